Background: an optimization exercise with open tools, aiming at a short achievable clock period and few clock cycles. Do not read the settings as production practice.
Where RTL was checked, it was by simulation tests only, not by an equivalence proof against the original.
Order is by start time. A run may have started before the one above it ended, and the first run may already hold edits.
Some runs may be left out. An edit can pass the tests and still lose a function that they never use.
Function not checked in runs 2 to 6: the RTL went through the layout flow alone.

[config.mk]
export PLATFORM = sky130hd
export DESIGN_NAME = cpu
export DESIGN_NICKNAME = cpu
export VERILOG_FILES = /design/flow/design.v
export SDC_FILE = /design/flow/constraint.sdc
export NUM_CORES = 4
export LEC_CHECK = 0
export CAP_MARGIN = 20
export CORE_MARGIN = 2
export CORE_UTILIZATION = 40
export PLACE_DENSITY = 0.6
export SLEW_MARGIN = 20
[constraint.sdc]
create_clock -name core_clock -period 9.0 [get_ports {clk}]
set_input_delay 1.8000 -clock core_clock [delete_from_list [all_inputs] [get_ports {clk}]]
set_output_delay 1.8000 -clock core_clock [all_outputs]
set_load 0.01 [all_outputs]
[design.v]
typedef logic [1:0] expcmux_sel_t;
localparam expcmux_sel_t expcmux_none = 2'b00;
localparam expcmux_sel_t expcmux_br = 2'b01;
localparam expcmux_sel_t expcmux_alu_out = 2'b10;
localparam expcmux_sel_t expcmux_alu_mod2 = 2'b11;
typedef logic [0:0] cmpmux2_sel_t;
localparam cmpmux2_sel_t cmpmux_rs2_out = 1'b0;
localparam cmpmux2_sel_t cmpmux_i_imm = 1'b1;
typedef logic [0:0] alumux1_sel_t;
localparam alumux1_sel_t alumux_rs1_out = 1'b0;
localparam alumux1_sel_t alumux_pc_out = 1'b1;
typedef logic [2:0] alumux2_sel_t;
localparam alumux2_sel_t alumux_i_imm = 3'b000;
localparam alumux2_sel_t alumux_u_imm = 3'b001;
localparam alumux2_sel_t alumux_b_imm = 3'b010;
localparam alumux2_sel_t alumux_s_imm = 3'b011;
localparam alumux2_sel_t alumux_j_imm = 3'b100;
localparam alumux2_sel_t alumux_rs2_out = 3'b101;
typedef logic [3:0] wbdatamux_sel_t;
localparam wbdatamux_sel_t wbdatamux_alu_out = 4'b0000;
localparam wbdatamux_sel_t wbdatamux_br_en = 4'b0001;
localparam wbdatamux_sel_t wbdatamux_u_imm = 4'b0010;
localparam wbdatamux_sel_t wbdatamux_pc_plus4 = 4'b0011;
localparam wbdatamux_sel_t wbdatamux_lb = 4'b1000;
localparam wbdatamux_sel_t wbdatamux_lh = 4'b1001;
localparam wbdatamux_sel_t wbdatamux_lw = 4'b1010;
localparam wbdatamux_sel_t wbdatamux_lbu = 4'b1100;   
localparam wbdatamux_sel_t wbdatamux_lhu = 4'b1101;   
typedef logic [2:0] rsmux_sel_t;
localparam rsmux_sel_t rsmux_regfile_out = 3'b100;   
localparam rsmux_sel_t rsmux_alu_out = 3'b000;   
localparam rsmux_sel_t rsmux_cmp_out = 3'b001;   
localparam rsmux_sel_t rsmux_u_imm_ex = 3'b010;   
localparam rsmux_sel_t rsmux_pc_ex_plus4 = 3'b011;   
localparam rsmux_sel_t rsmux_wbdatamux_out = 3'b101;   
localparam rsmux_sel_t rsmux_wbdata_out = 3'b110;   
typedef logic [31:0] rv32i_word;
typedef logic [4:0] rv32i_reg;
typedef logic [3:0] rv32i_mem_wmask;
typedef logic [6:0] rv32i_opcode;
localparam rv32i_opcode op_lui = 7'b0110111;   
localparam rv32i_opcode op_auipc = 7'b0010111;   
localparam rv32i_opcode op_jal = 7'b1101111;   
localparam rv32i_opcode op_jalr = 7'b1100111;   
localparam rv32i_opcode op_br = 7'b1100011;   
localparam rv32i_opcode op_load = 7'b0000011;   
localparam rv32i_opcode op_store = 7'b0100011;   
localparam rv32i_opcode op_imm = 7'b0010011;   
localparam rv32i_opcode op_reg = 7'b0110011;   
localparam rv32i_opcode op_csr = 7'b1110011;   
localparam rv32i_opcode op_none = 7'b0000000;
typedef logic [2:0] branch_funct3_t;
localparam branch_funct3_t beq = 3'b000;
localparam branch_funct3_t bne = 3'b001;
localparam branch_funct3_t blt = 3'b100;
localparam branch_funct3_t bge = 3'b101;
localparam branch_funct3_t bltu = 3'b110;
localparam branch_funct3_t bgeu = 3'b111;
typedef logic [2:0] load_funct3_t;
localparam load_funct3_t lb = 3'b000;
localparam load_funct3_t lh = 3'b001;
localparam load_funct3_t lw = 3'b010;
localparam load_funct3_t lbu = 3'b100;
localparam load_funct3_t lhu = 3'b101;
typedef logic [2:0] store_funct3_t;
localparam store_funct3_t sb = 3'b000;
localparam store_funct3_t sh = 3'b001;
localparam store_funct3_t sw = 3'b010;
typedef logic [2:0] arith_funct3_t;
localparam arith_funct3_t add = 3'b000;   
localparam arith_funct3_t sll = 3'b001;
localparam arith_funct3_t slt = 3'b010;
localparam arith_funct3_t sltu = 3'b011;
localparam arith_funct3_t axor = 3'b100;
localparam arith_funct3_t sr = 3'b101;   
localparam arith_funct3_t aor = 3'b110;
localparam arith_funct3_t aand = 3'b111;
typedef logic [2:0] alu_ops;
localparam alu_ops alu_add = 3'b000;
localparam alu_ops alu_sll = 3'b001;
localparam alu_ops alu_sra = 3'b010;
localparam alu_ops alu_sub = 3'b011;
localparam alu_ops alu_xor = 3'b100;
localparam alu_ops alu_srl = 3'b101;
localparam alu_ops alu_or = 3'b110;
localparam alu_ops alu_and = 3'b111;
typedef struct packed {
    rv32i_opcode opcode;
    alumux1_sel_t alumux1_sel;
    alumux2_sel_t alumux2_sel;
    cmpmux2_sel_t cmpmux2_sel;
    rv32i_reg rs1;   
    rv32i_reg rs2;   
    alu_ops aluop;
    branch_funct3_t cmpop;
    expcmux_sel_t expcmux_sel;
    logic d_read;
    logic d_write;
    logic [3:0] d_byte_enable;
    wbdatamux_sel_t wbdatamux_sel;
    rv32i_reg rd;   
} rv32i_control_word;
module alu (
    input alu_ops aluop,
    input [31:0] a, b,
    output logic [31:0] f
);
always_comb begin
    unique case (aluop)
        alu_add:  f = a + b;
        alu_sll:  f = a << b[4:0];
        alu_sra:  f = $signed(a) >>> b[4:0];
        alu_sub:  f = a - b;
        alu_xor:  f = a ^ b;
        alu_srl:  f = a >> b[4:0];
        alu_or:   f = a | b;
        alu_and:  f = a & b;
    endcase
end
endmodule
module cmp (
    input branch_funct3_t cmpop,
    input [31:0] a, b,
    output logic f
);
always_comb begin
    unique case (cmpop)
        beq:   f = (a == b);
        bne:   f = (a != b);
        blt:   f = ($signed(a) < $signed(b));
        bge:   f = ($signed(a) >= $signed(b));
        bltu:  f = (a < b);
        bgeu:  f = (a >= b);
        default: f = 1'b0;
    endcase
end
endmodule
module control_rom (   
    input rv32i_opcode opcode,
    input logic [2:0] funct3,
    input logic [6:0] funct7,
    input rv32i_reg rs1,
    input rv32i_reg rs2,
    input rv32i_reg rd,
    output rv32i_control_word ctrl
);
function void set_defaults();
    ctrl.opcode = opcode;
    ctrl.alumux1_sel = alumux_rs1_out;
    ctrl.alumux2_sel = alumux_i_imm;
    ctrl.cmpmux2_sel = cmpmux_rs2_out;
    ctrl.rs1 = (5'b00000);
    ctrl.rs2 = (5'b00000);
    ctrl.aluop = (funct3);
    ctrl.cmpop = (funct3);
    ctrl.expcmux_sel = expcmux_none;
    ctrl.d_read = 1'b0;
    ctrl.d_write = 1'b0;
    ctrl.d_byte_enable = 4'b0000;
    ctrl.wbdatamux_sel = wbdatamux_alu_out;
    ctrl.rd = (5'b00000);
endfunction
function void set_alu(alumux1_sel_t sel1,
                      alumux2_sel_t sel2,
                      alu_ops op);
    ctrl.alumux1_sel = sel1;
    ctrl.alumux2_sel = sel2;
    ctrl.aluop = op;
endfunction
function automatic void set_cmp(cmpmux2_sel_t sel, branch_funct3_t op);
    ctrl.cmpmux2_sel = sel;
    ctrl.cmpop = op;
endfunction
function void load_pc_at_ex(expcmux_sel_t sel);
    ctrl.expcmux_sel = sel;
endfunction
function void load_regfile(wbdatamux_sel_t sel);
    ctrl.rd = rd;
    ctrl.wbdatamux_sel = sel;
endfunction
always_comb begin
    set_defaults();
    unique case (opcode)
        op_auipc: begin   
            set_alu(alumux_pc_out, alumux_u_imm, alu_add);
            load_regfile(wbdatamux_alu_out);
        end
        op_lui: begin   
            load_regfile(wbdatamux_u_imm);
        end
        op_jal: begin   
            set_alu(alumux_pc_out, alumux_j_imm, alu_add); 
            load_pc_at_ex(expcmux_alu_out);
            load_regfile(wbdatamux_pc_plus4);
        end
        op_jalr: begin   
            set_alu(alumux_rs1_out, alumux_i_imm, alu_add); 
            load_pc_at_ex(expcmux_alu_mod2);
            load_regfile(wbdatamux_pc_plus4);
            ctrl.rs1 = rs1;
        end
        op_br: begin   
            set_alu(alumux_pc_out, alumux_b_imm, alu_add);
            load_pc_at_ex(expcmux_br);
            ctrl.rs1 = rs1;
            ctrl.rs2 = rs2;
        end
        op_load: begin   
            set_alu(alumux_rs1_out, alumux_i_imm, alu_add); 
            ctrl.d_read = 1'b1;
            unique case((funct3))
                lb:  load_regfile(wbdatamux_lb);
                lh:  load_regfile(wbdatamux_lh);
                lw:  load_regfile(wbdatamux_lw);
                lbu: load_regfile(wbdatamux_lbu);
                lhu: load_regfile(wbdatamux_lhu);
                default: ;   
            endcase
            unique case((funct3))
                lb, lbu:  ctrl.d_byte_enable = 4'b0001; 
                lh, lhu:  ctrl.d_byte_enable = 4'b0011;
                lw:       ctrl.d_byte_enable = 4'b1111;
                default:;   
            endcase
            ctrl.rs1 = rs1;
        end
        op_store: begin   
            set_alu(alumux_rs1_out, alumux_s_imm, alu_add);
            ctrl.d_write = 1'b1; 
            unique case((funct3))
                sb : ctrl.d_byte_enable = 4'b0001; 
                sh : ctrl.d_byte_enable = 4'b0011;
                sw : ctrl.d_byte_enable = 4'b1111;
                default:;   
            endcase
            ctrl.rs1 = rs1;
            ctrl.rs2 = rs2;
        end
        op_imm: begin   
            unique case ((funct3))
                slt: begin
                    set_cmp(cmpmux_i_imm, blt);
                    load_regfile(wbdatamux_br_en);
                end
                sltu: begin
                    set_cmp(cmpmux_i_imm, bltu);
                    load_regfile(wbdatamux_br_en);
                end
                sr: begin
                    if (funct7[5] == 1'b1) begin   
                        set_alu(alumux_rs1_out, alumux_i_imm, alu_sra);
                        load_regfile(wbdatamux_alu_out);
                    end else begin
                        set_alu(alumux_rs1_out, alumux_i_imm, alu_srl);
                        load_regfile(wbdatamux_alu_out);
                    end
                end
                default: begin
                    set_alu(alumux_rs1_out, alumux_i_imm, (funct3));
                    load_regfile(wbdatamux_alu_out);
                end
            endcase
            ctrl.rs1 = rs1;
        end
        op_reg: begin   
            unique case ((funct3))
                add: begin
                    if (funct7[5] == 1'b1) begin   
                        set_alu(alumux_rs1_out, alumux_rs2_out, alu_sub);
                        load_regfile(wbdatamux_alu_out);
                    end else begin   
                        set_alu(alumux_rs1_out, alumux_rs2_out, alu_add);
                        load_regfile(wbdatamux_alu_out);
                    end
                end
                sr: begin
                    if (funct7[5] == 1'b1) begin   
                        set_alu(alumux_rs1_out, alumux_rs2_out, alu_sra);
                        load_regfile(wbdatamux_alu_out);
                    end else begin   
                        set_alu(alumux_rs1_out, alumux_rs2_out, alu_srl);
                        load_regfile(wbdatamux_alu_out);
                    end
                end
                slt: begin
                    set_cmp(cmpmux_rs2_out, blt);
                    load_regfile(wbdatamux_br_en);
                end
                sltu: begin
                    set_cmp(cmpmux_rs2_out, bltu);
                    load_regfile(wbdatamux_br_en);
                end
                default: begin
                    set_alu(alumux_rs1_out, alumux_rs2_out, (funct3));
                    load_regfile(wbdatamux_alu_out);
                end
            endcase
            ctrl.rs1 = rs1;
            ctrl.rs2 = rs2;
        end
        default: ;   
    endcase
end
endmodule
module control
(
    input clk,
    input rst,
    input rv32i_word instruction,
    output alumux1_sel_t alumux1_sel,
    output alumux2_sel_t alumux2_sel,
    output cmpmux2_sel_t cmpmux2_sel,
    output rsmux_sel_t rs1mux_sel,
    output rsmux_sel_t rs2mux_sel,
    output rv32i_reg regfile_rs1,
    output rv32i_reg regfile_rs2,
    output alu_ops aluop,
    output branch_funct3_t cmpop,
    output expcmux_sel_t expcmux_sel,
    input  logic ex_load_pc,
    output wbdatamux_sel_t wbdatamux_sel,
    output logic d_read,
    output logic d_write,
    output logic [3:0] d_byte_enable,
    output rv32i_reg regfile_rd,
    output logic bp_update,
    input logic i_resp,
    input logic d_resp,
    output logic stall_id,
    output logic stall_ex,
    output logic stall_mem,
    output logic stall_wb
);
rv32i_control_word if_id, id_ex, ex_mem, mem_wb;   
rv32i_control_word FLUSH;                          
rv32i_control_word new_control_word;               
logic [3:0] flush_list;
logic stall_all, stall_decode;
logic d_ready, d_ready_next;
assign stall_id  = stall_all || stall_decode;
assign stall_ex  = stall_all;
assign stall_mem = stall_all;
assign stall_wb  = stall_all;
assign stall_all = (!i_resp) || (!d_ready_next);
assign bp_update = id_ex.opcode == op_br;
function void set_defaults();
    alumux1_sel = if_id.alumux1_sel;
    alumux2_sel = if_id.alumux2_sel;
    cmpmux2_sel = if_id.cmpmux2_sel;
    rs1mux_sel = rsmux_regfile_out;
    rs2mux_sel = rsmux_regfile_out;
    regfile_rs1 = if_id.rs1;
    regfile_rs2 = if_id.rs2;
    aluop = id_ex.aluop;
    cmpop = id_ex.cmpop;
    expcmux_sel = id_ex.expcmux_sel;
    d_read = ex_mem.d_read;
    d_write = ex_mem.d_write;
    d_byte_enable = ex_mem.d_byte_enable;
    wbdatamux_sel = ex_mem.wbdatamux_sel;
    regfile_rd = mem_wb.rd;
    stall_decode = 1'b0;
    flush_list = 4'b0000;
endfunction
control_rom control_rom(
    .opcode((instruction[6:0])),
    .funct3(instruction[14:12]),
    .funct7(instruction[31:25]),
    .rs1(instruction[19:15]),
    .rs2(instruction[24:20]),
    .rd(instruction[11:7]),
    .ctrl(new_control_word)
);
always_comb begin : FLUSH_ASSIGN
    FLUSH.opcode = op_none;
    FLUSH.alumux1_sel = (1'b0);
    FLUSH.alumux2_sel = (3'b000);
    FLUSH.cmpmux2_sel = (1'b0);
    FLUSH.wbdatamux_sel = (4'b0000);
    FLUSH.aluop = (3'b000);
    FLUSH.cmpop = (3'b000);
    FLUSH.expcmux_sel = expcmux_none;
    FLUSH.d_read = 1'b0;
    FLUSH.d_write = 1'b0;
    FLUSH.d_byte_enable = 4'b0000;
    FLUSH.rs1 = (5'b00000);
    FLUSH.rs2 = (5'b00000);
    FLUSH.rd = (5'b00000);
end
always_comb begin : MAIN_COMB
    set_defaults();
    if (ex_load_pc) begin
        flush_list[1:0] = 2'b11;   
    end
    if (if_id.rs1) begin
        if (id_ex.rd == if_id.rs1) begin
            if (id_ex.wbdatamux_sel[3] == 1'b1) begin
                stall_decode = 1'b1;    
                flush_list[1] = 1'b1;   
            end else begin
                rs1mux_sel = (id_ex.wbdatamux_sel[2:0]);
            end
        end else if (ex_mem.rd == if_id.rs1) begin
            rs1mux_sel = rsmux_wbdatamux_out;   
        end else if (mem_wb.rd == if_id.rs1) begin
            rs1mux_sel = rsmux_wbdata_out;   
        end
    end
    if (if_id.rs2) begin
        if (id_ex.rd == if_id.rs2) begin
            if (id_ex.wbdatamux_sel[3] == 1'b1) begin
                stall_decode = 1'b1;    
                flush_list[1] = 1'b1;   
            end else begin
                rs2mux_sel = (id_ex.wbdatamux_sel[2:0]);
            end
        end else if (ex_mem.rd == if_id.rs2) begin
            rs2mux_sel = rsmux_wbdatamux_out;   
        end else if (mem_wb.rd == if_id.rs2) begin
            rs2mux_sel = rsmux_wbdata_out;   
        end
    end
end
always_comb begin : DATA_READY_CHECK
    d_ready_next = d_ready;
    if (!ex_mem.d_read && !ex_mem.d_write) begin
        d_ready_next = 1'b1;
    end else if (d_resp) begin
        d_ready_next = 1'b1;
    end
end
always_ff @(posedge clk) begin : FF
    if (rst) begin
        if_id <= FLUSH;
        id_ex <= FLUSH;
        ex_mem <= FLUSH;
        mem_wb <= FLUSH;
        d_ready <= 1'b0;
    end else if (stall_all) begin
        if_id <= if_id;
        id_ex <= id_ex;
        ex_mem <= ex_mem;
        mem_wb <= mem_wb;
        d_ready <= d_ready_next;
    end else begin
        if_id <= (stall_decode) ? if_id : ((flush_list[0]) ? FLUSH : new_control_word);
        id_ex <= (flush_list[1]) ? FLUSH : if_id;
        ex_mem <= (flush_list[2]) ? FLUSH : id_ex;
        mem_wb <= (flush_list[3]) ? FLUSH : ex_mem;
        d_ready <= 1'b0;
    end
end
endmodule
module regfile (
    input clk,
    input rst,
    input load,
    input [31:0] in,
    input [4:0] src_a, src_b, dest,
    output logic [31:0] reg_a, reg_b
);
logic [31:0] data [32];
always_ff @(posedge clk) begin
    if (rst) begin
        for (int i=0; i<32; i=i+1) begin
            data[i] <= '0;
        end
    end else if (load && dest) begin
        data[dest] <= in;
    end
end
always_comb begin
    reg_a = src_a ? data[src_a] : 0;
    reg_b = src_b ? data[src_b] : 0;
end
endmodule
module pc_register #(parameter width = 32) (
    input clk,
    input rst,
    input load,
    input [width-1:0] in,
    output logic [width-1:0] out
);
logic [width-1:0] data;
always_ff @(posedge clk) begin
    if (rst) begin
        data <= 32'h00000060;
    end else if (load) begin
        data <= in;
    end else begin
        data <= data;
    end
end
always_comb begin
    out = data;
end
endmodule
module register #(parameter width = 32) (
    input clk,
    input rst,
    input load,
    input [width-1:0] in,
    output logic [width-1:0] out
);
logic [width-1:0] data;
always_ff @(posedge clk) begin
    if (rst) begin
        data <= '0;
    end else if (load) begin
        data <= in;
    end else begin
        data <= data;
    end
end
always_comb begin
    out = data;
end
endmodule
module ir (
    input clk,
    input rst,
    input load,
    input [31:0] in,
    output [2:0] funct3,
    output [6:0] funct7,
    output rv32i_opcode opcode,
    output [31:0] i_imm,
    output [31:0] s_imm,
    output [31:0] b_imm,
    output [31:0] u_imm,
    output [31:0] j_imm,
    output [4:0] rs1,
    output [4:0] rs2,
    output [4:0] rd
);
logic [31:0] data;
assign funct3 = data[14:12];
assign funct7 = data[31:25];
assign opcode = (data[6:0]);
assign i_imm = {{21{data[31]}}, data[30:20]};
assign s_imm = {{21{data[31]}}, data[30:25], data[11:7]};
assign b_imm = {{20{data[31]}}, data[7], data[30:25], data[11:8], 1'b0};
assign u_imm = {data[31:12], 12'h000};
assign j_imm = {{12{data[31]}}, data[19:12], data[20], data[30:21], 1'b0};
assign rs1 = data[19:15];
assign rs2 = data[24:20];
assign rd = data[11:7];
always_ff @(posedge clk) begin
    if (rst) begin
        data <= '0;
    end else if (load == 1) begin
        data <= in;
    end else begin
        data <= data;
    end
end
endmodule
module mem_align (
    input  rv32i_word  raw_addr,
    output rv32i_word  raw_rdata,
    input  rv32i_word  raw_wdata,
    input  logic [3:0] raw_byte_enable,
    output rv32i_word  mem_addr,
    input  rv32i_word  mem_rdata,
    output rv32i_word  mem_wdata,
    output logic [3:0] mem_byte_enable
);
assign mem_addr = {raw_addr[31:2], 2'b00};   
always_comb begin
    unique case (raw_addr[1:0])  
    2'b00: begin
        mem_wdata = raw_wdata;
        mem_byte_enable = raw_byte_enable;
        raw_rdata = mem_rdata;
    end
    2'b01: begin
        mem_wdata = {raw_wdata[23:0], 8'b0};
        mem_byte_enable = {raw_byte_enable[2:0], 1'b0};
        raw_rdata = {8'b0, mem_rdata[31:8]};
    end
    2'b10: begin
        mem_wdata = {raw_wdata[15:0], 16'b0};
        mem_byte_enable = {raw_byte_enable[1:0], 2'b0};
        raw_rdata = {16'b0, mem_rdata[31:16]};
    end
    2'b11: begin
        mem_wdata = {raw_wdata[7:0], 24'b0};
        mem_byte_enable = {raw_byte_enable[0], 3'b0};
        raw_rdata = {24'b0, mem_rdata[31:24]};
    end
    default: begin
        mem_wdata = raw_wdata;
        mem_byte_enable = raw_byte_enable;
        raw_rdata = mem_rdata;
    end
endcase
end
endmodule
module datapath #(
    parameter bp_type = 3
)
(
    input clk,
    input rst,
    output rv32i_word i_addr,
    input  rv32i_word i_rdata,
    input alumux1_sel_t alumux1_sel,
    input alumux2_sel_t alumux2_sel,
    input cmpmux2_sel_t cmpmux2_sel,
    input rsmux_sel_t rs1mux_sel,
    input rsmux_sel_t rs2mux_sel,
    input rv32i_reg regfile_rs1,
    input rv32i_reg regfile_rs2,
    input alu_ops aluop,
    input branch_funct3_t cmpop,
    input expcmux_sel_t expcmux_sel,
    output logic ex_load_pc,
    input wbdatamux_sel_t wbdatamux_sel,
    output rv32i_word d_addr,
    input  rv32i_word d_rdata,
    output rv32i_word d_wdata,
    input rv32i_reg regfile_rd,
    input logic bp_update,
    input logic stall_id,
    input logic stall_ex,
    input logic stall_mem,
    input logic stall_wb
);
rv32i_reg rs1, rs2;
rv32i_word i_imm, u_imm, b_imm, s_imm, j_imm;
rv32i_opcode opcode;
logic [2:0] funct3;
logic [6:0] funct7;
rv32i_reg rd_out;
rv32i_word regfile_rs1_out, regfile_rs2_out;
rv32i_word alu_out;
logic br_en;
rv32i_word cmp_out;   
rv32i_word pc_out, pc_id_out, pc_ex_out, pc_mem_out;
rv32i_word bp_pc_in;
logic br_take, mispred, bp_enable;
rv32i_word regfile_in, alu_in1, alu_in2, cmp_in1, cmp_in2, alu_wb_imm_out, mwdr_ex_out;
rv32i_word u_imm_ex_out, u_imm_mem_out, cmp_wb_imm_out, cmpmux2_out;
rv32i_word alumux1_out, alumux2_out, wbdatamux_out, pc_in;
rv32i_word rs1_actual, rs2_actual;
assign i_addr = pc_out;
assign cmp_out = {31'b0, br_en};
assign bp_pc_in = pc_out + {{20{i_rdata[31]}}, i_rdata[7], i_rdata[30:25], i_rdata[11:8], 1'b0};
assign bp_enable = i_rdata[6:0] == op_br;
logic ld_pc;
ir ir(
    .clk(clk),
    .rst(rst),
    .load(~stall_id),
    .in(i_rdata),
    .funct3(funct3),
    .funct7(funct7),
    .opcode(opcode),
    .i_imm(i_imm),
    .u_imm(u_imm),
    .b_imm(b_imm),
    .s_imm(s_imm),
    .j_imm(j_imm),
    .rs1(rs1),
    .rs2(rs2),
    .rd(rd_out)
);
register u_imm_ex(
    .clk(clk),
    .rst(rst),
    .load(~stall_ex),
    .in(u_imm),
    .out(u_imm_ex_out)
);
register u_imm_mem(
    .clk(clk),
    .rst(rst),
    .load(~stall_mem),
    .in(u_imm_ex_out),
    .out(u_imm_mem_out)
);
pc_register pc(
    .clk(clk),
    .rst(rst),
    .load(ld_pc),
    .in(pc_in),
    .out(pc_out)
);
register pc_id(
    .clk(clk),
    .rst(rst),
    .load(~stall_id),
    .in(pc_out),
    .out(pc_id_out)
);
register pc_ex(
    .clk(clk),
    .rst(rst),
    .load(~stall_ex),
    .in(pc_id_out),
    .out(pc_ex_out)
);
register pc_mem(
    .clk(clk),
    .rst(rst),
    .load(~stall_mem),
    .in(pc_ex_out),
    .out(pc_mem_out)
);
register mdar(
    .clk(clk),
    .rst(rst),
    .load(~stall_mem),
    .in(alu_out),
    .out(d_addr)
);
register mwdr(
    .clk(clk),
    .rst(rst),
    .load(~stall_mem),
    .in(mwdr_ex_out),
    .out(d_wdata)
);
register mwdr_ex(
    .clk(clk),
    .rst(rst),
    .load(~stall_ex),
    .in(rs2_actual),
    .out(mwdr_ex_out)
);
register wbdata(
    .clk(clk),
    .rst(rst),
    .load(~stall_mem),
    .in(wbdatamux_out),
    .out(regfile_in)
);
register alu_imm1(
    .clk(clk),
    .rst(rst),
    .load(~stall_ex),
    .in(alumux1_out),
    .out(alu_in1)
);
register alu_imm2(
    .clk(clk),
    .rst(rst),
    .load(~stall_ex),
    .in(alumux2_out),
    .out(alu_in2)
);
register alu_wb_imm(
    .clk(clk),
    .rst(rst),
    .load(~stall_mem),
    .in(alu_out),
    .out(alu_wb_imm_out)
);
register cmp_imm1(
    .clk(clk),
    .rst(rst),
    .load(~stall_ex),
    .in(rs1_actual),
    .out(cmp_in1)
);
register cmp_imm2(
    .clk(clk),
    .rst(rst),
    .load(~stall_ex),
    .in(cmpmux2_out),
    .out(cmp_in2)
);
register cmp_wb_imm(
    .clk(clk),
    .rst(rst),
    .load(~stall_mem),
    .in(cmp_out),
    .out(cmp_wb_imm_out)
);
regfile regfile(
    .clk(clk),
    .rst(rst),
    .load(~stall_wb),   
    .in(regfile_in),
    .src_a(regfile_rs1),   
    .src_b(regfile_rs2),   
    .dest(regfile_rd),     
    .reg_a(regfile_rs1_out),
    .reg_b(regfile_rs2_out)
);
alu alu(
    .aluop(aluop),
    .a(alu_in1),
    .b(alu_in2),
    .f(alu_out)
);
cmp cmp(
    .cmpop(cmpop),
    .a(cmp_in1),
    .b(cmp_in2),
    .f(br_en)
);
assign br_take = 1'b0;
assign mispred = br_en;
always_comb begin
    unique case ({expcmux_sel, mispred})
        3'b100, 3'b101: begin   
            pc_in = alu_out; 
            ld_pc = ~stall_ex;
            ex_load_pc = 1'b1;
        end
        3'b110, 3'b111: begin   
            pc_in = {alu_out[31:1], 1'b0};
            ld_pc = ~stall_ex;
            ex_load_pc = 1'b1;
        end
        3'b011: begin   
            pc_in = (br_en) ? alu_out : (pc_ex_out + 4);
            ld_pc = ~stall_ex;
            ex_load_pc = 1'b1;
        end
        default: begin
            pc_in = (bp_enable & br_take) ? bp_pc_in : (pc_out + 4);   
            ld_pc = ~stall_id;
            ex_load_pc = 1'b0;
        end
    endcase
end
always_comb begin
    unique case (rs1mux_sel)
        rsmux_regfile_out:    rs1_actual = regfile_rs1_out;
        rsmux_alu_out:        rs1_actual = alu_out;
        rsmux_cmp_out:        rs1_actual = cmp_out;
        rsmux_u_imm_ex:       rs1_actual = u_imm_ex_out;
        rsmux_pc_ex_plus4:    rs1_actual = pc_ex_out + 4;
        rsmux_wbdatamux_out:  rs1_actual = wbdatamux_out;
        rsmux_wbdata_out:     rs1_actual = regfile_in;
        default:              rs1_actual = '0;
    endcase
end
always_comb begin
    unique case (rs2mux_sel)
        rsmux_regfile_out:    rs2_actual = regfile_rs2_out;
        rsmux_alu_out:        rs2_actual = alu_out;
        rsmux_cmp_out:        rs2_actual = cmp_out;
        rsmux_u_imm_ex:       rs2_actual = u_imm_ex_out;
        rsmux_pc_ex_plus4:    rs2_actual = pc_ex_out + 4;
        rsmux_wbdatamux_out:  rs2_actual = wbdatamux_out;
        rsmux_wbdata_out:     rs2_actual = regfile_in;
        default:              rs2_actual = '0;
    endcase
end
always_comb begin
    unique case (wbdatamux_sel)
        wbdatamux_alu_out:   wbdatamux_out = alu_wb_imm_out;
        wbdatamux_br_en:     wbdatamux_out = cmp_wb_imm_out;
        wbdatamux_u_imm:     wbdatamux_out = u_imm_mem_out;
        wbdatamux_pc_plus4:  wbdatamux_out = pc_mem_out + 4;
        wbdatamux_lw:        wbdatamux_out = d_rdata;
        wbdatamux_lb:        wbdatamux_out = {{24{d_rdata[7]}}, d_rdata[7:0]};
        wbdatamux_lbu:       wbdatamux_out = {24'b0, d_rdata[7:0]};
        wbdatamux_lh:        wbdatamux_out = {{16{d_rdata[15]}}, d_rdata[15:0]};
        wbdatamux_lhu:       wbdatamux_out = {16'b0, d_rdata[15:0]};
        default: wbdatamux_out = '0;
    endcase
end
always_comb begin
    unique case (alumux1_sel)
        alumux_rs1_out:  alumux1_out = rs1_actual;
        alumux_pc_out:   alumux1_out = pc_id_out;
        default: alumux1_out = '0;
    endcase
end
always_comb begin
    unique case (alumux2_sel)
        alumux_i_imm:    alumux2_out = i_imm;
        alumux_u_imm:    alumux2_out = u_imm;
        alumux_b_imm:    alumux2_out = b_imm;
        alumux_s_imm:    alumux2_out = s_imm;
        alumux_j_imm:    alumux2_out = j_imm;
        alumux_rs2_out:  alumux2_out = rs2_actual;
        default: alumux2_out = '0;
    endcase
end
always_comb begin
    unique case (cmpmux2_sel)
        cmpmux_rs2_out:  cmpmux2_out = rs2_actual;
        cmpmux_i_imm:    cmpmux2_out = i_imm;
        default: cmpmux2_out = '0;
    endcase
end
endmodule
module cpu #(
    parameter bp_type = 3
)
(
    input clk,
    input rst,
    output rv32i_word i_addr,
    input  rv32i_word i_rdata,
    output logic      i_read,
    input  logic      i_resp,
    output rv32i_word  d_addr,
    input  rv32i_word  d_rdata,
    output rv32i_word  d_wdata,
    output logic [3:0] d_byte_enable,
    output logic       d_read,
    output logic       d_write,
    input  logic       d_resp
);
rv32i_word  raw_d_addr;
rv32i_word  raw_d_rdata;
rv32i_word  raw_d_wdata;
logic [3:0] raw_d_byte_enable;
alumux1_sel_t alumux1_sel;
alumux2_sel_t alumux2_sel;
cmpmux2_sel_t cmpmux2_sel;
rsmux_sel_t rs1mux_sel;
rsmux_sel_t rs2mux_sel;
rv32i_reg regfile_rs1;
rv32i_reg regfile_rs2;
alu_ops aluop;
branch_funct3_t cmpop;
expcmux_sel_t expcmux_sel;
logic ex_load_pc;
wbdatamux_sel_t wbdatamux_sel;
rv32i_reg regfile_rd;
logic bp_update;
logic stall_id;
logic stall_ex;
logic stall_mem;
logic stall_wb;
control control(
    .instruction(i_rdata),
    .d_byte_enable(raw_d_byte_enable),
    .*
);
datapath #(.bp_type(bp_type)) datapath(
    .d_addr(raw_d_addr),
    .d_rdata(raw_d_rdata),
    .d_wdata(raw_d_wdata),
    .*
);
mem_align d_align(
    .raw_addr(raw_d_addr),
    .raw_rdata(raw_d_rdata),
    .raw_wdata(raw_d_wdata),
    .raw_byte_enable(raw_d_byte_enable),
    .mem_addr(d_addr),
    .mem_rdata(d_rdata),
    .mem_wdata(d_wdata),
    .mem_byte_enable(d_byte_enable)
);
assign i_read = 1'b1;
endmodule
[run.sh]
#!/bin/bash
# synth_recipe.tcl (not shown) runs the flow's synth.tcl, then flattens the netlist and writes it again
# the make line also repeats each setting of config.mk as NAME=value (left out here)
make -C /OpenROAD-flow-scripts/flow DESIGN_CONFIG=/design/flow/config.mk WORK_HOME=/design/flow/orfs CLKGATE_MAP_FILE= SYNTH_SCRIPT=/design/flow/synth_recipe.tcl finish
==> notes.md, run 1 <==
* Design area at 99930 um2
* CTS tree: yes
* Synthesized netlist cell count at 7861
* Fin. max-slew vios at 0
* Kind of critical path: reg -> reg
* Crit share post-route at 0.7482
* First-pass GRT wire length at 501100 um
* Most common cell after layout, fill and taps aside: edfxtp_1
* DR pass1 iterations at 10
* Total core area at 221700 um2
* RSZ-0062 raised after global routing: false
* Worst slew margin at 0.1322
* Maximum clock insertion buffer count at 3
* Cts bufs inserted at 172
* Height of the chip at 475.5 um
* Initial Utilization at 0.4012
* Mapped Avg Cell Area at 11.31 um2
* Compound-Gate Fraction of Synth Area at 0.1042
* Hold Violations, Final at 0
* Top_reg_cell synth: edfxtp_1
* Fraction of final layout cells sized beyond drive strength 1 at 0.1814
* IO Pins at 171
* Minimum clock period at between 6000 and 7000 ps
* GR Overflow Total at 0
* Initial antenna violation count at 25
* CTS-repair resized insts at 0
* First DRT Iteration DRCs at 9997
* DP Area at around 94000 um2
* Sequential-to-total area share from yosys stat at 0.4672
* Yosys cell types at 89
* Number of synthesized register bits at 1563
* Routed Antenna Nets at 0
* Mux share of post-synthesis cell area at 0.1978
* PortBufs at 167
* Worst slew pin tran at 1302 ps
* Syn. warnings at 10
* H-tree depth at 4
* Reg2Reg Depth at 17
* Clk latency of the worst-skew pair at 870 ps
* Number of synthesized flops with an enable pin at a little over 1k
* Crit start category: flip-flop
* Cell Rows at roughly 170
* Fin Setup TNS at 0 ps
* Most frequent cells in the layout: edfxtp_1, and2_1, nand2_1
* Post-CTS Hold Buffers at 0
* CTS sink cnt at 1563
* CTS root buf: clkbuf_16
* Post-CTS setup buffer count at 0
* Largest family of logic cells by synthesized area: multiplexers
* WL final at 357400 um
* Synth Area in XOR/XNOR at 0.01359
* All-Layer GR Usage at 0.3107
* Skew final at 80.70 ps
* Width of the chip at roughly 480 um
* Share of synthesized cell area in full adder, half adder and majority cells at 0.01880
* CP required at around 9700 ps
* Post-DP HPWL at around 240000 um
* Hold Path Class: reg -> reg
* DRC at 0
* Setup-failing EPs final at 0
* Post-layout nets at 7906
* Synth Cell Area at between 80000 and 90000 um2
* Die area at about 230000 um2
* Placer congestion estimate at around 1
* Vias in the first global route at 65.92k
* Max_cap viols at 0
* DR vias at between 60k and 70k
* Ys async rst share at 0
* DR vias/cell at roughly 6.4
* Area grow syn2layout at 12.39%
* Critical Path End Type: flip-flop
* Worst hold stages at 2
* Crit path DAT at 7410 ps
* Synth Area in Simple Gates at 0.1572
* Clock Pin Slew Worst Setup and Hold Paths at approximately 60 ps
* Largest net degree at the start of global routing at 240
* Fmax at 148.5 MHz
* Wirelength per Cell at 33.00 um
* Status: timing/DRC/antenna clean
* Worst-path fanout max at 30
[layer usage]
layer	part of all wire	wire, um	GRT usage
met1	0.37	132800	0.3981
met2	0.45	159800	0.4749
met3	0.12	41460	0.08576
met4	0.065	23320	0.1741
met5	0.00019	69	0
[worst max-delay path, cell delays in order, from the launching register on]
cell and delay, ps:
dfxtp_2 410, inv_2 610, ha_1 340, nor3b_1 320, nor2b_1 640, a31oi_1 190
xnor2_1 180, ha_1 370, a21oi_1 250, nor2_1 80, a211oi_1 580, o21bai_1 250
a2111oi_1 850, o21ai_0 400, a2111oi_4 390, nor3_2 150, a2111oi_4 440, a21oi_1 120
[through the flow]
| stage | utilization | hold slack, ps | std cells | setup WS [ps] |
|---|---|---|---|---|
| 6_report | 0.4509 | 427.2 | 10833 | 2267 |
| 4_1_cts | 0.4507 | 438.5 | 10825 | 2265 |
| 2_1_floorplan | - | 415.6 | 7894 | 3472 |
| 3_5_place_dp | 0.4238 | 429.6 | 10506 | 2289 |
| 5_1_grt | 0.4508 | 451.0 | 10826 | 1988 |
| 3_3_place_gp | 0.4234 | 426.3 | 10501 | 2270 |
[worst paths after layout]
kind	from	to	slack [ps]
setup reg to reg	datapath.alu_imm2.data[0]	datapath.mwdr_ex.data[31]	2270
setup / recovery	datapath.alu_imm2.data[0]	datapath.mwdr_ex.data[31]	2270
hold reg to reg	datapath.pc_id.data[25]	datapath.pc_ex.data[25]	430
hold / removal	datapath.pc_id.data[25]	datapath.pc_ex.data[25]	430
[registers in the layout, indices dropped and copies added, names as in the netlist, named ones only]
register	cells
datapath.pc_ex.data	32
datapath.alu_imm2.data	32
control.id_ex	22
datapath.cmp_wb_imm.data	1
datapath.pc.data	32
control.d_ready	1
datapath.cmp_imm2.data	32
control.mem_wb	5
datapath.ir.data	25
datapath.u_imm_ex.data	20
control.ex_mem	14
datapath.mwdr.data	32
datapath.u_imm_mem.data	20
datapath.alu_imm1.data	32
control.if_id	37
datapath.pc_id.data	32
datapath.pc_mem.data	32
datapath.wbdata.data	32
datapath.regfile.data	1024
datapath.mdar.data	32
datapath.mwdr_ex.data	32
datapath.cmp_imm1.data	32
[cells in the mapped netlist (43+ instances only)]
cell	instances	area share
clkbuf_1	612	0.026
dfxtp_1	539	0.12
a22oi_1	52	0.0044
nand4_1	44	0.0031
xnor2_1	89	0.0088
o21ai_0	265	0.015
nand2_1	820	0.035
a21oi_1	525	0.030
nor3_1	114	0.0064
mux2_2	68	0.0086
xor2_1	49	0.0048
mux4_2	687	0.17
o211ai_1	50	0.0042
mux2i_1	135	0.015
ha_1	132	0.019
inv_1	147	0.0062
and2_1	1017	0.072
nand3_1	119	0.0067
edfxtp_1	1024	0.35
buf_2	61	0.0034
o22ai_1	43	0.0030
buf_1	58	0.0024
a211oi_1	106	0.0089
nor2_1	462	0.020
[cells by family (layout without fill, tap and decap cells)]
kind of cell	Yosys count	in the layout
adders and majority gates	133	133
buffers and inverters	917	873
DFF	1563	1563
muxes	890	890
xor gates and xnor gates	138	138
and+or+nand+nor	2777	2777
AOI/OAI and AO/OA	1441	1441
other	2	43
[layout make-up]
| type | count | area (um2) |
|---|---|---|
| fill | 20367 | 121700 |
| inverter | 151 | 568.0 |
| multi-input combinational | 5414 | 44470 |
| timing repair buffer | 403 | 3593 |
| clock buffer | 215 | 4690 |
| clock inverter | 104 | 1274 |
| sequential | 1563 | 41600 |
| antenna | 8 | 20.02 |
| tap | 2975 | 3722 |
Testbench counts, summed over its fixed seeds: cycles 118,644.
Power of run 1 is not shown: the default activity estimate is doubtful for this run.
==> run 2, diff against run 1 <==
==> design.v (replaced) <==
module cpu (
    input clk,
    input rst,
    output logic [31:0] i_addr,
    input  logic [31:0] i_rdata,
    output logic        i_read,
    input  logic        i_resp,
    output logic [31:0] d_addr,
    input  logic [31:0] d_rdata,
    output logic [31:0] d_wdata,
    output logic [3:0]  d_byte_enable,
    output logic        d_read,
    output logic        d_write,
    input  logic        d_resp
);
logic [31:0] pc;
logic        ifid_v;
logic [31:0] ifid_ir;
logic [31:0] ifid_pc;
logic        idex_v;
logic [31:0] idex_a, idex_b, idex_sd, idex_alt;
logic        idex_fa1, idex_fa2, idex_fb1, idex_fb2, idex_fs1, idex_fs2;
logic [4:0]  idex_rd;
logic        idex_ld, idex_st, idex_br, idex_jalr, idex_pred;
logic [2:0]  idex_f3;
logic        idex_sub, idex_s_sum, idex_s_sh, idex_s_xor, idex_s_or, idex_s_and,
             idex_s_slt, idex_s_sltu, idex_s_link, idex_sh_r, idex_sh_a;
logic [31:0] exmem_res;
logic [31:0] exmem_wdata;
logic [3:0]  exmem_be;
logic [4:0]  exmem_rd;
logic        exmem_ld, exmem_st;
logic [2:0]  exmem_f3;
logic [31:0] memwb_res;
logic [4:0]  memwb_rd;
logic [31:0] rf [1:31];
logic freeze;      
logic stall_lu;    
logic ex_redir, id_redir;
logic [31:0] ex_target, id_target;
assign freeze = (exmem_ld | exmem_st) & ~d_resp;
assign i_addr = pc;
assign i_read = 1'b1;
always_ff @(posedge clk) begin
    if (rst) begin
        pc <= 32'h00000060;
    end else if (!freeze) begin
        if (ex_redir)
            pc <= ex_target;
        else if (id_redir)
            pc <= id_target;
        else if (!stall_lu && i_resp)
            pc <= pc + 32'd4;
    end
end
always_ff @(posedge clk) begin
    if (rst) begin
        ifid_v <= 1'b0;
    end else if (!freeze) begin
        if (ex_redir || id_redir) begin
            ifid_v <= 1'b0;
        end else if (!stall_lu) begin
            ifid_v  <= i_resp;
            ifid_ir <= i_rdata;
            ifid_pc <= pc;
        end
    end
end
wire [4:0] op  = ifid_ir[6:2];
wire [4:0] rd  = ifid_ir[11:7];
wire [2:0] f3  = ifid_ir[14:12];
wire [4:0] rs1 = ifid_ir[19:15];
wire [4:0] rs2 = ifid_ir[24:20];
wire       f7b5 = ifid_ir[30];
wire is_lui   = (op == 5'b01101);
wire is_auipc = (op == 5'b00101);
wire is_jal   = (op == 5'b11011);
wire is_jalr  = (op == 5'b11001);
wire is_br    = (op == 5'b11000);
wire is_load  = (op == 5'b00000);
wire is_store = (op == 5'b01000);
wire is_opimm = (op == 5'b00100);
wire is_opreg = (op == 5'b01100);
wire is_alu   = is_opimm | is_opreg;
wire use_rs1 = is_jalr | is_br | is_load | is_store | is_alu;
wire use_rs2 = is_br | is_store | is_opreg;
wire writes  = is_lui | is_auipc | is_jal | is_jalr | is_load | is_alu;
wire [31:0] imm_i = {{20{ifid_ir[31]}}, ifid_ir[31:20]};
wire [31:0] imm_s = {{20{ifid_ir[31]}}, ifid_ir[31:25], ifid_ir[11:7]};
wire [31:0] imm_b = {{19{ifid_ir[31]}}, ifid_ir[31], ifid_ir[7], ifid_ir[30:25], ifid_ir[11:8], 1'b0};
wire [31:0] imm_u = {ifid_ir[31:12], 12'b0};
wire [31:0] imm_j = {{11{ifid_ir[31]}}, ifid_ir[31], ifid_ir[19:12], ifid_ir[20], ifid_ir[30:21], 1'b0};
wire rs1_nz = (rs1 != 5'd0);
wire rs2_nz = (rs2 != 5'd0);
wire m1_ex  = rs1_nz && (idex_rd == rs1);
wire m2_ex  = rs2_nz && (idex_rd == rs2);
wire m1_mem = rs1_nz && (exmem_rd == rs1);
wire m2_mem = rs2_nz && (exmem_rd == rs2);
wire m1_wb  = rs1_nz && (memwb_rd == rs1);
wire m2_wb  = rs2_nz && (memwb_rd == rs2);
logic [31:0] rv1, rv2;
always_comb begin
    if (!rs1_nz)                 rv1 = 32'd0;
    else if (m1_mem && !exmem_ld) rv1 = exmem_res;
    else if (m1_wb)              rv1 = memwb_res;
    else                         rv1 = rf[rs1];
    if (!rs2_nz)                 rv2 = 32'd0;
    else if (m2_mem && !exmem_ld) rv2 = exmem_res;
    else if (m2_wb)              rv2 = memwb_res;
    else                         rv2 = rf[rs2];
end
wire fwd1_ex  = m1_ex;
wire fwd1_mem = !m1_ex && m1_mem && exmem_ld;
wire fwd2_ex  = m2_ex;
wire fwd2_mem = !m2_ex && m2_mem && exmem_ld;
assign stall_lu = ifid_v && idex_ld && ((use_rs1 && m1_ex) || (use_rs2 && m2_ex));
wire [31:0] pc_plus4 = ifid_pc + 32'd4;
wire [31:0] pc_imm   = ifid_pc + (is_jal ? imm_j : imm_b);
wire        pred_tk  = is_br && ifid_ir[31];
assign id_redir  = ifid_v && !stall_lu && (is_jal || pred_tk);
assign id_target = pc_imm;
logic sub, s_sum, s_sh, s_xor, s_or, s_and, s_slt, s_sltu, s_link, sh_r, sh_a;
always_comb begin
    sub = 1'b0; s_sum = 1'b0; s_sh = 1'b0; s_xor = 1'b0; s_or = 1'b0; s_and = 1'b0;
    s_slt = 1'b0; s_sltu = 1'b0; s_link = 1'b0; sh_r = 1'b0; sh_a = 1'b0;
    if (is_alu) begin
        case (f3)
            3'b000: begin s_sum = 1'b1; sub = is_opreg & f7b5; end
            3'b001: begin s_sh = 1'b1; end
            3'b010: begin s_slt = 1'b1; end
            3'b011: begin s_sltu = 1'b1; end
            3'b100: begin s_xor = 1'b1; end
            3'b101: begin s_sh = 1'b1; sh_r = 1'b1; sh_a = f7b5; end
            3'b110: begin s_or = 1'b1; end
            default: begin s_and = 1'b1; end
        endcase
    end else if (is_jal || is_jalr) begin
        s_link = 1'b1;
    end else begin
        s_sum = 1'b1;
    end
end
logic [31:0] a_val, b_val;
always_comb begin
    if (is_lui)                 a_val = 32'd0;
    else if (is_auipc)          a_val = ifid_pc;
    else                        a_val = rv1;
    if (is_opreg || is_br)      b_val = rv2;
    else if (is_lui || is_auipc) b_val = imm_u;
    else if (is_store)          b_val = imm_s;
    else                        b_val = imm_i;
end
wire a_reg = use_rs1;
wire b_reg = is_opreg | is_br;
always_ff @(posedge clk) begin
    if (rst) begin
        idex_v <= 1'b0;
        idex_rd <= 5'd0;
        idex_ld <= 1'b0;
        idex_st <= 1'b0;
        idex_br <= 1'b0;
        idex_jalr <= 1'b0;
    end else if (!freeze) begin
        if (ex_redir || stall_lu || !ifid_v) begin
            idex_v <= 1'b0;
            idex_rd <= 5'd0;
            idex_ld <= 1'b0;
            idex_st <= 1'b0;
            idex_br <= 1'b0;
            idex_jalr <= 1'b0;
        end else begin
            idex_v <= 1'b1;
            idex_rd <= writes ? rd : 5'd0;
            idex_ld <= is_load;
            idex_st <= is_store;
            idex_br <= is_br;
            idex_jalr <= is_jalr;
        end
    end
end
always_ff @(posedge clk) begin
    if (!freeze) begin
        idex_a   <= a_val;
        idex_b   <= b_val;
        idex_sd  <= (is_jal || is_jalr) ? pc_plus4 : rv2;
        idex_alt <= pred_tk ? pc_plus4 : pc_imm;
        idex_fa1 <= a_reg & fwd1_ex;
        idex_fa2 <= a_reg & fwd1_mem;
        idex_fb1 <= b_reg & fwd2_ex;
        idex_fb2 <= b_reg & fwd2_mem;
        idex_fs1 <= is_store & fwd2_ex;
        idex_fs2 <= is_store & fwd2_mem;
        idex_pred <= pred_tk;
        idex_f3  <= f3;
        idex_sub <= sub | is_br;
        idex_s_sum <= s_sum;
        idex_s_sh <= s_sh;
        idex_s_xor <= s_xor;
        idex_s_or <= s_or;
        idex_s_and <= s_and;
        idex_s_slt <= s_slt;
        idex_s_sltu <= s_sltu;
        idex_s_link <= s_link;
        idex_sh_r <= sh_r;
        idex_sh_a <= sh_a;
    end
end
logic [31:0] opa, opb, sdv;
always_comb begin
    opa = idex_fa1 ? exmem_res : (idex_fa2 ? memwb_res : idex_a);
    opb = idex_fb1 ? exmem_res : (idex_fb2 ? memwb_res : idex_b);
    sdv = idex_fs1 ? exmem_res : (idex_fs2 ? memwb_res : idex_sd);
end
wire [31:0] sum = idex_sub ? (opa - opb) : (opa + opb);
wire        eq  = (opa == opb);
wire        ltu = (opa < opb);
wire        lt  = ($signed(opa) < $signed(opb));
wire [4:0]  shamt = opb[4:0];
logic [31:0] sh_in, sh_out, sh_rev;
always_comb begin
    for (int i = 0; i < 32; i++) sh_in[i] = idex_sh_r ? opa[i] : opa[31 - i];
    sh_rev = $unsigned($signed({idex_sh_a & sh_in[31], sh_in}) >>> shamt);
    for (int i = 0; i < 32; i++) sh_out[i] = idex_sh_r ? sh_rev[i] : sh_rev[31 - i];
end
logic [31:0] res;
always_comb begin
    res = ({32{idex_s_sum}} & sum)
        | ({32{idex_s_sh}}  & sh_out)
        | ({32{idex_s_xor}} & (opa ^ opb))
        | ({32{idex_s_or}}  & (opa | opb))
        | ({32{idex_s_and}} & (opa & opb))
        | ({32{idex_s_link}} & idex_sd);
    res[0] = res[0] | (idex_s_slt & lt) | (idex_s_sltu & ltu);
end
logic taken;
always_comb begin
    case (idex_f3)
        3'b000: taken = eq;
        3'b001: taken = ~eq;
        3'b100: taken = lt;
        3'b101: taken = ~lt;
        3'b110: taken = ltu;
        default: taken = ~ltu;
    endcase
end
assign ex_redir  = idex_br ? (taken != idex_pred) : idex_jalr;
assign ex_target = idex_jalr ? {sum[31:1], 1'b0} : idex_alt;
logic [31:0] st_data;
logic [3:0]  st_be;
always_comb begin
    case (idex_f3[1:0])
        2'b00: begin
            st_data = {4{sdv[7:0]}};
            st_be = 4'b0001 << sum[1:0];
        end
        2'b01: begin
            st_data = {2{sdv[15:0]}};
            st_be = sum[1] ? 4'b1100 : 4'b0011;
        end
        default: begin
            st_data = sdv;
            st_be = 4'b1111;
        end
    endcase
end
always_ff @(posedge clk) begin
    if (rst) begin
        exmem_rd <= 5'd0;
        exmem_ld <= 1'b0;
        exmem_st <= 1'b0;
    end else if (!freeze) begin
        exmem_rd <= idex_rd;
        exmem_ld <= idex_ld;
        exmem_st <= idex_st;
    end
end
always_ff @(posedge clk) begin
    if (!freeze) begin
        exmem_res   <= res;
        exmem_wdata <= st_data;
        exmem_be    <= st_be;
        exmem_f3    <= idex_f3;
    end
end
assign d_addr        = {exmem_res[31:2], 2'b00};
assign d_wdata       = exmem_wdata;
assign d_byte_enable = exmem_be;
assign d_read        = exmem_ld;
assign d_write       = exmem_st;
logic [31:0] ld_data;
logic [15:0] ld_half;
logic [7:0]  ld_byte;
always_comb begin
    ld_half = exmem_res[1] ? d_rdata[31:16] : d_rdata[15:0];
    ld_byte = exmem_res[0] ? ld_half[15:8] : ld_half[7:0];
    case (exmem_f3)
        3'b000:  ld_data = {{24{ld_byte[7]}}, ld_byte};
        3'b001:  ld_data = {{16{ld_half[15]}}, ld_half};
        3'b100:  ld_data = {24'd0, ld_byte};
        3'b101:  ld_data = {16'd0, ld_half};
        default: ld_data = d_rdata;
    endcase
end
always_ff @(posedge clk) begin
    if (rst) begin
        memwb_rd <= 5'd0;
    end else if (!freeze) begin
        memwb_rd <= exmem_rd;
    end
end
always_ff @(posedge clk) begin
    if (!freeze) begin
        memwb_res <= exmem_ld ? ld_data : exmem_res;
    end
end
always_ff @(posedge clk) begin
    if (rst) begin
        for (int i = 1; i < 32; i++) rf[i] <= 32'd0;
    end else if (memwb_rd != 5'd0) begin
        rf[memwb_rd] <= memwb_res;
    end
end
endmodule
--- a/config.mk
+++ b/config.mk
@@ -6,7 +6,11 @@
 export NUM_CORES = 4
 export LEC_CHECK = 0
+export ABC_CLOCK_PERIOD_IN_PS = 2500
 export CAP_MARGIN = 20
 export CORE_MARGIN = 2
 export CORE_UTILIZATION = 40
+export GPL_TIMING_DRIVEN = 1
 export PLACE_DENSITY = 0.6
+export SETUP_SLACK_MARGIN = 5
 export SLEW_MARGIN = 20
+export TNS_END_PERCENT = 100
==> run 2 against run 1 <==
Non-clock buffer count up 260. Critical path type unchanged. Synthesized cell count down 15%. Setup slack better by 1900 ps. Cell count down 9.5%. Sequential share of layout area up 0.14 points. Still clean on timing, DRC and antenna. Clock skew down 6.2 ps.
==> notes.md, run 2 <==
* Crit share post-route at 0.5355
* Most common cell on crit path: buf_12
* Vias in the first global route at 60.24k
* Total core area at around 210000 um2
* DRC at 0
* RR Endpoint: ifid_ir[14]
* Top cells by area, synth: edfxtp_1, mux4_2, and2_1
* PortBufs at 165
* Most common cell after layout, fill and taps aside: edfxtp_1
* Post-layout nets at 7077
* Max_cap viols at 0
* Top delay family on crit path: simple AND/OR/NAND/NOR gates
* All-Layer GR Usage at 0.3225
* Clock Pin Slew Worst Setup and Hold Paths at 60 ps
* First-pass GRT wire length at 476700 um
* CTS tree: yes
* Most frequent cells in the layout: edfxtp_1, and2_1, mux4_2
* Status: timing/DRC/antenna clean
* Final core utilization at 0.4783
* IO Pins at 171
* Post-synth top cells: edfxtp_1, and2_1, mux4_2, clkbuf_1, nand2_1
* Hold_sp: idex_st
* Worst-path fanout max at 9
* Synth Cell Area at 83760 um2
* CP required at between 9000 and 10000 ps
* Largest net degree at the start of global routing at 125
* Worst slew pin tran at 1215 ps
* Skew final at between 70 and 80 ps
* Most numerous cell in the Yosys netlist: edfxtp_1
* Kind of critical path: reg -> reg
* Fraction of final layout cells sized beyond drive strength 1 at 0.2597
* Buf+Inv Stages, Crit Path at 7
* Minimum clock period at 4819 ps
* Placer congestion estimate at 1.047
* Worst slew margin at 0.1903
* Worst hold slack at approximately 500 ps
* Area occupied by registers at 41490 um2
* Maximum clock insertion buffer count at 3
* Number of synthesized register bits at 1402
* DR vias at 62.40k
* Slowest CP cell: ha_2
* Top reg by flops: rf
* Hold EP: exmem_st
* Hold Path Class: reg -> reg
* Yosys top cell area share at 0.4797
* Width of the chip at 461.6 um
* Height of the chip at 461.6 um
* Fmax at 207.5 MHz
* Area grow syn2layout at 18.60%
* H-tree depth at 4
* Cells along the critical path: buf_12, buf_12, buf_8, mux2_2, mux2i_4, ha_2, nor2_4, nand4_1, buf_4, nor4_4, mux2i_2, o21ai_1, mux2i_1, o22a_2, and2_4, nand2_4, nor3_4, buf_6, buf_12, buf_12
* Post-synth top area cell: edfxtp_1
* Ys async rst share at 0
* Top_reg_cell synth: edfxtp_1
* Initial antenna violation count at 26
* Reg2reg start: idex_fa2
* Worst hold stages at 2
* DR vias/cell at 6.366
* Crit path DAT at 5370 ps
* Critical Path Max Stage Delay at 430 ps
* Cell Rows at 167
* Sequential-to-total area share from yosys stat at 0.4950
* CTS root buf: clkbuf_16
* Post-CTS Hold Buffers at 0
* Number of synthesized flops with an enable pin at about 1.3k
* Mapped Avg Cell Area at roughly 13 um2
* Setup-failing EPs final at 0
* Clk latency of the worst-skew pair at between 800 and 900 ps
* Die area at between 200000 and 250000 um2
* Routed Antenna Nets at 0
* Number of flip-flops in the largest register at 1024
* Wirelength per Cell at 35.58 um
* Synthesized netlist cell count at 6681
* WL final at 348700 um
* GR Overflow Total at 0
* Yosys cell types at 93
* Hold Violations, Final at 0
* CTS sink cnt at about 1.4k
* Multi-input logic area at 41750 um2
* Syn. warnings at 1
* Reg2Reg Depth at 20
* RSZ-0062 raised after global routing: true
* Fillers at 18.16k
* Crit start category: flip-flop
* First DRT Iteration DRCs at slightly below 10k
* Post-DP HPWL at about 220000 um
* Fin Setup TNS at 0 ps
* Critical Path End Type: flip-flop
* Initial Utilization at 0.4033
* Setup slack, reg-to-reg at 4180 ps
* Fin. max-slew vios at 0
* Cts bufs inserted at roughly 160
* DR pass1 iterations at 9
[run 2: cell count changes in the layout (fill, tap and decap cells not counted), moves of 44 or more]
cell / delta
mux2i_1: +74
dfxtp_1: -460
nand2_1: -327
edfxtp_1: +314
ha_1: -47
a211oi_1: -85
buf_4: +138
nand3_1: -44
a21oi_1: -189
nor3_1: -67
nor2_1: -155
o21ai_0: +44
[run 2: final cells by class]
class | instances | area share
multi-input cells | 4518 | 0.4203
flip-flops and latches | 1402 | 0.4177
repair buffers | 663 | 0.06995
clock buffers | 197 | 0.04243
well taps | 2788 | 0.03511
clock inverters | 91 | 0.008905
inverters | 132 | 0.005315
diodes | 11 | 0.0002771
[run 2: kinds of logic (layout without fill, tap and decap cells)]
family          Yosys count  in the layout  synth area share
mux                     978            978            0.2189
fa+ha+maj               131            131           0.01984
other cells               2             46        0.00008966
simple gates           2111           2119            0.1326
xor+xnor                144            144           0.01506
compound gates         1111           1111           0.08025
flops                  1402           1402            0.4950
buf+inv                 802           1083           0.03830
[run 2: worst max path at each step]
stage / from / end / cells past startpoint
after floorplan: idex_fb2 / flip-flop / 22
after global placement: idex_fa2 / flip-flop / 15
after detailed placement: idex_fa2 / flip-flop / 15
after CTS: idex_fb2 / ifid_pc[15] / 22
after global routing: idex_fa2 / ifid_ir[14] / 20
final: idex_fa2 / ifid_ir[14] / 20
[run 2: worst min-delay path, delay by kind of cell, from the launching register on]
family | cells | cell delay, ps
flip-flops | 1 | 330
AO/OA/AOI/OAI | 2 | 140
[run 2: per-layer routing]
layer	vias up	routed length [um]	part of all wire	global-route usage
met3	999	38480	0.11	0.07668
met1	31681	123500	0.35	0.4028
met2	4241	153900	0.44	0.4832
met5	-	66	0.00019	0
met4	10	32740	0.094	0.2510
li1	25469	-	-	-
[run 2: what timing repair did]
action,in CTS,in global routing
gates resized for setup,354,162
pin swaps,70,71
setup buffers,185,79
endpoints found under the setup margin,660,826
gates cloned,24,9
endpoints found under the hold margin,0,0
[run 2: stage by stage]
stage | cells | instance area (um2) | setup slack (ps)
2_1_floorplan | 6714 | 84130 | 4415
3_3_place_gp | 9194 | 88670 | 2020
3_5_place_dp | 9205 | 88930 | 1969
4_1_cts | 9702 | 97670 | 4283
5_1_grt | 9794 | 99320 | 4136
6_report | 9802 | 99340 | 4181
Power of run 2 is not shown: the default activity estimate is doubtful for this run.
==> run 3, diff against run 2 <==
==> config.mk (replaced) <==
export PLATFORM = sky130hd
export DESIGN_NAME = cpu
export DESIGN_NICKNAME = cpu
export VERILOG_FILES = /design/flow/design.v
export SDC_FILE = /design/flow/constraint.sdc
export NUM_CORES = 4
export LEC_CHECK = 0
export CAP_MARGIN = 20
export CORE_MARGIN = 2
export CORE_UTILIZATION = 40
export PLACE_DENSITY = 0.6
export SLEW_MARGIN = 20
==> run 3 against run 2 <==
First-iteration DRC count down 11%. Critical path depth down 5. Utilization down 2.8 points. Design area down 5.9%. Cell count down 3.2%. Critical path type unchanged. Largest cell class is now flip-flops and latches.
==> notes.md, run 3 <==
* Largest net degree at the start of global routing at 117
* Ys async rst share at 0
* Kind of critical path: reg -> reg
* Max_cap viols at 0
* Crit start category: flip-flop
* DR vias at slightly below 60k
* CTS sink cnt at 1402
* Total core area at around 210000 um2
* Crit share post-route at 0.7870
* WL final at 326400 um
* Hold Violations, Final at 0
* Die area at 213100 um2
* Mapped Avg Cell Area at 12.54 um2
* Skew final at between 40 and 50 ps
* Post-CTS Hold Buffers at 0
* Post-synth top area cell: edfxtp_1
* GR Overflow Total at 0
* First DRT Iteration DRCs at 8750
* Fraction of final layout cells sized beyond drive strength 1 at 0.1894
* Critical Path Max Stage Delay at 850 ps
* Slowest CP cell: nor3_1
* CP required at 9760 ps
* All-Layer GR Usage at 0.3033
* Initial antenna violation count at 20
* Post-synth top cells: edfxtp_1, and2_1, mux4_2, clkbuf_1, nand2_1
* Top reg by flops: rf
* Multi-input logic area at 39800 um2
* CTS-repair resized insts at 0
* Area grow syn2layout at 11.59%
* Status: timing/DRC/antenna clean
* Most common cell on crit path: mux2i_1
* Minimum clock period at 7083 ps
* DR vias/cell at roughly 6.3
* Syn. warnings at 1
* Most frequent cells in the layout: edfxtp_1, and2_1, mux4_2
* Setup-failing EPs final at 0
* Placer congestion estimate at 1.003
* Buf+Inv Stages, Crit Path at 1
* Top delay family on crit path: simple AND/OR/NAND/NOR gates
* Post-DP HPWL at ~210000 um
* IO Pins at roughly 170
* Worst slew pin tran at 1193 ps
* CTS root buf: clkbuf_16
* Worst-path fanout max at 34
* Most numerous cell in the Yosys netlist: edfxtp_1
* DR pass1 iterations at 6
* H-tree depth at 4
* Top cells by area, synth: edfxtp_1, mux4_2, and2_1
* Post-CTS setup buffer count at 0
* Worst slew margin at 0.1960
* First-pass GRT wire length at 450500 um
* Clock Pin Slew Worst Setup and Hold Paths at about 60 ps
* Number of flip-flops in the largest register at 1024
* Synthesized netlist cell count at 6681
* Cell Rows at ~170
* Cts bufs inserted at 155
* Number of synthesized flops with an enable pin at 1338
* CTS tree: yes
* Initial Utilization at 0.4033
* Routed Antenna Nets at 0
* Sequential-to-total area share from yosys stat at 0.4950
* DRC at 0
* Hold Path Class: reg -> reg
* Vias in the first global route at approximately 58k
* Crit path DAT at 7840 ps
* Fin Setup TNS at 0 ps
* Wirelength per Cell at 34.38 um
* Fin. max-slew vios at 0
* RSZ-0062 raised after global routing: false
* Yosys cell types at 93
* Post-layout nets at 6768
* Maximum clock insertion buffer count at 3
* Height of the chip at 461.6 um
* Most common cell after layout, fill and taps aside: edfxtp_1
* Cells along the critical path: buf_4, mux2_2, mux2i_1, ha_1, nor4_2, nand4_1, nor4_1, mux2i_1, o21ai_0, mux2i_1, o22a_2, nand2_2, nor3_1, and3_1, a22o_1
* Fillers at between 15k and 20k
* Synth Cell Area at 83760 um2
* Clk latency of the worst-skew pair at 830 ps
* Fmax at 141.2 MHz
* Area occupied by registers at 41490 um2
* Width of the chip at roughly 460 um
* Number of synthesized register bits at roughly 1.4k
* Top_reg_cell synth: edfxtp_1
* Critical Path End Type: flip-flop
* PortBufs at between 150 and 200
* Yosys top cell area share at 0.4797
[run 3: cell types whose count changed in the layout (fill, tap and decap cells not counted), moves of 19 or more]
cell,change
a21oi_1,+24
buf_12,-37
ha_4,-27
mux2i_1,+34
buf_16,-25
buf_6,-42
o21ai_0,+43
buf_4,-167
ha_1,+43
a21oi_2,-19
o21ai_1,-25
[run 3: logic make-up (layout without fill, tap and decap cells)]
| logic type | Yosys count | count (layout) | synth area share |
|---|---|---|---|
| muxes | 978 | 978 | 0.2189 |
| xor gates and xnor gates | 144 | 144 | 0.01506 |
| AOI/OAI and AO/OA | 1111 | 1111 | 0.08025 |
| buffers and inverters | 802 | 782 | 0.03830 |
| and+or+nand+nor | 2111 | 2111 | 0.1326 |
| other | 2 | 45 | 0.00008966 |
| adders and majority gates | 131 | 131 | 0.01984 |
| DFF | 1402 | 1402 | 0.4950 |
[run 3: metal layers]
| metal | wire (um) | track usage |
|---|---|---|
| met1 | 118400 | 0.3804 |
| met2 | 149400 | 0.4721 |
| met3 | 34190 | 0.07085 |
| met4 | 24450 | 0.1958 |
| met5 | 18 | 0 |
[run 3: cell type report]
type,count,area share
clock inverters,87,0.008688
well taps,2788,0.03732
multi-input cells,4510,0.4258
diodes,10,0.0002677
flip-flops and latches,1402,0.4439
repair buffers,368,0.03486
inverters,132,0.005395
clock buffers,195,0.04376
[run 3: worst paths after layout]
path	from	endpoint	slack, ps	depth (start not counted)
worst max-delay path	idex_fa2	idex_rd[4]	1920	15
worst max register to register	idex_fa2	idex_rd[4]	1920	15
worst min register to register	pc[11]	pc[11]	520	2
worst min-delay path	pc[11]	pc[11]	520	2
[run 3: per-stage QoR]
stage | cells | area [um2] | utilization | worst slack (ps) | hold WS (ps)
2_1_floorplan | 6714 | 83890 | - | 54.06 | 424.4
3_3_place_gp | 9199 | 88520 | 0.4262 | 2192 | 502.9
3_5_place_dp | 9199 | 88520 | 0.4262 | 2095 | 496.6
4_1_cts | 9481 | 93420 | 0.4498 | 2079 | 520.1
5_1_grt | 9483 | 93450 | 0.4499 | 1696 | 541.0
6_report | 9492 | 93470 | 0.4500 | 1917 | 521.3
[run 3: worst reg2reg max path: stages, from the launching register on]
cell and delay, ps:
edfxtp_1 670, buf_4 490, mux2_2 400, mux2i_1 680
ha_1 530, nor4_2 420, nand4_1 320, nor4_1 770
mux2i_1 360, o21ai_0 130, mux2i_1 150, o22a_2 230
nand2_2 470, nor3_1 870, and3_1 380, a22o_1 160
Power of run 3 is not shown: the default activity estimate is doubtful for this run.
==> run 4, diff against run 3 <==
--- a/design.v
+++ b/design.v
@@ -14,14 +14,23 @@
     input  logic        d_resp
 );
+localparam int BI = 4;             
+localparam int BN = 1 << BI;       
+localparam int BT = 30 - BI;       
 logic [31:0] pc;
+logic          btb_v   [BN];
+logic [BT-1:0] btb_tag [BN];
+logic [29:0]   btb_tgt [BN];
 logic        ifid_v;
 logic [31:0] ifid_ir;
 logic [31:0] ifid_pc;
+logic        ifid_pt;              
+logic [29:0] ifid_ptgt;            
 logic        idex_v;
-logic [31:0] idex_a, idex_b, idex_sd, idex_alt;
-logic        idex_fa1, idex_fa2, idex_fb1, idex_fb2, idex_fs1, idex_fs2;
+logic [31:0] idex_a, idex_b, idex_sd, idex_alt, idex_tgt, idex_jd0, idex_jd1;
+logic [29:0] idex_pc;
 logic [4:0]  idex_rd;
-logic        idex_ld, idex_st, idex_br, idex_jalr, idex_pred;
+logic        idex_ld, idex_st, idex_br, idex_jal, idex_jalr, idex_pred, idex_pt;
 logic [2:0]  idex_f3;
+logic        idex_t_eq, idex_t_ne, idex_t_lt, idex_t_ge, idex_t_ltu, idex_t_geu;
 logic        idex_sub, idex_s_sum, idex_s_sh, idex_s_xor, idex_s_or, idex_s_and,
              idex_s_slt, idex_s_sltu, idex_s_link, idex_sh_r, idex_sh_a;
@@ -32,6 +41,11 @@
 logic        exmem_ld, exmem_st;
 logic [2:0]  exmem_f3;
+logic          bw_en, bw_set;
+logic [BI-1:0] bw_idx;
+logic [BT-1:0] bw_tag;
+logic [29:0]   bw_tgt;
 logic [31:0] memwb_res;
 logic [4:0]  memwb_rd;
+logic [31:0] res, ld_data;
 logic [31:0] rf [1:31];
 logic freeze;      
@@ -42,15 +56,23 @@
 assign i_addr = pc;
 assign i_read = 1'b1;
+wire [BI-1:0] f_idx = pc[BI+1:2];
+wire          f_hit = btb_v[f_idx] && (btb_tag[f_idx] == pc[31:BI+2]);
+wire [29:0]   f_tgt = btb_tgt[f_idx];
+logic [31:0] pc_next;
+always_comb begin
+    if (rst)
+        pc_next = 32'h00000060;
+    else if (id_redir)
+        pc_next = id_target;
+    else if (stall_lu || !i_resp)
+        pc_next = pc;
+    else if (f_hit)
+        pc_next = {f_tgt, 2'b00};
+    else
+        pc_next = pc + 32'd4;
+end
 always_ff @(posedge clk) begin
-    if (rst) begin
-        pc <= 32'h00000060;
-    end else if (!freeze) begin
-        if (ex_redir)
-            pc <= ex_target;
-        else if (id_redir)
-            pc <= id_target;
-        else if (!stall_lu && i_resp)
-            pc <= pc + 32'd4;
-    end
+    if (!freeze || rst)
+        pc <= ex_redir ? ex_target : pc_next;
 end
 always_ff @(posedge clk) begin
@@ -58,11 +80,16 @@
         ifid_v <= 1'b0;
     end else if (!freeze) begin
-        if (ex_redir || id_redir) begin
+        if (ex_redir || id_redir)
             ifid_v <= 1'b0;
-        end else if (!stall_lu) begin
-            ifid_v  <= i_resp;
-            ifid_ir <= i_rdata;
-            ifid_pc <= pc;
-        end
+        else if (!stall_lu)
+            ifid_v <= i_resp;
+    end
+end
+always_ff @(posedge clk) begin
+    if (!freeze && !stall_lu) begin
+        ifid_ir   <= i_rdata;
+        ifid_pc   <= pc;
+        ifid_pt   <= f_hit;
+        ifid_ptgt <= f_tgt;
     end
 end
@@ -101,23 +128,24 @@
 logic [31:0] rv1, rv2;
 always_comb begin
-    if (!rs1_nz)                 rv1 = 32'd0;
-    else if (m1_mem && !exmem_ld) rv1 = exmem_res;
-    else if (m1_wb)              rv1 = memwb_res;
-    else                         rv1 = rf[rs1];
-    if (!rs2_nz)                 rv2 = 32'd0;
-    else if (m2_mem && !exmem_ld) rv2 = exmem_res;
-    else if (m2_wb)              rv2 = memwb_res;
-    else                         rv2 = rf[rs2];
-end
-wire fwd1_ex  = m1_ex;
-wire fwd1_mem = !m1_ex && m1_mem && exmem_ld;
-wire fwd2_ex  = m2_ex;
-wire fwd2_mem = !m2_ex && m2_mem && exmem_ld;
+    if (!rs1_nz)      rv1 = 32'd0;
+    else if (m1_mem)  rv1 = exmem_res;
+    else if (m1_wb)   rv1 = memwb_res;
+    else              rv1 = rf[rs1];
+    if (!rs2_nz)      rv2 = 32'd0;
+    else if (m2_mem)  rv2 = exmem_res;
+    else if (m2_wb)   rv2 = memwb_res;
+    else              rv2 = rf[rs2];
+end
+wire f1_ex  = m1_ex;
+wire f1_ld  = !m1_ex && m1_mem && exmem_ld;
+wire f2_ex  = m2_ex;
+wire f2_ld  = !m2_ex && m2_mem && exmem_ld;
 assign stall_lu = ifid_v && idex_ld && ((use_rs1 && m1_ex) || (use_rs2 && m2_ex));
 wire [31:0] pc_plus4 = ifid_pc + 32'd4;
-wire [31:0] pc_imm   = ifid_pc + (is_jal ? imm_j : imm_b);
-wire        pred_tk  = is_br && ifid_ir[31];
-assign id_redir  = ifid_v && !stall_lu && (is_jal || pred_tk);
+wire [31:0] pc_imm   = ifid_pc + (ifid_ir[3] ? imm_j : imm_b);   
+wire        pred_tk  = is_br && (ifid_pt || ifid_ir[31]);
+assign id_redir  = ifid_v && !stall_lu && !ifid_pt && (is_jal || (is_br && ifid_ir[31]));
 assign id_target = pc_imm;
+wire [31:0] jd0 = {ifid_ptgt, 2'b00} - imm_i;
 logic sub, s_sum, s_sh, s_xor, s_or, s_and, s_slt, s_sltu, s_link, sh_r, sh_a;
 always_comb begin
@@ -141,16 +169,23 @@
     end
 end
-logic [31:0] a_val, b_val;
+logic [31:0] a_val, b_val, sd_val;
 always_comb begin
-    if (is_lui)                 a_val = 32'd0;
-    else if (is_auipc)          a_val = ifid_pc;
-    else                        a_val = rv1;
-    if (is_opreg || is_br)      b_val = rv2;
+    if (is_lui)                  a_val = 32'd0;
+    else if (is_auipc)           a_val = ifid_pc;
+    else                         a_val = rv1;
+    if (is_opreg || is_br)       b_val = rv2;
     else if (is_lui || is_auipc) b_val = imm_u;
-    else if (is_store)          b_val = imm_s;
-    else                        b_val = imm_i;
-end
-wire a_reg = use_rs1;
-wire b_reg = is_opreg | is_br;
+    else if (is_store)           b_val = imm_s;
+    else                         b_val = imm_i;
+    sd_val = (is_jal || is_jalr) ? pc_plus4 : rv2;
+end
+wire a_reg  = use_rs1;
+wire b_reg  = is_opreg | is_br;
+wire sa_ex  = a_reg & f1_ex;
+wire sa_ld  = a_reg & f1_ld;
+wire sb_ex  = b_reg & f2_ex;
+wire sb_ld  = b_reg & f2_ld;
+wire ss_ex  = is_store & f2_ex;
+wire ss_ld  = is_store & f2_ld;
 always_ff @(posedge clk) begin
     if (rst) begin
@@ -160,4 +195,5 @@
         idex_st <= 1'b0;
         idex_br <= 1'b0;
+        idex_jal <= 1'b0;
         idex_jalr <= 1'b0;
     end else if (!freeze) begin
@@ -168,4 +204,5 @@
             idex_st <= 1'b0;
             idex_br <= 1'b0;
+            idex_jal <= 1'b0;
             idex_jalr <= 1'b0;
         end else begin
@@ -175,4 +212,5 @@
             idex_st <= is_store;
             idex_br <= is_br;
+            idex_jal <= is_jal;
             idex_jalr <= is_jalr;
         end
@@ -181,17 +219,22 @@
 always_ff @(posedge clk) begin
     if (!freeze) begin
-        idex_a   <= a_val;
-        idex_b   <= b_val;
-        idex_sd  <= (is_jal || is_jalr) ? pc_plus4 : rv2;
-        idex_alt <= pred_tk ? pc_plus4 : pc_imm;
-        idex_fa1 <= a_reg & fwd1_ex;
-        idex_fa2 <= a_reg & fwd1_mem;
-        idex_fb1 <= b_reg & fwd2_ex;
-        idex_fb2 <= b_reg & fwd2_mem;
-        idex_fs1 <= is_store & fwd2_ex;
-        idex_fs2 <= is_store & fwd2_mem;
+        idex_a   <= sa_ex ? res : (sa_ld ? ld_data : a_val);
+        idex_b   <= sb_ex ? res : (sb_ld ? ld_data : b_val);
+        idex_sd  <= ss_ex ? res : (ss_ld ? ld_data : sd_val);
+        idex_alt <= pred_tk ? pc_plus4 : pc_imm;   
+        idex_tgt <= pc_imm;
+        idex_jd0 <= jd0;
+        idex_jd1 <= jd0 + 32'd1;
+        idex_pc  <= ifid_pc[31:2];
         idex_pred <= pred_tk;
+        idex_pt  <= ifid_pt;
         idex_f3  <= f3;
-        idex_sub <= sub | is_br;
+        idex_t_eq  <= (f3 == 3'b000);
+        idex_t_ne  <= (f3 == 3'b001);
+        idex_t_lt  <= (f3 == 3'b100);
+        idex_t_ge  <= (f3 == 3'b101);
+        idex_t_ltu <= (f3 == 3'b110);
+        idex_t_geu <= (f3 == 3'b111);
+        idex_sub <= sub;
         idex_s_sum <= s_sum;
         idex_s_sh <= s_sh;
@@ -206,10 +249,7 @@
     end
 end
-logic [31:0] opa, opb, sdv;
-always_comb begin
-    opa = idex_fa1 ? exmem_res : (idex_fa2 ? memwb_res : idex_a);
-    opb = idex_fb1 ? exmem_res : (idex_fb2 ? memwb_res : idex_b);
-    sdv = idex_fs1 ? exmem_res : (idex_fs2 ? memwb_res : idex_sd);
-end
+wire [31:0] opa = idex_a;
+wire [31:0] opb = idex_b;
+wire [31:0] sdv = idex_sd;
 wire [31:0] sum = idex_sub ? (opa - opb) : (opa + opb);
 wire        eq  = (opa == opb);
@@ -223,5 +263,4 @@
     for (int i = 0; i < 32; i++) sh_out[i] = idex_sh_r ? sh_rev[i] : sh_rev[31 - i];
 end
-logic [31:0] res;
 always_comb begin
     res = ({32{idex_s_sum}} & sum)
@@ -233,17 +272,29 @@
     res[0] = res[0] | (idex_s_slt & lt) | (idex_s_sltu & ltu);
 end
-logic taken;
-always_comb begin
-    case (idex_f3)
-        3'b000: taken = eq;
-        3'b001: taken = ~eq;
-        3'b100: taken = lt;
-        3'b101: taken = ~lt;
-        3'b110: taken = ltu;
-        default: taken = ~ltu;
-    endcase
-end
-assign ex_redir  = idex_br ? (taken != idex_pred) : idex_jalr;
+wire taken = (idex_t_eq & eq) | (idex_t_ne & ~eq) | (idex_t_lt & lt) | (idex_t_ge & ~lt)
+           | (idex_t_ltu & ltu) | (idex_t_geu & ~ltu);
+wire jalr_ok = idex_pt && ((opa == idex_jd0) || (opa == idex_jd1));
+assign ex_redir  = idex_br ? (taken != idex_pred) : (idex_jalr && !jalr_ok);
 assign ex_target = idex_jalr ? {sum[31:1], 1'b0} : idex_alt;
+always_ff @(posedge clk) begin
+    if (rst) begin
+        bw_en <= 1'b0;
+    end else begin
+        bw_en  <= !freeze && (idex_jal || idex_jalr || idex_br);
+        bw_set <= !idex_br || taken;
+        bw_idx <= idex_pc[BI-1:0];
+        bw_tag <= idex_pc[29:BI];
+        bw_tgt <= idex_jalr ? sum[31:2] : idex_tgt[31:2];
+    end
+end
+always_ff @(posedge clk) begin
+    if (rst) begin
+        for (int i = 0; i < BN; i++) btb_v[i] <= 1'b0;
+    end else if (bw_en) begin
+        btb_v[bw_idx]   <= bw_set;
+        btb_tag[bw_idx] <= bw_tag;
+        btb_tgt[bw_idx] <= bw_tgt;
+    end
+end
 logic [31:0] st_data;
 logic [3:0]  st_be;
@@ -288,5 +339,4 @@
 assign d_read        = exmem_ld;
 assign d_write       = exmem_st;
-logic [31:0] ld_data;
 logic [15:0] ld_half;
 logic [7:0]  ld_byte;
--- a/config.mk
+++ b/config.mk
@@ -6,7 +6,11 @@
 export NUM_CORES = 4
 export LEC_CHECK = 0
+export ABC_CLOCK_PERIOD_IN_PS = 2500
 export CAP_MARGIN = 20
 export CORE_MARGIN = 2
 export CORE_UTILIZATION = 40
+export GPL_TIMING_DRIVEN = 1
 export PLACE_DENSITY = 0.6
+export SETUP_SLACK_MARGIN = 5
 export SLEW_MARGIN = 20
+export TNS_END_PERCENT = 100
==> run 4 against run 3 <==
Still clean. Area after synthesis rose by 53%. Maximum frequency is 67% higher. Synthesized cell count grew 31%. Clock skew increased by 37 ps. First-iteration DRC count rose by 31%. Non-clock buffer count rose by 406. Wire length is 44% higher. Sequential share of layout area increased by 5.4 points. Die area rose by 53%. Design area rose by 63%. Global-route usage decreased by 2.3 points. Critical path depth increased by 1. Largest cell class unchanged.
==> notes.md, run 4 <==
* Status: timing/DRC/antenna clean
* Kind of critical path: reg -> reg
* Synth Cell Area at 128200 um2
* Die area at around 330000 um2
* Cells along the critical path: inv_1, ha_2, inv_1, a21o_1, a21boi_0, o211a_2, o31ai_4, o31ai_4, mux2i_1, a211o_1, and2_4, buf_12, a31o_4, buf_8, clkinvlp_4, buf_6
* Syn. warnings at 1
* Skew final at 77.26 ps
* Top cells by area, synth: edfxtp_1, mux4_2, and2_1
* Hold Violations, Final at 0
* DRC at 0
* Cts bufs inserted at 291
* Top delay family on crit path: compound AO/OA/AOI/OAI gates
* WL final at 468400 um
* Worst hold stages at 0
* Placer congestion estimate at 0.9936
* DR vias/cell at just over 6
* First-pass GRT wire length at 641600 um
* GR Layer Usage met2 at 0.4467
* Clk latency of the worst-skew pair at 930 ps
* Most numerous cell in the Yosys netlist: edfxtp_1
* Height of the chip at between 500 and 600 um
* GRT Max-Usage Layer: met2
* DR vias at 84.41k
* Worst-path fanout max at 9
* Maximum clock insertion buffer count at 4
* Worst path depth at 16
* Number of synthesized register bits at around 2.5k
* CTS sink cnt at approximately 2.5k
* Cell Rows at 207
* Area grow syn2layout at 18.80%
* Post-synth top area cell: edfxtp_1
* Top Registers: rf (1024), btb_tgt (480), btb_tag (416)
* DR pass1 iterations at 7
* Most frequent cells in the layout: edfxtp_1, and2_1, mux4_2
* Number of flip-flops in the largest register at 1024
* Sequential-to-total area share from yosys stat at 0.5913
* Hold Path Class: reg -> reg
* Fin. max-slew vios at 0
* Largest net degree at the start of global routing at 146
* Critical Path End Type: flip-flop
* Ys async rst share at 0
* Yosys top cell area share at 0.5854
* Post-synth top cells: edfxtp_1, and2_1, mux4_2, clkbuf_1, nand2_1
* Global Route met1 Usage at 0.3581
* Initial Utilization at 0.4024
* GR Overflow Total at 0
* Fraction of final layout cells sized beyond drive strength 1 at 0.2696
* Met3 Resource Use GR at 0.05799
* Post-DP HPWL at about 290000 um
* H-tree depth at 5
* Critical Path Max Stage Delay at a little over 500 ps
* Clock Pin Slew Worst Setup and Hold Paths at about 60 ps
* Vias in the first global route at around 80k
* Crit start category: flip-flop
* Most common cell after layout, fill and taps aside: edfxtp_1
* CTS root buf: clkbuf_16
* Post-CTS Hold Buffers at 0
* Crit share post-route at 0.4719
* Max_cap viols at 0
* Worst slew margin at 0.1058
* All-Layer GR Usage at 0.2802
* RSZ-0062 raised after global routing: true
* Crit path DAT at around 5000 ps
* Minimum clock period at 4247 ps
* First DRT Iteration DRCs at 11.44k
* Total core area at 318600 um2
* Mapped Avg Cell Area at 14.69 um2
* Fin Setup TNS at 0 ps
* Width of the chip at 570.1 um
* IO Pins at between 150 and 200
* Yosys cell types at 91
* Fmax at ~240 MHz
* Number of synthesized flops with an enable pin at 2499
* Routed Antenna Nets at 0
* Top_reg_cell synth: edfxtp_1
* Synthesized netlist cell count at 8728
* Wirelength per Cell at 34.57 um
* CTS tree: yes
* Slowest CP cell: ha_2
* Worst slew pin tran at 1341 ps
* Initial antenna violation count at 38
* Top reg by flops: rf
* Setup-failing EPs final at 0
* PortBufs at 165
* Buf+Inv Stages, Crit Path at 6
* Post-layout nets at 9354
* Reg2Reg Depth at 16
* CP required at 9620 ps
## run 4: changes by cell type in the layout (fill, tap and decap cells not counted), moves of 48 or more
cell	change
xor2_1	+98
buf_6	+58
o21ai_0	-48
clkbuf_16	+158
edfxtp_1	+1161
mux4_2	+234
mux2i_1	-55
buf_4	+202
## run 4: cell type report
type / instances / area, um2
inverter: 195 / 893.4
antenna: 18 / 45.04
sequential: 2537 / 75860
fill: 27076 / 166300
clock inverter: 173 / 1937
multi-input combinational: 5320 / 52040
clock buffer: 346 / 7690
tap: 4180 / 5230
timing repair buffer: 774 / 8563
timing repair inverter: 5 / 43.79
## run 4: worst reg2reg max path, stage by stage (launching register included)
cell        delay (ps)
edfxtp_1           370
inv_1               80
ha_2               510
inv_1              190
a21o_1             230
a21boi_0           210
o211a_2            310
o31ai_4            160
o31ai_4            310
mux2i_1            170
a211o_1            390
and2_4             200
buf_12             130
a31o_4             260
buf_8              140
clkinvlp_4         130
buf_6              170
## run 4: stage by stage
step / utilization / hold slack, ps / setup slack [ps] / std cells / cell area, um2
after CTS: 0.4688 / 419.8 / 4738 / 13399 / 149300
after floorplan: - / 400.3 / 4228 / 8761 / 128500
after global placement: 0.4234 / 406.2 / 2415 / 12639 / 134900
after global routing: 0.4780 / 428.5 / 4709 / 13534 / 152300
final: 0.4781 / 419.6 / 4753 / 13548 / 152300
after detailed placement: 0.4235 / 405.6 / 2400 / 12641 / 134900
## run 4: metal layers
layer / vias up / share of wire
met4: 16 / 0.065
met3: 1061 / 0.094
met2: 4821 / 0.47
li1: 34631 / -
met1: 43876 / 0.37
met5: - / 0.00022
## run 4: repair_timing
action / CTS / global route
cloned: 32 / 16
gates resized for setup: 476 / 306
pin swaps: 88 / 117
buffers inserted: 207 / 90
endpoints found under the setup margin: 1233 / 591
hold endpoints to repair: 0 / 0
## run 4: cells by family after synthesis
family | synth area share
flops | 0.5913
simple gates | 0.09336
compound gates | 0.06742
mux | 0.1827
buf+inv | 0.02887
xor+xnor | 0.02029
fa+ha+maj | 0.01599
other cells | 0.00005858
## run 4: worst paths after layout
path | start | endpoint | slack (ps)
min | idex_pc[25] | bw_tag[21] | 420
max | idex_b[21] | pc[30] | 4750
max reg2reg | idex_b[21] | pc[30] | 4750
min reg2reg | idex_pc[25] | bw_tag[21] | 420
Power of run 4 is not shown: the default activity estimate is doubtful for this run.
==> run 5, diff against run 4 <==
==> flow/run.sh (new file) <==
#!/bin/bash
set -o pipefail
cp standard.sh standard.sh.txt
export SETUP_SLACK_MARGIN=6
bash standard.sh > standard.log 2>&1
==> standard.sh (new file) <==
#!/bin/bash
# synth_recipe.tcl (not shown) runs the flow's synth.tcl, then flattens the netlist and writes it again
# the make line also repeats each setting of config.mk as NAME=value (left out here)
make -C /OpenROAD-flow-scripts/flow DESIGN_CONFIG=/design/flow/config.mk WORK_HOME=/design/flow/orfs CLKGATE_MAP_FILE= SYNTH_SCRIPT=/design/flow/synth_recipe.tcl "${@:-finish}"
--- a/config.mk
+++ b/config.mk
@@ -12,5 +12,4 @@
 export GPL_TIMING_DRIVEN = 1
 export PLACE_DENSITY = 0.6
-export SETUP_SLACK_MARGIN = 5
 export SLEW_MARGIN = 20
 export TNS_END_PERCENT = 100
removed: run.sh
==> run 5 against run 4 <==
Critical path depth unchanged. Design area increased by 6.3%. Die area unchanged. Still clean on timing, DRC and antenna. Worst hold slack about the same. Setup slack improved by 49 ps. Non-clock buffer count increased by 514. First-iteration DRC count increased by 15%. Wire length increased by 7.7%. Cell count increased by 3.6%. Utilization increased by 3.0 points. Flip-flop and latch count unchanged. Clock skew decreased by 0.57 ps.
==> notes.md, run 5 <==
* Status: timing/DRC/antenna clean
* Sequential-to-total area share from yosys stat at 0.5913
* Critical Path End Type: flip-flop
* First DRT Iteration DRCs at approximately 13k
* Cell Rows at 207
* Top reg by flops: rf
* Most numerous cell in the Yosys netlist: edfxtp_1
* Cells along the critical path: inv_2, ha_4, nor4_4, nand4_1, nor2_4, mux2i_4, nand2b_1, or4_4, nor2_4, nor4_4, and2_4, buf_12, a31o_4, buf_8, buf_4, mux2_4
* Synth Cell Area at 128200 um2
* Post-synth top cells: edfxtp_1, and2_1, mux4_2, clkbuf_1, nand2_1
* Reg2Reg Depth at 16
* Syn. warnings at 1
* DR vias/cell at approximately 6.4
* Top delay family on crit path: simple AND/OR/NAND/NOR gates
* Post-DP HPWL at 294200 um
* RSZ-0062 raised after global routing: true
* Clock Pin Slew Worst Setup and Hold Paths at 60 ps
* Top_reg_cell synth: edfxtp_1
* Clk latency of the worst-skew pair at 930 ps
* Minimum clock period at 4198 ps
* Height of the chip at 570.1 um
* Crit share post-route at 0.4665
* Worst slew pin tran at 1221 ps
* Total core area at 318600 um2
* CTS sink cnt at 2537
* Routed Antenna Nets at 0
* WL final at 504600 um
* Ys async rst share at 0
* Max_cap viols at 0
* Most frequent cells in the layout: edfxtp_1, and2_1, mux4_2
* Placed Cells at 12.63k
* Largest net degree at the start of global routing at 83
* All-Layer GR Usage at 0.2989
* Non-Filler Instances at between 10k and 15k
* Crit path DAT at 5000 ps
* DRC at 0
* First-pass GRT wire length at 679000 um
* Width of the chip at 570.1 um
* Buf+Inv Stages, Crit Path at 4
* Fraction of final layout cells sized beyond drive strength 1 at 0.3620
* Worst slew margin at 0.1860
* Initial antenna violation count at 35
* Synthesized netlist cell count at between 8k and 9k
* PortBufs at 165
* Setup-failing EPs final at 0
* Hold Violations, Final at 0
* Mapped Avg Cell Area at between 10 and 15 um2
* Yosys cell types at 91
* Maximum clock insertion buffer count at 4
* Post-layout nets at 9870
* IO Pins at 171
* Number of synthesized flops with an enable pin at 2499
* Placer congestion estimate at 0.9811
* Die area at 325000 um2
* DR pass1 iterations at 9
* Top cells by area, synth: edfxtp_1, mux4_2, and2_1
* Most common cell after layout, fill and taps aside: edfxtp_1
* Vias in the first global route at 85.54k
* Hold Path Class: reg -> reg
* Fmax at 238.2 MHz
* H-tree depth at 5
* Number of flip-flops in the largest register at 1024
* Worst hold stages at 0
* Number of synthesized register bits at 2537
* Slowest CP cell: edfxtp_1
* CP required at about 9800 ps
* CTS root buf: clkbuf_16
* Fin. max-slew vios at 0
* Kind of critical path: reg -> reg
* CTS tree: yes
* Cts bufs inserted at 284
* Worst hold slack at 419.7 ps
* DR vias at 89.41k
* GR Overflow Total at 0
* Worst path depth at 16
* Top Registers: rf (1024), btb_tgt (480), btb_tag (416)
* Wirelength per Cell at 35.94 um
* Critical Path Max Stage Delay at 560 ps
* Post-synth top area cell: edfxtp_1
* Yosys top cell area share at 0.5854
* Worst-path fanout max at 5
* Crit start category: flip-flop
* Fin Setup TNS at 0 ps
* Skew final at 76.69 ps
* Area grow syn2layout at 26.31%
* Initial Utilization at 0.4024
## run 5: logic make-up after synthesis
| kind of cell | count (synthesis) | synth area share |
|---|---|---|
| mux | 1198 | 0.1827 |
| other cells | 2 | 0.00005858 |
| fa+ha+maj | 162 | 0.01599 |
| flops | 2537 | 0.5913 |
| compound gates | 1357 | 0.06742 |
| xor+xnor | 297 | 0.02029 |
| buf+inv | 906 | 0.02887 |
| simple gates | 2269 | 0.09336 |
## run 5: worst paths after layout
| path | startpoint | end | slack (ps) |
|---|---|---|---|
| worst min-delay path | idex_pc[5] | bw_tag[1] | 420 |
| worst min register to register | idex_pc[5] | bw_tag[1] | 420 |
| worst max-delay path | idex_a[1] | flip-flop | 4800 |
| worst max register to register | idex_a[1] | flip-flop | 4800 |
## run 5: what timing repair did
item / CTS / global route
setup buffers: 538 / 233
pin swaps: 290 / 345
gates resized for setup: 1732 / 667
hold buffers: 0 / 0
cloned: 84 / 32
endpoints found under the setup margin: 3573 / 1190
## run 5: through the flow
stage	util	area (um2)	setup WS, ps
floorplan	-	128500	4482
finish	0.5083	161900	4802
CTS	0.4900	156100	4887
global route	0.5082	161900	4768
global placement	0.4231	134800	2230
detailed placement	0.4233	134800	2280
## run 5: area by class of cell
type	instances	area, um2
antenna	13	32.53
clock buffer	345	7527
clock inverter	146	1396
fill	26146	156600
inverter	195	915.9
multi-input combinational	5320	55440
sequential	2537	75860
tap	4180	5230
timing repair buffer	1288	15320
timing repair inverter	14	190.2
## run 5: per-layer routing
metal,vias to the layer above,track usage,part of all wire
met5,-,0,0.00022
met4,16,0.1808,0.073
met3,1337,0.06680,0.11
met2,6038,0.4716,0.46
met1,46282,0.3767,0.36
li1,35734,-,-
Power of run 5 is not shown: the default activity estimate is doubtful for this run.
==> run 6, diff against run 5 <==
--- a/design.v
+++ b/design.v
@@ -26,6 +26,12 @@
 logic        ifid_pt;              
 logic [29:0] ifid_ptgt;            
+logic [31:0] ifid_pc4;             
+logic [18:0] ifid_hb_inc, ifid_hb_dec;    
+logic [10:0] ifid_hj_inc, ifid_hj_dec;    
 logic        idex_v;
 logic [31:0] idex_a, idex_b, idex_sd, idex_alt, idex_tgt, idex_jd0, idex_jd1;
+logic [31:0] idex_an;              
+logic [31:0] idex_bx;              
+logic [4:0]  idex_shn;             
 logic [29:0] idex_pc;
 logic [4:0]  idex_rd;
@@ -33,6 +39,6 @@
 logic [2:0]  idex_f3;
 logic        idex_t_eq, idex_t_ne, idex_t_lt, idex_t_ge, idex_t_ltu, idex_t_geu;
-logic        idex_sub, idex_s_sum, idex_s_sh, idex_s_xor, idex_s_or, idex_s_and,
-             idex_s_slt, idex_s_sltu, idex_s_link, idex_sh_r, idex_sh_a;
+logic        idex_sub, idex_s_sum, idex_s_sll, idex_s_srx, idex_s_xor, idex_s_or, idex_s_and,
+             idex_s_slt, idex_s_sltu, idex_s_link, idex_sh_a;
 logic [31:0] exmem_res;
 logic [31:0] exmem_wdata;
@@ -60,4 +66,5 @@
 wire [29:0]   f_tgt = btb_tgt[f_idx];
 logic [31:0] pc_next;
+wire  [31:0] pc_seq = pc + 32'd4;
 always_comb begin
     if (rst)
@@ -70,5 +77,5 @@
         pc_next = {f_tgt, 2'b00};
     else
-        pc_next = pc + 32'd4;
+        pc_next = pc_seq;
 end
 always_ff @(posedge clk) begin
@@ -92,4 +99,9 @@
         ifid_pt   <= f_hit;
         ifid_ptgt <= f_tgt;
+        ifid_pc4  <= pc_seq;
+        ifid_hb_inc <= pc[31:13] + 19'd1;
+        ifid_hb_dec <= pc[31:13] - 19'd1;
+        ifid_hj_inc <= pc[31:21] + 11'd1;
+        ifid_hj_dec <= pc[31:21] - 11'd1;
     end
 end
@@ -142,22 +154,42 @@
 wire f2_ld  = !m2_ex && m2_mem && exmem_ld;
 assign stall_lu = ifid_v && idex_ld && ((use_rs1 && m1_ex) || (use_rs2 && m2_ex));
-wire [31:0] pc_plus4 = ifid_pc + 32'd4;
-wire [31:0] pc_imm   = ifid_pc + (ifid_ir[3] ? imm_j : imm_b);   
+wire [31:0] pc_plus4 = ifid_pc4;
+wire [13:0] br_lo = {1'b0, ifid_pc[12:0]} + {1'b0, imm_b[12:0]};
+wire [21:0] jl_lo = {1'b0, ifid_pc[20:0]} + {1'b0, imm_j[20:0]};
+logic [18:0] br_hi;
+logic [10:0] jl_hi;
+always_comb begin
+    case ({imm_b[31], br_lo[13]})
+        2'b01:   br_hi = ifid_hb_inc;
+        2'b10:   br_hi = ifid_hb_dec;
+        default: br_hi = ifid_pc[31:13];
+    endcase
+    case ({imm_j[31], jl_lo[21]})
+        2'b01:   jl_hi = ifid_hj_inc;
+        2'b10:   jl_hi = ifid_hj_dec;
+        default: jl_hi = ifid_pc[31:21];
+    endcase
+end
+wire [31:0] pc_br  = {br_hi, br_lo[12:0]};
+wire [31:0] pc_jal = {jl_hi, jl_lo[20:0]};
+wire [31:0] pc_imm = ifid_ir[3] ? pc_jal : pc_br;   
 wire        pred_tk  = is_br && (ifid_pt || ifid_ir[31]);
 assign id_redir  = ifid_v && !stall_lu && !ifid_pt && (is_jal || (is_br && ifid_ir[31]));
 assign id_target = pc_imm;
+wire [12:0] imm_i_m1 = {imm_i[11], imm_i[11:0]} - 13'd1;
 wire [31:0] jd0 = {ifid_ptgt, 2'b00} - imm_i;
-logic sub, s_sum, s_sh, s_xor, s_or, s_and, s_slt, s_sltu, s_link, sh_r, sh_a;
+wire [31:0] jd1 = {ifid_ptgt, 2'b00} - {{19{imm_i_m1[12]}}, imm_i_m1};
+logic sub, s_sum, s_sll, s_srx, s_xor, s_or, s_and, s_slt, s_sltu, s_link, sh_a;
 always_comb begin
-    sub = 1'b0; s_sum = 1'b0; s_sh = 1'b0; s_xor = 1'b0; s_or = 1'b0; s_and = 1'b0;
-    s_slt = 1'b0; s_sltu = 1'b0; s_link = 1'b0; sh_r = 1'b0; sh_a = 1'b0;
+    sub = 1'b0; s_sum = 1'b0; s_sll = 1'b0; s_srx = 1'b0; s_xor = 1'b0; s_or = 1'b0; s_and = 1'b0;
+    s_slt = 1'b0; s_sltu = 1'b0; s_link = 1'b0; sh_a = 1'b0;
     if (is_alu) begin
         case (f3)
             3'b000: begin s_sum = 1'b1; sub = is_opreg & f7b5; end
-            3'b001: begin s_sh = 1'b1; end
+            3'b001: begin s_sll = 1'b1; end
             3'b010: begin s_slt = 1'b1; end
             3'b011: begin s_sltu = 1'b1; end
             3'b100: begin s_xor = 1'b1; end
-            3'b101: begin s_sh = 1'b1; sh_r = 1'b1; sh_a = f7b5; end
+            3'b101: begin s_srx = 1'b1; sh_a = f7b5; end
             3'b110: begin s_or = 1'b1; end
             default: begin s_and = 1'b1; end
@@ -217,13 +249,18 @@
     end
 end
+wire [31:0] a_fwd = sa_ex ? res : (sa_ld ? ld_data : a_val);
+wire [31:0] b_fwd = sb_ex ? res : (sb_ld ? ld_data : b_val);
 always_ff @(posedge clk) begin
     if (!freeze) begin
-        idex_a   <= sa_ex ? res : (sa_ld ? ld_data : a_val);
-        idex_b   <= sb_ex ? res : (sb_ld ? ld_data : b_val);
+        idex_a   <= a_fwd;
+        idex_an  <= ~a_fwd;
+        idex_b   <= b_fwd;
+        idex_bx  <= b_fwd ^ {32{sub}};
+        idex_shn <= ~b_fwd[4:0];
         idex_sd  <= ss_ex ? res : (ss_ld ? ld_data : sd_val);
         idex_alt <= pred_tk ? pc_plus4 : pc_imm;   
         idex_tgt <= pc_imm;
         idex_jd0 <= jd0;
-        idex_jd1 <= jd0 + 32'd1;
+        idex_jd1 <= jd1;
         idex_pc  <= ifid_pc[31:2];
         idex_pred <= pred_tk;
@@ -238,5 +275,6 @@
         idex_sub <= sub;
         idex_s_sum <= s_sum;
-        idex_s_sh <= s_sh;
+        idex_s_sll <= s_sll;
+        idex_s_srx <= s_srx;
         idex_s_xor <= s_xor;
         idex_s_or <= s_or;
@@ -245,5 +283,4 @@
         idex_s_sltu <= s_sltu;
         idex_s_link <= s_link;
-        idex_sh_r <= sh_r;
         idex_sh_a <= sh_a;
     end
@@ -252,18 +289,32 @@
 wire [31:0] opb = idex_b;
 wire [31:0] sdv = idex_sd;
-wire [31:0] sum = idex_sub ? (opa - opb) : (opa + opb);
-wire        eq  = (opa == opb);
-wire        ltu = (opa < opb);
-wire        lt  = ($signed(opa) < $signed(opb));
-wire [4:0]  shamt = opb[4:0];
-logic [31:0] sh_in, sh_out, sh_rev;
-always_comb begin
-    for (int i = 0; i < 32; i++) sh_in[i] = idex_sh_r ? opa[i] : opa[31 - i];
-    sh_rev = $unsigned($signed({idex_sh_a & sh_in[31], sh_in}) >>> shamt);
-    for (int i = 0; i < 32; i++) sh_out[i] = idex_sh_r ? sh_rev[i] : sh_rev[31 - i];
-end
+wire [32:0] sum33 = {opa, 1'b1} + {idex_bx, idex_sub};
+wire [31:0] sum   = sum33[32:1];
+logic eq, ltu, lt;
+always_comb begin
+    logic [31:0] l, e, ln, en;
+    for (int i = 0; i < 32; i++) begin
+        l[i] = idex_an[i] & opb[i];
+        e[i] = idex_an[i] ^ opb[i];
+    end
+    for (int d = 1; d < 32; d = d * 2) begin
+        ln = l; en = e;
+        for (int i = 0; i + d < 32; i += 2 * d) begin
+            ln[i] = l[i + d] | (e[i + d] & l[i]);
+            en[i] = e[i + d] & e[i];
+        end
+        l = ln; e = en;
+    end
+    eq  = e[0];
+    ltu = l[0];
+    lt  = (idex_an[31] ^ opb[31]) ? l[0] : ~idex_an[31];
+end
+wire [4:0]  shamt = ~idex_shn;
+wire [31:0] sh_l  = opa << shamt;
+wire [31:0] sh_r  = $unsigned($signed({idex_sh_a & opa[31], opa}) >>> shamt);
 always_comb begin
     res = ({32{idex_s_sum}} & sum)
-        | ({32{idex_s_sh}}  & sh_out)
+        | ({32{idex_s_sll}} & sh_l)
+        | ({32{idex_s_srx}} & sh_r)
         | ({32{idex_s_xor}} & (opa ^ opb))
         | ({32{idex_s_or}}  & (opa | opb))
@@ -274,5 +325,5 @@
 wire taken = (idex_t_eq & eq) | (idex_t_ne & ~eq) | (idex_t_lt & lt) | (idex_t_ge & ~lt)
            | (idex_t_ltu & ltu) | (idex_t_geu & ~ltu);
-wire jalr_ok = idex_pt && ((opa == idex_jd0) || (opa == idex_jd1));
+wire jalr_ok = idex_pt && ((~idex_an == idex_jd0) || (~idex_an == idex_jd1));
 assign ex_redir  = idex_br ? (taken != idex_pred) : (idex_jalr && !jalr_ok);
 assign ex_target = idex_jalr ? {sum[31:1], 1'b0} : idex_alt;
==> run.sh (new file) <==
#!/bin/bash
# synth_recipe.tcl (not shown) runs the flow's synth.tcl, then flattens the netlist and writes it again
# the make line also repeats each setting of config.mk as NAME=value (left out here)
make -C /OpenROAD-flow-scripts/flow DESIGN_CONFIG=/design/flow/config.mk WORK_HOME=/design/flow/orfs CLKGATE_MAP_FILE= SYNTH_SCRIPT=/design/flow/synth_recipe.tcl finish
--- a/config.mk
+++ b/config.mk
@@ -12,4 +12,5 @@
 export GPL_TIMING_DRIVEN = 1
 export PLACE_DENSITY = 0.6
+export SETUP_SLACK_MARGIN = 5
 export SLEW_MARGIN = 20
 export TNS_END_PERCENT = 100
removed: flow/run.sh
removed: standard.sh
==> run 6 against run 5 <==
Still clean on timing, DRC and antenna. Non-clock buffer count fell by 519. Register-to-register slack got worse by 140 ps. Design area fell by 1.7%. Maximum frequency down 3.3%. Critical path type unchanged. Highest routed layer unchanged.
==> notes.md, run 6 <==
* Synthesized netlist cell count at 9213
* Global Route met1 Usage at 0.3872
* Fillers at 29.33k
* Worst slew pin tran at 1276 ps
* Initial Utilization at 0.4017
* RR Endpoint: pc[30]
* Top Registers: rf (1024), btb_tgt (480), btb_tag (416)
* H-tree depth at 5
* Width of the chip at 587.9 um
* Post-layout nets at just under 10k
* WL final at 503700 um
* Fin. max-slew vios at 0
* Most numerous cell in the Yosys netlist: edfxtp_1
* Ys async rst share at 0
* First DRT Iteration DRCs at about 14k
* Initial antenna violation count at 58
* Reg2Reg Depth at 16
* Post-synth top area cell: edfxtp_1
* Crit share post-route at 0.4826
* Multi-input logic area at about 54000 um2
* Sequential-to-total area share from yosys stat at 0.5903
* Die area at 345700 um2
* Kind of critical path: reg -> reg
* Post-DP HPWL at 319400 um
* Clk latency of the worst-skew pair at 940 ps
* RSZ-0062 raised after global routing: true
* Total core area at around 340000 um2
* Routed Antenna Nets at 0
* CP required at 9660 ps
* Minimum clock period at 4343 ps
* Setup-failing EPs final at 0
* Hold_sp: idex_pc[15]
* Met3 Resource Use GR at 0.05992
* Crit start category: flip-flop
* Number of synthesized register bits at 2694
* Cells along the critical path: ha_1, and2_1, a22o_1, a311o_1, nor3b_4, o31ai_2, nand2b_1, a21o_1, ha_4, buf_8, mux2i_2, nor2_1, a211oi_2, buf_4, o211ai_1, o22ai_1
* CTS tree: yes
* GR Overflow Total at 0
* Number of synthesized flops with an enable pin at 2656
* Top reg by flops: rf
* PortBufs at roughly 170
* Number of flip-flops in the largest register at 1024
* Crit path DAT at roughly 5000 ps
* Worst hold stages at 0
* All-Layer GR Usage at 0.2828
* Post-CTS Hold Buffers at 0
* Yosys top cell area share at 0.5847
* Status: timing/DRC/antenna clean
* Max_cap viols at 0
* Syn. warnings at 1
* Critical Path End Type: flip-flop
* GR Layer Usage met2 at 0.4293
* Setup slack, reg-to-reg at 4660 ps
* Most common cell after layout, fill and taps aside: edfxtp_1
* Post-synth top cells: edfxtp_1, and2_1, mux4_2, clkbuf_1, nor2_1
* GRT Max-Usage Layer: met2
* DRC at 0
* Hold Path Class: reg -> reg
* DR vias/cell at 6.265
* First-pass GRT wire length at 688100 um
* Cell Rows at 214
* Top cells by area, synth: edfxtp_1, mux4_2, and2_1
* Worst slew margin at 0.1461
* Clock Pin Slew Worst Setup and Hold Paths at 60 ps
* Area grow syn2layout at 16.67%
* Hold EP: bw_tag[11]
* Fmax at roughly 230 MHz
* CTS sink cnt at approximately 2.7k
* Mapped Avg Cell Area at 14.80 um2
* Maximum clock insertion buffer count at 4
* Worst-path fanout max at 6
* Reg2reg start: ifid_pc[12]
* Fraction of final layout cells sized beyond drive strength 1 at 0.2545
* Critical Path Max Stage Delay at 830 ps
* DR vias at approximately 90k
* Wirelength per Cell at between 30 and 40 um
* Top_reg_cell synth: edfxtp_1
* Area occupied by registers at 80570 um2
* DR pass1 iterations at 7
* Fin Setup TNS at 0 ps
* Largest net degree at the start of global routing at 160
* Cts bufs inserted at 303
* Synth Cell Area at 136400 um2
* Vias in the first global route at about 87k
* Slowest CP cell: edfxtp_1
* Placer congestion estimate at 0.9968
* IO Pins at 171
* CTS root buf: clkbuf_16
* Skew final at 87.12 ps
* Height of the chip at around 600 um
* Hold Violations, Final at 0
* Most frequent cells in the layout: edfxtp_1, and2_1, mux4_2
* Yosys cell types at 92
==> run 6: cell types whose count changed after synthesis, sizes merged, moves of 63 or more <==
| cell | change |
|---|---|
| edfxtp | +157 |
| nand2 | -65 |
| ha | +63 |
| xnor2 | +122 |
| a21oi | -120 |
==> run 6: layout make-up <==
class,instances,area share
well taps,4536,0.03566
multi-input cells,5588,0.3411
clock inverters,172,0.01010
inverters,231,0.005873
diodes,22,0.0003459
flip-flops and latches,2694,0.5063
clock buffers,372,0.05007
repair buffers,769,0.05055
==> run 6: worst max-delay path by stage <==
stage	start	endpoint	slack, ps
final	ifid_pc[12]	pc[30]	4660
after global routing	ifid_ir[25]	pc[22]	4620
after CTS	ifid_pc4[1]	pc[22]	4720
after detailed placement	ifid_ir[26]	pc[30]	3180
after global placement	ifid_ir[26]	pc[30]	3260
after floorplan	rst	rf[12][0]	4540
==> run 6: worst max-delay path, delay by kind of cell (launching register included) <==
kind | cells | cell delay [ps]
AO/OA/AOI/OAI | 7 | 1450
adder cells (fa/ha/maj) | 2 | 730
buffers and inverters | 2 | 320
flip-flops | 1 | 830
multiplexers | 1 | 70
AND/OR/NAND/NOR | 4 | 630
==> run 6: kinds of logic (layout without fill, tap and decap cells) <==
group	count (synthesis)	in the layout	synth area share
flip-flops	2694	2694	0.5903
AND/OR/NAND/NOR	2313	2316	0.08946
AO/OA/AOI/OAI	1372	1373	0.06537
multiplexers	1282	1282	0.1812
buffers and inverters	968	1544	0.02987
XOR/XNOR	357	357	0.02292
adder cells (fa/ha/maj)	225	225	0.02080
other	2	57	0.00005506
==> run 6: through the flow <==
stage	instances	instance area, um2	worst slack [ps]	utilization	hold slack (ps)
3_3_place_gp	13461	143500	3263	0.4227	410.7
4_1_cts	14236	157100	4716	0.4626	385.8
2_1_floorplan	9246	136700	4539	-	400.3
5_1_grt	14366	159100	4620	0.4686	379.6
3_5_place_dp	13465	143600	3178	0.4229	404.5
6_report	14384	159100	4657	0.4687	378.0
==> run 6: routing by layer <==
layer	vias to the layer above	wire length [um]
li1	36489	-
met4	24	28170
met3	980	54200
met2	5487	226200
met1	47142	195000
met5	-	160
==> run 6: repair_timing <==
action                                  4_1_cts  5_1_grt
endpoints found under the hold margin         0        0
pin swaps                                    87       80
resized for setup                           374      153
endpoints found under the setup margin      854      311
cloned                                       19        9
setup buffers                               208      101
Power of run 6 is not shown: the default activity estimate is doubtful for this run.
==> run 7, diff against run 6 <==
--- a/design.v
+++ b/design.v
@@ -26,12 +26,6 @@
 logic        ifid_pt;              
 logic [29:0] ifid_ptgt;            
-logic [31:0] ifid_pc4;             
-logic [18:0] ifid_hb_inc, ifid_hb_dec;    
-logic [10:0] ifid_hj_inc, ifid_hj_dec;    
 logic        idex_v;
 logic [31:0] idex_a, idex_b, idex_sd, idex_alt, idex_tgt, idex_jd0, idex_jd1;
-logic [31:0] idex_an;              
-logic [31:0] idex_bx;              
-logic [4:0]  idex_shn;             
 logic [29:0] idex_pc;
 logic [4:0]  idex_rd;
@@ -39,6 +33,6 @@
 logic [2:0]  idex_f3;
 logic        idex_t_eq, idex_t_ne, idex_t_lt, idex_t_ge, idex_t_ltu, idex_t_geu;
-logic        idex_sub, idex_s_sum, idex_s_sll, idex_s_srx, idex_s_xor, idex_s_or, idex_s_and,
-             idex_s_slt, idex_s_sltu, idex_s_link, idex_sh_a;
+logic        idex_sub, idex_s_sum, idex_s_sh, idex_s_xor, idex_s_or, idex_s_and,
+             idex_s_slt, idex_s_sltu, idex_s_link, idex_sh_r, idex_sh_a;
 logic [31:0] exmem_res;
 logic [31:0] exmem_wdata;
@@ -66,5 +60,4 @@
 wire [29:0]   f_tgt = btb_tgt[f_idx];
 logic [31:0] pc_next;
-wire  [31:0] pc_seq = pc + 32'd4;
 always_comb begin
     if (rst)
@@ -77,5 +70,5 @@
         pc_next = {f_tgt, 2'b00};
     else
-        pc_next = pc_seq;
+        pc_next = pc + 32'd4;
 end
 always_ff @(posedge clk) begin
@@ -99,9 +92,4 @@
         ifid_pt   <= f_hit;
         ifid_ptgt <= f_tgt;
-        ifid_pc4  <= pc_seq;
-        ifid_hb_inc <= pc[31:13] + 19'd1;
-        ifid_hb_dec <= pc[31:13] - 19'd1;
-        ifid_hj_inc <= pc[31:21] + 11'd1;
-        ifid_hj_dec <= pc[31:21] - 11'd1;
     end
 end
@@ -154,42 +142,22 @@
 wire f2_ld  = !m2_ex && m2_mem && exmem_ld;
 assign stall_lu = ifid_v && idex_ld && ((use_rs1 && m1_ex) || (use_rs2 && m2_ex));
-wire [31:0] pc_plus4 = ifid_pc4;
-wire [13:0] br_lo = {1'b0, ifid_pc[12:0]} + {1'b0, imm_b[12:0]};
-wire [21:0] jl_lo = {1'b0, ifid_pc[20:0]} + {1'b0, imm_j[20:0]};
-logic [18:0] br_hi;
-logic [10:0] jl_hi;
-always_comb begin
-    case ({imm_b[31], br_lo[13]})
-        2'b01:   br_hi = ifid_hb_inc;
-        2'b10:   br_hi = ifid_hb_dec;
-        default: br_hi = ifid_pc[31:13];
-    endcase
-    case ({imm_j[31], jl_lo[21]})
-        2'b01:   jl_hi = ifid_hj_inc;
-        2'b10:   jl_hi = ifid_hj_dec;
-        default: jl_hi = ifid_pc[31:21];
-    endcase
-end
-wire [31:0] pc_br  = {br_hi, br_lo[12:0]};
-wire [31:0] pc_jal = {jl_hi, jl_lo[20:0]};
-wire [31:0] pc_imm = ifid_ir[3] ? pc_jal : pc_br;   
+wire [31:0] pc_plus4 = ifid_pc + 32'd4;
+wire [31:0] pc_imm   = ifid_pc + (ifid_ir[3] ? imm_j : imm_b);   
 wire        pred_tk  = is_br && (ifid_pt || ifid_ir[31]);
 assign id_redir  = ifid_v && !stall_lu && !ifid_pt && (is_jal || (is_br && ifid_ir[31]));
 assign id_target = pc_imm;
-wire [12:0] imm_i_m1 = {imm_i[11], imm_i[11:0]} - 13'd1;
 wire [31:0] jd0 = {ifid_ptgt, 2'b00} - imm_i;
-wire [31:0] jd1 = {ifid_ptgt, 2'b00} - {{19{imm_i_m1[12]}}, imm_i_m1};
-logic sub, s_sum, s_sll, s_srx, s_xor, s_or, s_and, s_slt, s_sltu, s_link, sh_a;
+logic sub, s_sum, s_sh, s_xor, s_or, s_and, s_slt, s_sltu, s_link, sh_r, sh_a;
 always_comb begin
-    sub = 1'b0; s_sum = 1'b0; s_sll = 1'b0; s_srx = 1'b0; s_xor = 1'b0; s_or = 1'b0; s_and = 1'b0;
-    s_slt = 1'b0; s_sltu = 1'b0; s_link = 1'b0; sh_a = 1'b0;
+    sub = 1'b0; s_sum = 1'b0; s_sh = 1'b0; s_xor = 1'b0; s_or = 1'b0; s_and = 1'b0;
+    s_slt = 1'b0; s_sltu = 1'b0; s_link = 1'b0; sh_r = 1'b0; sh_a = 1'b0;
     if (is_alu) begin
         case (f3)
             3'b000: begin s_sum = 1'b1; sub = is_opreg & f7b5; end
-            3'b001: begin s_sll = 1'b1; end
+            3'b001: begin s_sh = 1'b1; end
             3'b010: begin s_slt = 1'b1; end
             3'b011: begin s_sltu = 1'b1; end
             3'b100: begin s_xor = 1'b1; end
-            3'b101: begin s_srx = 1'b1; sh_a = f7b5; end
+            3'b101: begin s_sh = 1'b1; sh_r = 1'b1; sh_a = f7b5; end
             3'b110: begin s_or = 1'b1; end
             default: begin s_and = 1'b1; end
@@ -249,18 +217,13 @@
     end
 end
-wire [31:0] a_fwd = sa_ex ? res : (sa_ld ? ld_data : a_val);
-wire [31:0] b_fwd = sb_ex ? res : (sb_ld ? ld_data : b_val);
 always_ff @(posedge clk) begin
     if (!freeze) begin
-        idex_a   <= a_fwd;
-        idex_an  <= ~a_fwd;
-        idex_b   <= b_fwd;
-        idex_bx  <= b_fwd ^ {32{sub}};
-        idex_shn <= ~b_fwd[4:0];
+        idex_a   <= sa_ex ? res : (sa_ld ? ld_data : a_val);
+        idex_b   <= sb_ex ? res : (sb_ld ? ld_data : b_val);
         idex_sd  <= ss_ex ? res : (ss_ld ? ld_data : sd_val);
         idex_alt <= pred_tk ? pc_plus4 : pc_imm;   
         idex_tgt <= pc_imm;
         idex_jd0 <= jd0;
-        idex_jd1 <= jd1;
+        idex_jd1 <= jd0 + 32'd1;
         idex_pc  <= ifid_pc[31:2];
         idex_pred <= pred_tk;
@@ -275,6 +238,5 @@
         idex_sub <= sub;
         idex_s_sum <= s_sum;
-        idex_s_sll <= s_sll;
-        idex_s_srx <= s_srx;
+        idex_s_sh <= s_sh;
         idex_s_xor <= s_xor;
         idex_s_or <= s_or;
@@ -283,4 +245,5 @@
         idex_s_sltu <= s_sltu;
         idex_s_link <= s_link;
+        idex_sh_r <= sh_r;
         idex_sh_a <= sh_a;
     end
@@ -289,32 +252,18 @@
 wire [31:0] opb = idex_b;
 wire [31:0] sdv = idex_sd;
-wire [32:0] sum33 = {opa, 1'b1} + {idex_bx, idex_sub};
-wire [31:0] sum   = sum33[32:1];
-logic eq, ltu, lt;
-always_comb begin
-    logic [31:0] l, e, ln, en;
-    for (int i = 0; i < 32; i++) begin
-        l[i] = idex_an[i] & opb[i];
-        e[i] = idex_an[i] ^ opb[i];
-    end
-    for (int d = 1; d < 32; d = d * 2) begin
-        ln = l; en = e;
-        for (int i = 0; i + d < 32; i += 2 * d) begin
-            ln[i] = l[i + d] | (e[i + d] & l[i]);
-            en[i] = e[i + d] & e[i];
-        end
-        l = ln; e = en;
-    end
-    eq  = e[0];
-    ltu = l[0];
-    lt  = (idex_an[31] ^ opb[31]) ? l[0] : ~idex_an[31];
-end
-wire [4:0]  shamt = ~idex_shn;
-wire [31:0] sh_l  = opa << shamt;
-wire [31:0] sh_r  = $unsigned($signed({idex_sh_a & opa[31], opa}) >>> shamt);
+wire [31:0] sum = idex_sub ? (opa - opb) : (opa + opb);
+wire        eq  = (opa == opb);
+wire        ltu = (opa < opb);
+wire        lt  = ($signed(opa) < $signed(opb));
+wire [4:0]  shamt = opb[4:0];
+logic [31:0] sh_in, sh_out, sh_rev;
+always_comb begin
+    for (int i = 0; i < 32; i++) sh_in[i] = idex_sh_r ? opa[i] : opa[31 - i];
+    sh_rev = $signed({idex_sh_a & sh_in[31], sh_in}) >>> shamt;
+    for (int i = 0; i < 32; i++) sh_out[i] = idex_sh_r ? sh_rev[i] : sh_rev[31 - i];
+end
 always_comb begin
     res = ({32{idex_s_sum}} & sum)
-        | ({32{idex_s_sll}} & sh_l)
-        | ({32{idex_s_srx}} & sh_r)
+        | ({32{idex_s_sh}}  & sh_out)
         | ({32{idex_s_xor}} & (opa ^ opb))
         | ({32{idex_s_or}}  & (opa | opb))
@@ -325,5 +274,5 @@
 wire taken = (idex_t_eq & eq) | (idex_t_ne & ~eq) | (idex_t_lt & lt) | (idex_t_ge & ~lt)
            | (idex_t_ltu & ltu) | (idex_t_geu & ~ltu);
-wire jalr_ok = idex_pt && ((~idex_an == idex_jd0) || (~idex_an == idex_jd1));
+wire jalr_ok = idex_pt && ((opa == idex_jd0) || (opa == idex_jd1));
 assign ex_redir  = idex_br ? (taken != idex_pred) : (idex_jalr && !jalr_ok);
 assign ex_target = idex_jalr ? {sum[31:1], 1'b0} : idex_alt;
==> run 7 against run 6 <==
Cell count decreased by 5.8%. First-iteration DRC count decreased by 18%. Wire length decreased by 7.0%. Worst hold slack improved by 42 ps. Clock-buffer cell count decreased by 26. Flip-flop and latch count decreased by 157. Largest cell class unchanged. Highest routed layer unchanged.
==> notes.md, run 7 <==
* Crit start category: flip-flop
* Yosys top cell area share at 0.5854
* Slowest CP cell: ha_2
* Max_cap viols at 0
* Height of the chip at 570.1 um
* Crit path DAT at 4870 ps
* Post-CTS Hold Buffers at 0
* Ys async rst share at 0
* IO Pins at 171
* Routed Antenna Nets at 0
* First DRT Iteration DRCs at about 11k
* Initial antenna violation count at 38
* All-Layer GR Usage at 0.2802
* CTS sink cnt at 2537
* Total core area at 318600 um2
* Number of synthesized flops with an enable pin at around 2.5k
* Design area at ~150000 um2
* PortBufs at between 150 and 200
* Hold Violations, Final at 0
* Post-layout nets at 9354
* First-pass GRT wire length at 641600 um
* Kind of critical path: reg -> reg
* Wirelength per Cell at roughly 35 um
* Critical Path Max Stage Delay at 510 ps
* Most common cell after layout, fill and taps aside: edfxtp_1
* Post-DP HPWL at a little under 300000 um
* Sequential-to-total area share from yosys stat at 0.5913
* Reg2Reg Depth at 16
* Most frequent cells in the layout: edfxtp_1, and2_1, mux4_2
* Clk latency of the worst-skew pair at 930 ps
* Top_reg_cell synth: edfxtp_1
* Hold Path Class: reg -> reg
* Most numerous cell in the Yosys netlist: edfxtp_1
* Fraction of final layout cells sized beyond drive strength 1 at 0.2696
* Largest net degree at the start of global routing at 146
* Minimum clock period at 4247 ps
* Post-synth top area cell: edfxtp_1
* Crit share post-route at 0.4719
* Top Registers: rf (1024), btb_tgt (480), btb_tag (416)
* Number of synthesized register bits at 2537
* DRC at 0
* Synth Cell Area at 128200 um2
* CTS root buf: clkbuf_16
* Vias in the first global route at 82.39k
* DR vias at 84.41k
* RSZ-0062 raised after global routing: true
* Critical Path End Type: flip-flop
* RR Endpoint: pc[30]
* Buf+Inv Stages, Crit Path at 6
* Status: timing/DRC/antenna clean
* Hold EP: bw_tag[21]
* Cts bufs inserted at a little under 300
* Setup slack, reg-to-reg at 4750 ps
* Synthesized netlist cell count at 8728
* Skew final at 77.26 ps
* Area grow syn2layout at 18.80%
* Initial Utilization at 0.4024
* Post-synth top cells: edfxtp_1, and2_1, mux4_2, clkbuf_1, nand2_1
* Worst slew margin at 0.1058
* Worst hold slack at 419.6 ps
* Fin Setup TNS at 0 ps
* Top cells by area, synth: edfxtp_1, mux4_2, and2_1
* Top reg by flops: rf
* WL final at 468400 um
* Placer congestion estimate at 0.9936
* Width of the chip at 570.1 um
* Die area at 325000 um2
* Final WS setup at 4753 ps
* Cells along the critical path: inv_1, ha_2, inv_1, a21o_1, a21boi_0, o211a_2, o31ai_4, o31ai_4, mux2i_1, a211o_1, and2_4, buf_12, a31o_4, buf_8, clkinvlp_4, buf_6
* Yosys cell types at 91
* Number of flip-flops in the largest register at 1024
* Top delay family on crit path: compound AO/OA/AOI/OAI gates
* Reg2reg start: idex_b[21]
* GR Overflow Total at 0
* CTS tree: yes
* Clock Pin Slew Worst Setup and Hold Paths at 60 ps
* Worst slew pin tran at 1341 ps
* Start point of the critical path: idex_b[21]
* DR pass1 iterations at 7
* DP Area at 134900 um2
* DR vias/cell at around 6.2
* Mapped Avg Cell Area at 14.69 um2
* Cell Rows at 207
* Fin. max-slew vios at 0
* H-tree depth at 5
* Hold_sp: idex_pc[25]
* Maximum clock insertion buffer count at 4
* Fillers at 27.08k
* Setup-failing EPs final at 0
* Pre-CTS setup slack at approximately 2400 ps
* Syn. warnings at 1
* Fmax at between 200 and 250 MHz
* CP required at between 9000 and 10000 ps
* Worst-path fanout max at 9
* Worst hold stages at 0
run 7: how the worst max path moves through the flow:
stage / to / slack, ps / cells after the start
floorplan: pc[10] / 4230 / 17
global placement: pc[27] / 2410 / 13
detailed placement: pc[27] / 2400 / 13
CTS: flip-flop / 4740 / 17
global route: pc[30] / 4710 / 16
finish: pc[30] / 4750 / 16
run 7: cell type report:
type	instances	area, um2	share of cell area
sequential	2537	75860	0.4981
multi-input combinational	5320	52040	0.3417
timing repair buffer	774	8563	0.05623
clock buffer	346	7690	0.05049
tap	4180	5230	0.03434
clock inverter	173	1937	0.01272
inverter	195	893.4	0.005866
antenna	18	45.04	0.0002958
timing repair inverter	5	43.79	0.0002875
run 7: worst reg2reg max path, stage by stage (launching register included):
cell,delay [ps]
edfxtp_1,370
inv_1,80
ha_2,510
inv_1,190
a21o_1,230
a21boi_0,210
o211a_2,310
o31ai_4,160
o31ai_4,310
mux2i_1,170
a211o_1,390
and2_4,200
buf_12,130
a31o_4,260
buf_8,140
clkinvlp_4,130
buf_6,170
run 7: kinds of logic after synthesis:
logic type      after synthesis  synth area share
other cells                   2        0.00005858
xor+xnor                    297           0.02029
buf+inv                     906           0.02887
simple gates               2269           0.09336
flops                      2537            0.5913
fa+ha+maj                   162           0.01599
mux                        1198            0.1827
compound gates             1357           0.06742
run 7: metal layers:
layer	global-route usage	routed length (um)
met5	0	105
met4	0.1544	30520
met3	0.05799	44260
met2	0.4467	218800
met1	0.3581	174700
run 7: stage by stage:
stage            util  std cells
2_1_floorplan       -       8761
3_3_place_gp   0.4234      12639
3_5_place_dp   0.4235      12641
4_1_cts        0.4688      13399
5_1_grt        0.4780      13534
6_report       0.4781      13548
run 7: timing repair:
item / in CTS / in global routing
pin swaps: 88 / 117
resized for setup: 476 / 306
buffers inserted: 207 / 90
cloned: 32 / 16
endpoints found under the setup margin: 1233 / 591
Testbench counts for the RTL of run 7, summed over its fixed seeds: cycles 101,834.
Power of run 7 is not shown: the default activity estimate is doubtful for this run.

separate check: timing with driven ports:
No port has a modelled driver above. Below, the same layouts with a new extraction and two added sets of constraints.
Step 1 assumes that a clkbuf_16 drives the clock port and a buf_2 every other input.
Step 2 adds t to the input delays and takes it off the output delays; t is the mean of the earliest and latest rising clock arrival at the registers after step 1. Input paths then give back, and output paths get back, about the clock's delay inside the block.
a / b / c = ideal ports / drivers / drivers and shift; a / b = the first two.
run | shift t [ns] | setup WS [ns] | worst setup path at the end
run 1 | 0.914 | 2.267 / 2.267 / 2.267 | register to register
run 2 | 0.931 | 4.181 / 4.181 / 3.427 | input to register
run 3 | 0.903 | 1.917 / 1.917 / 1.917 | register to register
run 4 | 0.995 | 4.753 / 4.753 / 3.982 | input to register
run 5 | 0.984 | 4.802 / 4.802 / 4.500 | input to register
run 6 | 1.000 | 4.657 / 4.657 / 4.074 | input to register
run 7 | 0.995 | 4.753 / 4.753 / 3.982 | input to register
After both steps setup and hold are still met in every run listed.
